From an optimization exercise on the open Yosys and OpenROAD flow, aimed at small area; shortcuts taken in it are not production practice.
Function was checked by simulation only, so behaviour that the tests miss may differ from the original.
Runs are listed by start time; runs that overlapped did not see each other's results, and the first one shown may already differ from the original design.
Some runs may be left out. An edit can pass the tests and still lose a function that they never use.
Power figures rest on the tool's default switching activity, not on a simulated workload.

File: flow/config.mk
export PLATFORM = sky130hd
export DESIGN_NAME = processor_v3
export DESIGN_NICKNAME = processor_v3
export VERILOG_FILES = /design/flow/design.v
export SDC_FILE = /design/flow/constraint.sdc
export NUM_CORES = 8
export LEC_CHECK = 0
export CAP_MARGIN = 30
export CORE_MARGIN = 2
export CORE_UTILIZATION = 40
export SLEW_MARGIN = 35
File: flow/run.sh
#!/bin/bash
# synth_recipe.tcl (not shown) runs the flow's synth.tcl, then flattens the netlist and writes it again
# the make line also repeats each setting of config.mk as NAME=value (left out here)
make -C /OpenROAD-flow-scripts/flow DESIGN_CONFIG=/design/flow/config.mk WORK_HOME=/design/flow/orfs CLKGATE_MAP_FILE= SYNTH_SCRIPT=/design/flow/synth_recipe.tcl finish
File: flow/constraint.sdc
create_clock -name core_clock -period 8.5 [get_ports {clk}]
set_input_delay 1.7000 -clock core_clock [delete_from_list [all_inputs] [get_ports {clk}]]
set_output_delay 1.7000 -clock core_clock [all_outputs]
set_load 0.01 [all_outputs]
File: flow/design.v
`timescale 1ns / 1ps
module proc_pc(
    input clk,
    input nrst,
    input [31:0] new_pc,
    input pc_src,            
    output [31:0] pc
    );
    reg [31:0] r_pc;
    assign pc = r_pc;
    always@(posedge clk  ) begin
        if (nrst == 1) begin
            if (pc_src == 1) begin  
                r_pc <= new_pc;
            end
            else begin
                r_pc <= r_pc + 3'b100;
            end
        end
        else begin
            r_pc <= 0;
        end
    end
endmodule
`timescale 1ns / 1ps
module proc_rf(
    input clk,
    input nrst,
    input reg_write,
    input [4:0] rs1,
    input [4:0] rs2,
    input [4:0] rd,
    input [63:0] wdata,
    output [63:0] rdata1,
    output [63:0] rdata2
    );
    integer regs_i;
    reg [63:0] reg_arr [31:0];
    assign rdata1 = reg_arr[rs1];
    assign rdata2 = reg_arr[rs2];
    always@(posedge clk) begin
        if (nrst == 1) begin
            if (reg_write == 1 && rd != 0) begin
                reg_arr[rd] <= wdata;
            end
        end
        else begin
            for (regs_i = 0; regs_i < 32; regs_i = regs_i + 1) begin
                reg_arr[regs_i] <= 0;
            end
        end
    end
endmodule
`timescale 1ns / 1ps
module processor_v3
    #(  parameter DATA_DEP = 512,  
        parameter PROG_ADDR_WID = 30,    
        parameter DATA_ADDR_WID = 29
    ) 
    (
        input clk,
        input nrst,
        input [31:0] inst,
        input [63:0] rdata,
        output [31:0] pc,
        output [31:0] addr,
        output wr_en,
        output [63:0] wdata,
        output [7:0] wmask,
        output [63:0] ALUop1,
        output [63:0] ALUop2,
        output [63:0] ALUres,
        output [63:0] RFwrdata,
        output RFwren
    );
    reg RFi_wren;
    reg [4:0] RFi_rs1;
    reg [4:0] RFi_rs2;
    reg [4:0] RFi_rd;
    reg [63:0] RFi_wrdata;
    reg [63:0] wb_data;          
    wire [63:0] RFo_rs1data;
    wire [63:0] RFo_rs2data;
    reg [31:0] PCi_newpc;
    reg PCi_pcsrc;
    reg [31:0] mem_addr;
    reg mem_wren;
    reg [63:0] mem_wrdata;
    reg [7:0] mem_wrmask;
    reg [31:0] ID_inst;
    reg [63:0] ALU_op1;
    reg [63:0] ALU_op2;
    reg [63:0] ALU_res;
    reg [2:0] ALU_mode;
    reg IDf_RF_wren;             
    reg ALUf_RF_wren;
    reg MEMf_RF_wren;
    reg [4:0] IDf_RF_rd;         
    reg [4:0] ALUf_RF_rd;
    reg [4:0] MEMf_RF_rd;
    reg [7:0] IDf_RF_wrmask;     
    reg [7:0] ALUf_RF_wrmask;
    reg IDf_RF_u;                
    reg ALUf_RF_u;
    reg [63:0] IDf_mem_wrdata;   
    reg IDf_mem_wren;            
    reg [7:0] IDf_mem_wrmask;    
    reg IDf_RF_data_sel;         
    reg ALUf_RF_data_sel;       
    reg [31:0] IFf_pc;           
    assign addr = mem_addr;
    assign wr_en = mem_wren;
    assign wdata = mem_wrdata;
    assign wmask = mem_wrmask;
    assign ALUop1 = ALU_op1;
    assign ALUop2 = ALU_op2;
    assign ALUres = ALU_res;
    assign RFwrdata = RFi_wrdata;
    assign RFwren = RFi_wren;
    proc_rf RF(
        .clk(clk),
        .nrst(nrst),
        .reg_write(RFi_wren),
        .rs1(RFi_rs1),
        .rs2(RFi_rs2),
        .rd(RFi_rd),
        .wdata(RFi_wrdata),
        .rdata1(RFo_rs1data),
        .rdata2(RFo_rs2data)
    );
    proc_pc PC(
        .clk(clk),
        .nrst(nrst),
        .new_pc(PCi_newpc),
        .pc_src(PCi_pcsrc),
        .pc(pc)
    );
    always@(posedge clk) begin
        if (nrst == 1) begin
            if (ALUf_RF_data_sel) begin
                if (ALUf_RF_wrmask[7])
                    wb_data[63:56] = ALU_res[63:56];
                else
                    wb_data[63:56] = 0;
                if (ALUf_RF_wrmask[6])
                    wb_data[55:48] = ALU_res[55:48];
                else
                    wb_data[55:48] = 0;
                if (ALUf_RF_wrmask[5])
                    wb_data[47:40] = ALU_res[47:40];
                else
                    wb_data[47:40] = 0;
                if (ALUf_RF_wrmask[4])
                    wb_data[39:32] = ALU_res[39:32];
                else
                    wb_data[39:32] = 0;
                if (ALUf_RF_wrmask[3])
                    wb_data[31:24] = ALU_res[31:24];
                else
                    wb_data[31:24] = 0;
                if (ALUf_RF_wrmask[2])
                    wb_data[23:16] = ALU_res[23:16];
                else
                    wb_data[23:16] = 0;
                if (ALUf_RF_wrmask[1])
                    wb_data[15:8]  = ALU_res[15:8];
                else
                    wb_data[15:8] = 0;
                if (ALUf_RF_wrmask[0])
                    wb_data[7:0]   = ALU_res[7:0];
                else
                    wb_data[7:0] = 0;
            end
            else begin
                if (ALUf_RF_wrmask[7])
                    wb_data[63:56] = rdata[63:56];
                else
                    wb_data[63:56] = 0;
                if (ALUf_RF_wrmask[6])
                    wb_data[55:48] = rdata[55:48];
                else
                    wb_data[55:48] = 0;
                if (ALUf_RF_wrmask[5])
                    wb_data[47:40] = rdata[47:40];
                else
                    wb_data[47:40] = 0;
                if (ALUf_RF_wrmask[4])
                    wb_data[39:32] = rdata[39:32];
                else
                    wb_data[39:32] = 0;
                if (ALUf_RF_wrmask[3])
                    wb_data[31:24] = rdata[31:24];
                else
                    wb_data[31:24] = 0;
                if (ALUf_RF_wrmask[2])
                    wb_data[23:16] = rdata[23:16];
                else
                    wb_data[23:16] = 0;
                if (ALUf_RF_wrmask[1])
                    wb_data[15:8]  = rdata[15:8];
                else
                    wb_data[15:8] = 0;
                if (ALUf_RF_wrmask[0])
                    wb_data[7:0]   = rdata[7:0];
                else
                    wb_data[7:0] = 0;
            end
            if (!ALUf_RF_u) begin    
                if (ALUf_RF_wrmask == 8'h0F)
                    wb_data[63:32] = { 32{wb_data[31]} };
                else if (ALUf_RF_wrmask == 8'h03)
                    wb_data[63:16] = { 48{wb_data[15]} };
            end
            RFi_wrdata <= wb_data;
            RFi_wren <= ALUf_RF_wren;
            RFi_rd <= ALUf_RF_rd;
            if (ALU_mode == 0) begin  
                ALU_res = ALU_op1 + ALU_op2;
            end
            else if (ALU_mode == 1) begin  
                ALU_res = ALU_op1 - ALU_op2;
            end
            else if (ALU_mode == 2) begin  
                ALU_res = ALU_op1 & ALU_op2;
            end
            else if (ALU_mode == 3) begin  
                ALU_res = ALU_op1 | ALU_op2;
            end
            else if (ALU_mode == 4) begin  
                ALU_res = ALU_op1 ^ ALU_op2;
            end
            else if (ALU_mode == 5) begin  
                ALU_res = $signed(ALU_op1) < $signed(ALU_op2);
            end
            mem_addr = { ALU_res[31:3], 3'd0 };
            mem_wrdata = IDf_mem_wrdata;
            mem_wren = IDf_mem_wren;
            mem_wrmask = IDf_mem_wrmask;
            ALUf_RF_wren = IDf_RF_wren;
            ALUf_RF_data_sel = IDf_RF_data_sel;
            ALUf_RF_rd = IDf_RF_rd;
            ALUf_RF_wrmask = IDf_RF_wrmask;
            ALUf_RF_u = IDf_RF_u;
            if (ID_inst[6:0] == 7'b0000011) begin  
                ALU_op1 = RFo_rs1data;  
                ALU_op2 = { {52{ID_inst[31]}},ID_inst[31:20] };  
                ALU_mode = 0;  
                IDf_RF_wren = 1;  
                IDf_RF_data_sel = 0;  
                IDf_RF_rd = ID_inst[11:7];  
                IDf_mem_wren = 0;  
                IDf_mem_wrmask = 0;  
                PCi_pcsrc <= 0;  
                if (ID_inst[14:12] == 3'b011) begin  
                    IDf_RF_wrmask = 8'hFF;  
                    IDf_RF_u = 1;  
                end
                else if (ID_inst[14:12] == 3'b010) begin  
                    IDf_RF_wrmask = 8'h0F;  
                    IDf_RF_u = 0;  
                end
                else if (ID_inst[14:12] == 3'b110) begin  
                    IDf_RF_wrmask = 8'h0F;  
                    IDf_RF_u = 1;  
                end
                else if (ID_inst[14:12] == 3'b001) begin  
                    IDf_RF_wrmask = 8'h03;  
                    IDf_RF_u = 0;  
                end
                else if (ID_inst[14:12] == 3'b101) begin  
                    IDf_RF_wrmask = 8'h03;  
                    IDf_RF_u = 1;  
                end
            end
            else if (ID_inst[6:0] == 7'b0100011) begin  
                ALU_op1 = RFo_rs1data;  
                ALU_op2 = { {52{ID_inst[31]}}, {ID_inst[31:25],ID_inst[11:7]} };  
                IDf_mem_wrdata = RFo_rs2data;  
                ALU_mode = 0;  
                IDf_RF_wren = 0;  
                IDf_mem_wren = 1;  
                PCi_pcsrc <= 0;  
                if (ID_inst[14:12] == 3'b011) begin  
                    IDf_mem_wrmask = 8'hFF;  
                end
                else if (ID_inst[14:12] == 3'b010) begin  
                    IDf_mem_wrmask = 8'h0F;
                end
                else if (ID_inst[14:12] == 3'b001) begin  
                    IDf_mem_wrmask = 8'h03;
                end
            end
            else if (ID_inst[6:0] == 7'b0110011) begin  
                ALU_op1 = RFo_rs1data;
                ALU_op2 = RFo_rs2data;
                IDf_RF_wren = 1;  
                IDf_RF_data_sel = 1;  
                IDf_RF_rd = ID_inst[11:7];  
                IDf_RF_wrmask = 8'hFF;  
                IDf_RF_u = 1;  
                IDf_mem_wren = 0;  
                PCi_pcsrc <= 0;  
                if (ID_inst[14:12] == 3'b000 && ID_inst[31:25] == 7'b0) begin  
                    ALU_mode = 0;
                end
                else if (ID_inst[14:12] == 3'b000 && ID_inst[31:25] == 7'b0100000) begin  
                    ALU_mode = 1;
                end
                else if (ID_inst[14:12] == 3'b111) begin  
                    ALU_mode = 2;
                end
                else if (ID_inst[14:12] == 3'b110) begin  
                    ALU_mode = 3;
                end
                else if (ID_inst[14:12] == 3'b100) begin  
                    ALU_mode = 4;
                end
                else if (ID_inst[14:12] == 3'b010) begin  
                    ALU_mode = 5;
                end
            end
            else if (ID_inst[6:0] == 7'b0010011) begin  
                ALU_op1 = RFo_rs1data;
                ALU_op2 = { {52{ID_inst[31]}}, ID_inst[31:20]};
                ALU_mode = 0;
                IDf_RF_wren = 1;  
                IDf_RF_data_sel = 1;  
                IDf_RF_rd = ID_inst[11:7];  
                IDf_RF_wrmask = 8'hFF;  
                IDf_RF_u = 1;  
                IDf_mem_wren = 0;  
                PCi_pcsrc <= 0;  
            end
            else if (ID_inst[6:0] == 7'b1100011) begin  
                ALU_op1 = RFo_rs1data;
                ALU_op2 = RFo_rs2data;
                IDf_RF_wren = 0;  
                IDf_mem_wren = 0;  
                if ((ID_inst[14:12] == 3'b000 && RFo_rs1data == RFo_rs2data) 
                        || (ID_inst[14:12] == 3'b001 && RFo_rs1data != RFo_rs2data)) begin  
                    PCi_newpc <= IFf_pc + ({ {52{ID_inst[31]}}, ID_inst[31], ID_inst[7], ID_inst[30:25], ID_inst[11:8] } << 1);
                    PCi_pcsrc <= 1;
                end
            end
            else if (ID_inst[6:0] == 7'b1101111) begin  
                ALU_op1 = IFf_pc;
                ALU_op2 = 4;
                IDf_RF_wren = 1;  
                IDf_RF_data_sel = 1;  
                IDf_RF_rd = ID_inst[11:7];  
                IDf_RF_wrmask = 8'hFF;  
                IDf_RF_u = 1;  
                IDf_mem_wren = 0;  
                ALU_mode = 0;  
                PCi_newpc <= IFf_pc + { {13{ID_inst[31]}}, ID_inst[31], ID_inst[19:12], ID_inst[20], ID_inst[30:21], 1'b0 };
                PCi_pcsrc <= 1;
            end
            else if (ID_inst[6:0] == 7'b1100111) begin  
                ALU_op1 = IFf_pc;
                ALU_op2 = 4;
                IDf_RF_wren = 1;  
                IDf_RF_data_sel = 1;  
                IDf_RF_rd = ID_inst[11:7];  
                IDf_RF_wrmask = 8'hFF;  
                IDf_RF_u = 1;  
                IDf_mem_wren = 0;  
                ALU_mode = 0;  
                PCi_newpc <= RFo_rs1data + { {52{ID_inst[31]}},ID_inst[31:20] };
                PCi_pcsrc <= 1;
            end
            ID_inst = inst;
            IFf_pc = pc;
            RFi_rs1 <= ID_inst[19:15];  
            RFi_rs2 <= ID_inst[24:20];  
        end
        else begin
            RFi_wren <= 0;
            RFi_rs1 <= 0;
            RFi_rs2 <= 0;
            RFi_rd <= 0;
            RFi_wrdata <= 0;
            wb_data = 0;
            PCi_newpc <= 0;
            PCi_pcsrc <= 0;
            mem_addr = 0;
            mem_wren = 0;
            mem_wrdata = 0;
            mem_wrmask = 0;
            ID_inst = 0;
            ALU_op1 = 0;
            ALU_op2 = 0;
            ALU_res = 0;
            ALU_mode = 0;
            IDf_RF_wren = 0;
            ALUf_RF_wren = 0;
            MEMf_RF_wren = 0;
            IDf_RF_rd = 0;           
            ALUf_RF_rd = 0;
            MEMf_RF_rd = 0;
            IDf_RF_wrmask = 0;       
            ALUf_RF_wrmask = 0;
            IDf_RF_u = 0;            
            ALUf_RF_u = 0;
            IDf_mem_wrdata = 0;      
            IDf_mem_wren = 0;        
            IDf_mem_wrmask = 0;      
            IDf_RF_data_sel = 0;     
            ALUf_RF_data_sel = 0;
            IFf_pc = 0;              
        end
    end
endmodule
==> flow_metrics.tcl, run 1 <==
set metrics [dict create \
    worst_ep_required_time_ps 9260 \
    worst_setup_hold_path_clk_slew_ps 60 \
    pre_cts_ws_ps 1748 \
    tightest_slew_ps 1124 \
    htree_levels 5 \
    floorplan.die.width_um 590.2 \
    detail_route.drc_violations 0 \
    clock_sinks 2600 \
    yosys_warnings 3 \
    number_of_synthesized_flops_with_an_enable_pin 0 \
    cts_repair_resize_count 0 \
    cts_buffers 293 \
    postRouteAntennaNets 0 \
    postSynthCellCount 15930 \
    drt_pre_antenna_iters 10 \
    vdd_drop_max_mv 0.1401 \
    setup.worst_path.start_class "flop" \
    final_core_util_pct 45.72 \
    slowest_cell_on_the_critical_path "sky130_fd_sc_hd__dfxtp_4" \
    grt.overflow.total 0 \
    tritoncts_clock_tree "done" \
    number_of_antenna_violations_at_the_first_check_in_global_routing 59 \
    timing_max_transition_violations_final 0 \
    drt-total-wl_um 707500 \
    syn-mean-instance-area_um2 8.629 \
    cts_hold_buffers 0 \
    setup_viol 0 \
    routed_wire_length_per_instance_um 34.54 \
    nets 16000 \
    final-hold-violation-count 0 \
    max_stage_delay_ps 890 \
    portBuffers 488 \
    worstSetupPathType "flop to flop" \
    final_period_minus_worst_setup_slack_ps 7057 \
    via_per_inst 6.531 \
    dieHeight_um 590.2 \
    drt-initial-drc-count 21450 \
    clock-skew-final_ps 55.49 \
    first_pass_grt_wire_length_um 972700 \
    synth.largest_area_cell "sky130_fd_sc_hd__dfxtp_1" \
    timing.slew.headroom_pct 25.06 \
    grt_setup_unrepaired "no" \
    ys_ff_latch 2600 \
    layout-drive-gt1-share_pct 13.87 \
    critical_path_peak_fanout 57 \
    fin_total_pwr_mw 27.69 \
    ys_types 87 \
    gpl.final_weighted_congestion 1.014 \
    cts_setup_buffers 0 \
    areaGrowthSynthToFinish_pct 13.89 \
    cts-root-to-sink-buffers 4 \
    grt_util_all_layers_pct 39.18 \
    status "no timing/DRC/antenna violations" \
    cellLeakagePower_nw 51.57 \
    critPathArrivalTime_ps 7810 \
    grt_max_degree 207 \
    first_global_vias 121700 \
    synth.yosys.seq_area_share_pct 37.86 \
    io_pins 492 \
    maxCapViolations 0 \
    power.density_nw_per_um2 176.8 \
    synthesis.area_um2 137500 \
    clock_root_buffer "sky130_fd_sc_hd__clkbuf_16" \
    postLayoutSetupSlackWorst_ps 1443 \
    synth_async_sr_flop_share_pct 0 \
    period_share_pct 83.02 \
    via_count 133800 \
    min_path_type "flop to flop" \
    critical_path.top_delay_family "simple AND/OR/NAND/NOR gates" \
    buf_inv_stages_crit_path 4 \
    max_clock_freq_mhz 141.7 \
    insertion_delay_ps 920 \
    design.die.area_um2 348400 \
    dpl.hpwl_um 443000 \
    tns_ps 0 \
    worstSetupEndpointType "flop" \
    crit_chain "buf_12 -> buf_4 -> mux4_2 -> mux2i_1 -> o22ai_1 -> nor2_1 -> xor2_1 -> nand4_1 -> nor4_1 -> nand4_1 -> nor4_2 -> buf_4 -> xnor2_1 -> o41ai_4 -> buf_12 -> mux2i_1 -> nor2_1" \
    yosys_most_used_dff "sky130_fd_sc_hd__dfxtp_1" \
    post_synth_main_area_contributors "sky130_fd_sc_hd__dfxtp_1 38%, sky130_fd_sc_hd__mux4_2 17%, sky130_fd_sc_hd__nand2_1 13%" \
    yosysTopAreaCellShare_pct 37.86 \
    initial_core_utilization_pct 40.14 \
    core_area_um2 342400 \
    num_rows 215 \
]
## worst min-delay path, delay by kind of cell, from the launching register on
family        cells  cell delay (ps)
flops             1              300
buf+inv           1               50
simple gates      1               60
## worst paths after layout
path / from / to / slack [ps] / cells past startpoint
worst min register to register: IDf_RF_u$_SDFFE_PN0P_ / ALUf_RF_u$_SDFF_PN0_ / 430 / 2
worst max-delay path: ID_inst[16]$_SDFF_PN0_ / PCi_newpc[1]$_SDFFE_PN0P_ / 1440 / 17
worst min-delay path: IDf_RF_u$_SDFFE_PN0P_ / ALUf_RF_u$_SDFF_PN0_ / 430 / 2
worst max register to register: ID_inst[16]$_SDFF_PN0_ / PCi_newpc[1]$_SDFFE_PN0P_ / 1440 / 17
## cell usage in the layout, fill, tap and decap left out, types with 76 or more instances in the layout
cell | Yosys | final
sky130_fd_sc_hd__nand3_1 | 105 | 96
sky130_fd_sc_hd__inv_1 | 226 | 221
sky130_fd_sc_hd__dfxtp_1 | 2600 | 2573
sky130_fd_sc_hd__clkdlybuf4s50_1 | 0 | 487
sky130_fd_sc_hd__clkbuf_16 | 0 | 302
sky130_fd_sc_hd__a211oi_1 | 101 | 85
sky130_fd_sc_hd__mux4_2 | 1030 | 1030
sky130_fd_sc_hd__xnor2_1 | 119 | 117
sky130_fd_sc_hd__o21ai_0 | 309 | 307
sky130_fd_sc_hd__a22oi_1 | 76 | 76
sky130_fd_sc_hd__nand2_1 | 4643 | 4617
sky130_fd_sc_hd__nor3_1 | 89 | 84
sky130_fd_sc_hd__nor2_1 | 570 | 521
sky130_fd_sc_hd__a21oi_1 | 2507 | 2493
sky130_fd_sc_hd__buf_4 | 110 | 326
sky130_fd_sc_hd__ha_1 | 267 | 267
sky130_fd_sc_hd__and2_1 | 232 | 232
sky130_fd_sc_hd__mux2i_1 | 355 | 346
## registers in the layout, indices dropped and copies added (netlist names), 3 cells and up
register	count
ALU_op2	64
IDf_mem_wrdata	64
ID_inst	32
RFi_wrdata	64
RFi_rd	5
PCi_newpc	32
ALUf_RF_rd	5
IFf_pc	32
IDf_RF_wrmask	3
IDf_mem_wrmask	3
PC.r_pc	32
ALU_op1	64
mem_wrdata	64
RF.reg_arr	2048
ALU_res	35
ALU_mode	3
ALUf_RF_wrmask	3
IDf_RF_rd	5
mem_addr	29
mem_wrmask	3
## through the flow
stage / hold WS, ps / instance area [µm²] / std cells
6_report: 431.6 / 156600 / 20490
5_1_grt: 459.5 / 156400 / 20420
4_1_cts: 438.9 / 156100 / 20410
3_5_place_dp: 421.1 / 146800 / 19890
3_3_place_gp: 424.5 / 146200 / 19880
2_1_floorplan: 404.5 / 137500 / 15930
## cell type report
class                           instances  area [µm²]
Tap cell                             4557        5702
Sequential cell                      2600       52120
Clock inverter                        111       962.2
Antenna cell                           75       187.7
Clock buffer                          406        8408
Inverter                              234       910.9
Multi-Input combinational cell      11610       79330
Fill cell                           32790      185900
Timing Repair Buffer                  897        8940
## Yosys cell counts (53+ instances only)
cell type	number
sky130_fd_sc_hd__nand2_1	4643
sky130_fd_sc_hd__dfxtp_1	2600
sky130_fd_sc_hd__a21oi_1	2507
sky130_fd_sc_hd__clkbuf_1	1169
sky130_fd_sc_hd__mux4_2	1030
sky130_fd_sc_hd__nor2_1	570
sky130_fd_sc_hd__mux2i_1	355
sky130_fd_sc_hd__o21ai_0	309
sky130_fd_sc_hd__ha_1	267
sky130_fd_sc_hd__and2_1	232
sky130_fd_sc_hd__inv_1	226
sky130_fd_sc_hd__xnor2_1	119
sky130_fd_sc_hd__buf_2	111
sky130_fd_sc_hd__buf_4	110
sky130_fd_sc_hd__nand3_1	105
sky130_fd_sc_hd__a211oi_1	101
sky130_fd_sc_hd__nor3_1	89
sky130_fd_sc_hd__buf_1	77
sky130_fd_sc_hd__a22oi_1	76
sky130_fd_sc_hd__o22ai_1	74
sky130_fd_sc_hd__xor2_1	74
sky130_fd_sc_hd__a21o_1	72
sky130_fd_sc_hd__o211ai_1	66
sky130_fd_sc_hd__mux2_2	65
sky130_fd_sc_hd__a221oi_1	58
sky130_fd_sc_hd__o221ai_1	56
sky130_fd_sc_hd__o21bai_1	54
sky130_fd_sc_hd__and3_1	53
## cell families (layout without fill, tap and decap cells)
| kind of cell | count (synthesis) | count (layout) | synth area share (%) |
|---|---|---|---|
| other | 1 | 78 | 0.002728 |
| adders and majority gates | 272 | 272 | 2.503 |
| DFF | 2600 | 2600 | 37.86 |
| xor gates and xnor gates | 193 | 193 | 1.230 |
| muxes | 1450 | 1450 | 19.99 |
| and+or+nand+nor | 5912 | 5912 | 17.29 |
| buffers and inverters | 1727 | 1648 | 5.259 |
| AOI/OAI and AO/OA | 3776 | 3776 | 15.86 |
## power by group
part	internal [mW]	switching, mW	leakage (nW)
Sequential	12.2	0.120	21.0
Combinational	0.732	1.66	25.9
Clock	7.30	5.66	4.65
## routing by layer
| layer | track usage (%) | vias to the layer above | share of wire [%] |
|---|---|---|---|
| met1 | 47.85 | 64660 | 35 |
| met4 | 31.18 | 48 | 9.5 |
| met2 | 55.65 | 10920 | 41 |
| met3 | 14.06 | 2940 | 15 |
| li1 | - | 55230 | - |
| met5 | 0.3147 | - | 0.048 |
==> run 2: changes to the inputs <==
==> flow/design.v (replaced) <==
module proc_pc(
    input nrst,
    input [31:0] pc,
    input [31:0] new_pc,
    input pc_src,            
    output [31:0] d
    );
    wire [31:0] inc;
    wire [32:2] c;
    assign c[2] = 1'b1;
    assign inc[1:0] = pc[1:0];
    genvar i;
    generate
        for (i = 2; i < 32; i = i + 1) begin : g_inc
            if (i == 2) begin : g_first
                g_inv n(.a(pc[i]), .y(inc[i]));
                assign c[i+1] = pc[i];
            end else begin : g_rest
                g_ha h(.a(pc[i]), .b(c[i]), .s(inc[i]), .co(c[i+1]));
            end
        end
    endgenerate
    wire e_new = nrst & pc_src;
    wire e_inc = nrst & !pc_src;
    generate
        for (i = 0; i < 32; i = i + 1) begin : g_d
            g_a22o m(.a(e_new), .b(new_pc[i]), .c(e_inc), .d(inc[i]), .y(d[i]));
        end
    endgenerate
endmodule
module g_inv(input a, output y);
    assign y = !a;
endmodule
module g_nand2(input a, input b, output y);
    assign y = !(a & b);
endmodule
module g_and2(input a, input b, output y);
    assign y = a & b;
endmodule
module g_xor2(input a, input b, output y);
    assign y = a ^ b;
endmodule
module g_xnor2(input a, input b, output y);
    assign y = !(a ^ b);
endmodule
module g_nand3(input a, input b, input c, output y);
    assign y = !(a & b & c);
endmodule
module g_nand4(input a, input b, input c, input d, output y);
    assign y = !(a & b & c & d);
endmodule
module g_nor2(input a, input b, output y);
    assign y = !(a | b);
endmodule
module g_or3(input a, input b, input c, output y);
    assign y = a | b | c;
endmodule
module g_a21o(input a, input b, input c, output y);
    assign y = (a & b) | c;
endmodule
module g_a22o(input a, input b, input c, input d, output y);
    assign y = (a & b) | (c & d);
endmodule
module g_a221o(input a, input b, input c, input d, input e, output y);
    assign y = (a & b) | (c & d) | e;
endmodule
module g_a222oi(input a, input b, input c, input d, input e, input f, output y);
    assign y = !((a & b) | (c & d) | (e & f));
endmodule
module g_ha(input a, input b, output s, output co);
    assign s = a ^ b;
    assign co = a & b;
endmodule
module rf_rdbit(input [30:0] d, input [30:0] s, output y);
    wire [10:0] t;
    wire [2:0] u;
    genvar k;
    generate
        for (k = 0; k < 10; k = k + 1) begin : g_t
            g_a222oi a(.a(s[3*k]), .b(d[3*k]), .c(s[3*k+1]), .d(d[3*k+1]),
                       .e(s[3*k+2]), .f(d[3*k+2]), .y(t[k]));
        end
    endgenerate
    g_nand2 n0(.a(s[30]), .b(d[30]), .y(t[10]));
    g_nand4 n1(.a(t[0]), .b(t[1]), .c(t[2]), .d(t[3]), .y(u[0]));
    g_nand4 n2(.a(t[4]), .b(t[5]), .c(t[6]), .d(t[7]), .y(u[1]));
    g_nand3 n3(.a(t[8]), .b(t[9]), .c(t[10]), .y(u[2]));
    g_or3 o(.a(u[0]), .b(u[1]), .c(u[2]), .y(y));
endmodule
module proc_rf(
    input [31*64-1:0] d,
    input [30:0] sel,
    output [63:0] rdata
    );
    genvar j, k;
    generate
        for (j = 0; j < 64; j = j + 1) begin : g_bit
            wire [30:0] col;
            for (k = 0; k < 31; k = k + 1) begin : g_col
                assign col[k] = d[64*k+j];
            end
            rf_rdbit b(.d(col), .s(sel), .y(rdata[j]));
        end
    endgenerate
endmodule
module add_chain8(input [7:0] p, input [7:0] g, input ci, output [7:0] c);
    assign c[0] = ci;
    genvar k;
    generate
        for (k = 0; k < 7; k = k + 1) begin : g_c
            g_a21o a(.a(p[k]), .b(c[k]), .c(g[k]), .y(c[k+1]));
        end
    endgenerate
endmodule
module add_gp8(input [7:0] p, input [7:0] g, output gg, output pp);
    wire [7:0] c;
    assign c[0] = g[0];
    genvar k;
    generate
        for (k = 1; k < 8; k = k + 1) begin : g_c
            g_a21o a(.a(p[k]), .b(c[k-1]), .c(g[k]), .y(c[k]));
        end
    endgenerate
    assign gg = c[7];
    wire n0, n1;
    g_nand4 a0(.a(p[0]), .b(p[1]), .c(p[2]), .d(p[3]), .y(n0));
    g_nand4 a1(.a(p[4]), .b(p[5]), .c(p[6]), .d(p[7]), .y(n1));
    g_nor2 a2(.a(n0), .b(n1), .y(pp));
endmodule
module add_carry #(parameter N = 8) (input [8*N-1:0] p, input [8*N-1:0] g, input ci, output [8*N-1:0] c);
    wire [N:0] gc;
    assign gc[0] = ci;
    genvar j;
    generate
        for (j = 0; j < N; j = j + 1) begin : g_grp
            add_chain8 ch(.p(p[8*j +: 8]), .g(g[8*j +: 8]), .ci(gc[j]), .c(c[8*j +: 8]));
            if (j < N - 1) begin : g_la
                wire gg, pp;
                add_gp8 gp(.p(p[8*j +: 8]), .g(g[8*j +: 8]), .gg(gg), .pp(pp));
                g_a21o la(.a(pp), .b(gc[j]), .c(gg), .y(gc[j+1]));
            end
        end
    endgenerate
endmodule
module processor_v3
    #(  parameter DATA_DEP = 512,
        parameter PROG_ADDR_WID = 30,
        parameter DATA_ADDR_WID = 29
    )
    (
        input clk,
        input nrst,
        input [31:0] inst,
        input [63:0] rdata,
        output [31:0] pc,
        output [31:0] addr,
        output wr_en,
        output [63:0] wdata,
        output [7:0] wmask,
        output [63:0] ALUop1,
        output [63:0] ALUop2,
        output [63:0] ALUres,
        output [63:0] RFwrdata,
        output RFwren
    );
    reg RFi_wren;
    reg [4:0] RFi_rd;
    reg [63:0] RFi_wrdata;
    wire [63:0] RFo_rs1data;
    wire [63:0] RFo_rs2data;
    reg [31:0] PCi_newpc;
    reg PCi_pcsrc;
    reg mem_wren;
    reg [63:0] mem_wrdata;
    reg [2:0] mem_wrmask;        
    reg [31:0] ID_inst;
    reg ID_valid;                
    reg [31:0] IFf_pc;
    reg [63:0] ALU_op1;
    reg [63:0] ALU_op2;
    reg [63:0] ALU_res;
    reg [2:0] ALU_mode;
    reg IDf_RF_wren, ALUf_RF_wren;
    reg [4:0] IDf_RF_rd, ALUf_RF_rd;
    reg [2:0] IDf_RF_wrmask, ALUf_RF_wrmask;    
    reg IDf_RF_u, ALUf_RF_u;
    reg IDf_RF_data_sel, ALUf_RF_data_sel;
    reg [63:0] IDf_mem_wrdata;
    reg IDf_mem_wren;
    reg [2:0] IDf_mem_wrmask;
    assign addr = {ALU_res[31:3], 3'd0};
    assign wr_en = mem_wren;
    assign wdata = mem_wrdata;
    assign wmask = {{4{mem_wrmask[2]}}, {2{mem_wrmask[1]}}, {2{mem_wrmask[0]}}};
    assign ALUop1 = ALU_op1;
    assign ALUop2 = ALU_op2;
    assign ALUres = ALU_res;
    assign RFwrdata = RFi_wrdata;
    assign RFwren = RFi_wren;
    genvar gi, gj;
    wire [31*64-1:0] rf_q;
    wire [63:0] rf_wd = RFi_wrdata & {64{nrst}};
    generate
        for (gi = 1; gi < 32; gi = gi + 1) begin : g_row
            wire we = !nrst | (RFi_wren & (RFi_rd == gi));
            wire nwe = !we;
            wire [63:0] d;
            reg [63:0] q;
            for (gj = 0; gj < 64; gj = gj + 1) begin : g_b
                g_a22o h(.a(we), .b(rf_wd[gj]), .c(nwe), .d(q[gj]), .y(d[gj]));
            end
            always @(posedge clk)
                q <= d;
            assign rf_q[64*(gi-1) +: 64] = q;
        end
    endgenerate
    wire [30:0] sel1, sel2;
    generate
        for (gi = 1; gi < 32; gi = gi + 1) begin : g_sel
            assign sel1[gi-1] = ID_inst[19:15] == gi;
            assign sel2[gi-1] = ID_inst[24:20] == gi;
        end
    endgenerate
    proc_rf RP1(.d(rf_q), .sel(sel1), .rdata(RFo_rs1data));
    proc_rf RP2(.d(rf_q), .sel(sel2), .rdata(RFo_rs2data));
    wire [6:0] opc = {ID_inst[6:1], ID_inst[0] & ID_valid};
    wire [2:0] f3 = ID_inst[14:12];
    wire [6:0] f7 = ID_inst[31:25];
    wire is_ld   = opc == 7'b0000011;
    wire is_st   = opc == 7'b0100011;
    wire is_ar   = opc == 7'b0110011;
    wire is_ai   = opc == 7'b0010011;
    wire is_br   = opc == 7'b1100011;
    wire is_jal  = opc == 7'b1101111;
    wire is_jalr = opc == 7'b1100111;
    wire is_j    = is_jal | is_jalr;
    wire wr_rf   = is_ld | is_ar | is_ai | is_j;
    wire use_rs1 = is_ld | is_st | is_ar | is_ai | is_br;
    wire rs_eq;
    pipe_eq EQ(.a(RFo_rs1data), .b(RFo_rs2data), .y(rs_eq));
    wire taken = is_br & ((f3 == 3'b000 & rs_eq) | (f3 == 3'b001 & !rs_eq));
    wire redirect = taken | is_j;
    wire t_rs = is_jalr;
    wire t_pc = !is_jalr;
    wire [31:0] tgt_base;
    generate
        for (gi = 0; gi < 32; gi = gi + 1) begin : g_tb
            g_a22o m(.a(t_rs), .b(RFo_rs1data[gi]), .c(t_pc), .d(IFf_pc[gi]), .y(tgt_base[gi]));
        end
    endgenerate
    wire [31:0] tgt_off = is_jalr ? {{20{ID_inst[31]}}, ID_inst[31:20]} :
                          is_jal  ? {{12{ID_inst[31]}}, ID_inst[19:12], ID_inst[20], ID_inst[30:21], 1'b0} :
                                    {{20{ID_inst[31]}}, ID_inst[7], ID_inst[30:25], ID_inst[11:8], 1'b0};
    wire [31:0] tgt;
    pipe_add32 TGT(.a(tgt_base), .b(tgt_off), .y(tgt));
    wire np_en = redirect;
    wire np_hold = !redirect;
    wire [31:0] newpc_d;
    generate
        for (gi = 0; gi < 32; gi = gi + 1) begin : g_np
            g_a22o m(.a(np_en), .b(tgt[gi]), .c(np_hold), .d(PCi_newpc[gi]), .y(newpc_d[gi]));
        end
    endgenerate
    wire [31:0] pc_d;
    proc_pc PC(.nrst(nrst), .pc(pc), .new_pc(PCi_newpc), .pc_src(PCi_pcsrc), .d(pc_d));
    reg [31:0] r_pc;
    assign pc = r_pc;
    wire o1_rs = nrst & use_rs1;
    wire o1_pc = nrst & is_j;
    wire o1_h  = nrst & !(use_rs1 | is_j);
    wire [63:0] op1_d;
    generate
        for (gi = 0; gi < 32; gi = gi + 1) begin : g_o1l
            wire n;
            g_a222oi m(.a(o1_rs), .b(RFo_rs1data[gi]), .c(o1_pc), .d(IFf_pc[gi]), .e(o1_h), .f(ALU_op1[gi]), .y(n));
            g_inv i(.a(n), .y(op1_d[gi]));
        end
        for (gi = 32; gi < 64; gi = gi + 1) begin : g_o1h
            g_a22o m(.a(o1_rs), .b(RFo_rs1data[gi]), .c(o1_h), .d(ALU_op1[gi]), .y(op1_d[gi]));
        end
    endgenerate
    wire use_rs2 = is_ar | is_br;
    wire use_imm = is_ld | is_ai | is_st;
    wire o2_rs = nrst & use_rs2;
    wire o2_h  = nrst & !(use_rs2 | use_imm | is_j);
    wire o2_sx = nrst & use_imm & ID_inst[31];
    wire [63:0] op2_d;
    wire [11:0] imm12 = is_st ? {ID_inst[31:25], ID_inst[11:7]} : ID_inst[31:20];
    wire [11:0] op2_lo = use_imm ? imm12 : is_j ? 12'd4 : use_rs2 ? RFo_rs2data[11:0] : ALU_op2[11:0];
    assign op2_d[11:0] = nrst ? op2_lo : 12'd0;
    generate
        for (gi = 12; gi < 64; gi = gi + 1) begin : g_o2h
            g_a221o m(.a(o2_rs), .b(RFo_rs2data[gi]), .c(o2_h), .d(ALU_op2[gi]), .e(o2_sx), .y(op2_d[gi]));
        end
    endgenerate
    wire sd_en = nrst & is_st;
    wire sd_h = nrst & !is_st;
    wire [63:0] sdata_d;
    generate
        for (gi = 0; gi < 64; gi = gi + 1) begin : g_sd
            g_a22o m(.a(sd_en), .b(RFo_rs2data[gi]), .c(sd_h), .d(IDf_mem_wrdata[gi]), .y(sdata_d[gi]));
        end
    endgenerate
    wire [63:0] alu_n;           
    pipe_alu ALU(.mode(ALU_mode), .a(ALU_op1), .b(ALU_op2), .yn(alu_n));
    wire [63:0] wb_data;
    pipe_wb WB(.nrst(nrst), .sel(ALUf_RF_data_sel), .res(ALU_res), .rdata(rdata),
               .mask(ALUf_RF_wrmask), .u(ALUf_RF_u), .y(wb_data));
    always @(posedge clk) begin
        r_pc <= pc_d;
        PCi_newpc <= newpc_d;
        ALU_op1 <= op1_d;
        ALU_op2 <= op2_d;
        IDf_mem_wrdata <= sdata_d;
        RFi_wrdata <= wb_data;
        ALU_res <= ~alu_n & {64{nrst}};
        mem_wrdata <= IDf_mem_wrdata & {64{nrst}};
    end
    always @(posedge clk) begin
        if (!nrst) begin
            RFi_wren <= 0;
            PCi_pcsrc <= 0;
            mem_wren <= 0;
            mem_wrmask <= 0;
            ALU_mode <= 0;
            IDf_RF_wren <= 0;
            ALUf_RF_wren <= 0;
            IDf_RF_wrmask <= 0;
            ALUf_RF_wrmask <= 0;
            IDf_mem_wren <= 0;
            IDf_mem_wrmask <= 0;
            ID_valid <= 0;
        end else begin
            RFi_wren <= ALUf_RF_wren;
            mem_wren <= IDf_mem_wren;
            mem_wrmask <= IDf_mem_wrmask;
            ALUf_RF_wren <= IDf_RF_wren;
            ALUf_RF_wrmask <= IDf_RF_wrmask;
            if (is_ld | is_st | is_ai | is_j)
                ALU_mode <= 3'd0;
            else if (is_ar) begin
                if (f3 == 3'b000 && f7 == 7'b0000000) ALU_mode <= 3'd0;
                else if (f3 == 3'b000 && f7 == 7'b0100000) ALU_mode <= 3'd1;
                else if (f3 == 3'b111) ALU_mode <= 3'd2;
                else if (f3 == 3'b110) ALU_mode <= 3'd3;
                else if (f3 == 3'b100) ALU_mode <= 3'd4;
                else if (f3 == 3'b010) ALU_mode <= 3'd5;
            end
            if (wr_rf)
                IDf_RF_wren <= 1'b1;
            else if (is_st | is_br)
                IDf_RF_wren <= 1'b0;
            if (is_ld) begin
                case (f3)
                    3'b011: IDf_RF_wrmask <= 3'b111;
                    3'b010, 3'b110: IDf_RF_wrmask <= 3'b011;
                    3'b001, 3'b101: IDf_RF_wrmask <= 3'b001;
                    default: ;
                endcase
            end else if (is_ar | is_ai | is_j)
                IDf_RF_wrmask <= 3'b111;
            if (is_st)
                IDf_mem_wren <= 1'b1;
            else if (is_ld | is_ar | is_ai | is_br | is_j)
                IDf_mem_wren <= 1'b0;
            if (is_ld)
                IDf_mem_wrmask <= 3'b000;
            else if (is_st) begin
                case (f3)
                    3'b011: IDf_mem_wrmask <= 3'b111;
                    3'b010: IDf_mem_wrmask <= 3'b011;
                    3'b001: IDf_mem_wrmask <= 3'b001;
                    default: ;
                endcase
            end
            if (redirect)
                PCi_pcsrc <= 1'b1;
            else if (is_ld | is_st | is_ar | is_ai)
                PCi_pcsrc <= 1'b0;
            ID_valid <= 1'b1;
        end
    end
    always @(posedge clk) begin
        ID_inst <= inst;
        IFf_pc <= pc;
        RFi_rd <= ALUf_RF_rd;
        ALUf_RF_rd <= IDf_RF_rd;
        ALUf_RF_u <= IDf_RF_u;
        ALUf_RF_data_sel <= IDf_RF_data_sel;
        if (wr_rf)
            IDf_RF_rd <= ID_inst[11:7];
        if (is_ld)
            IDf_RF_data_sel <= 1'b0;
        else if (is_ar | is_ai | is_j)
            IDf_RF_data_sel <= 1'b1;
        if (is_ld) begin
            case (f3)
                3'b011, 3'b110, 3'b101: IDf_RF_u <= 1'b1;
                3'b010, 3'b001: IDf_RF_u <= 1'b0;
                default: ;
            endcase
        end else if (is_ar | is_ai | is_j)
            IDf_RF_u <= 1'b1;
    end
endmodule
module pipe_alu(input [2:0] mode, input [63:0] a, input [63:0] b, output [63:0] yn);
    wire sub = mode == 3'd1 || mode == 3'd5;
    wire k_sum = mode == 3'd0 || mode == 3'd1;
    wire k_g = mode == 3'd2 || mode == 3'd3;      
    wire k_p = mode == 3'd3 || mode == 3'd4;      
    wire k_slt = mode == 3'd5;
    wire [63:0] bx, p, g, c, s;
    genvar i;
    generate
        for (i = 0; i < 64; i = i + 1) begin : g_bit
            g_xor2 x0(.a(b[i]), .b(sub), .y(bx[i]));
            g_xor2 x1(.a(a[i]), .b(bx[i]), .y(p[i]));
            g_and2 a0(.a(a[i]), .b(bx[i]), .y(g[i]));
            g_xor2 x2(.a(p[i]), .b(c[i]), .y(s[i]));
        end
    endgenerate
    add_carry #(.N(8)) CY(.p(p), .g(g), .ci(sub), .c(c));
    wire slt = (a[63] ^ b[63]) ? a[63] : s[63];
    assign yn[0] = !((k_sum & s[0]) | (k_g & g[0]) | (k_p & p[0]) | (k_slt & slt));
    generate
        for (i = 1; i < 64; i = i + 1) begin : g_out
            g_a222oi m(.a(k_sum), .b(s[i]), .c(k_g), .d(g[i]), .e(k_p), .f(p[i]), .y(yn[i]));
        end
    endgenerate
endmodule
module pipe_wb(input nrst, input sel, input [63:0] res, input [63:0] rdata, input [2:0] mask, input u,
               output [63:0] y);
    wire [2:0] ms = {3{nrst & sel}} & mask;
    wire [2:0] mr = {3{nrst & !sel}} & mask;
    wire src15 = sel ? res[15] : rdata[15];
    wire src31 = sel ? res[31] : rdata[31];
    wire sx = nrst & !u;
    wire e1 = sx & !mask[1] & mask[0] & src15;
    wire e2 = sx & !mask[2] & (mask[1] ? src31 : mask[0] & src15);
    genvar i;
    generate
        for (i = 0; i < 16; i = i + 1) begin : g_r0
            g_a22o m(.a(ms[0]), .b(res[i]), .c(mr[0]), .d(rdata[i]), .y(y[i]));
        end
        for (i = 16; i < 32; i = i + 1) begin : g_r1
            g_a221o m(.a(ms[1]), .b(res[i]), .c(mr[1]), .d(rdata[i]), .e(e1), .y(y[i]));
        end
        for (i = 32; i < 64; i = i + 1) begin : g_r2
            g_a221o m(.a(ms[2]), .b(res[i]), .c(mr[2]), .d(rdata[i]), .e(e2), .y(y[i]));
        end
    endgenerate
endmodule
module pipe_eq(input [63:0] a, input [63:0] b, output y);
    assign y = a == b;
endmodule
module pipe_add32(input [31:0] a, input [31:0] b, output [31:0] y);
    wire [31:0] p, g, c;
    genvar i;
    generate
        for (i = 0; i < 32; i = i + 1) begin : g_bit
            g_xor2 x1(.a(a[i]), .b(b[i]), .y(p[i]));
            g_and2 a0(.a(a[i]), .b(b[i]), .y(g[i]));
            g_xor2 x2(.a(p[i]), .b(c[i]), .y(y[i]));
        end
    endgenerate
    add_carry #(.N(4)) CY(.p(p), .g(g), .ci(1'b0), .c(c));
endmodule
--- a/flow/config.mk
+++ b/flow/config.mk
@@ -7,5 +7,8 @@
 export LEC_CHECK = 0
-export CAP_MARGIN = 30
+export CAP_MARGIN = 20
 export CORE_MARGIN = 2
 export CORE_UTILIZATION = 40
-export SLEW_MARGIN = 35
+export CTS_CLUSTER_DIAMETER = 80
+export CTS_CLUSTER_SIZE = 20
+export SLEW_MARGIN = 20
+export SYNTH_HIERARCHICAL = 1
==> run 2 against run 1 <==
Still clean. First-iteration DRC count rose by 18%. Fmax fell by 9.5%. Clock power fell by 38%. Flip-flop and latch count fell by 63. Critical path type unchanged. Critical endpoint is now PCi_newpc[6]$_DFF_P_. Highest routed layer unchanged. Critical path depth fell by 1. Global-route usage rose by 2.3 points. Wire length fell by 23%. Total power fell by 22%. Via count fell by 25%. Largest power group is now registers. Sequential share of layout area rose by 11 points.
==> flow_metrics.tcl, run 2 <==
set metrics [dict create \
    cts_buffers 154 \
    critical_path.top_delay_family "simple AND/OR/NAND/NOR gates" \
    clock_sinks 2537 \
    first_global_vias 94280 \
    min_path_type "flop to flop" \
    mostFrequentLayoutCells "2531 x sky130_fd_sc_hd__dfxtp_1, 2193 x sky130_fd_sc_hd__a22o_1, 1375 x sky130_fd_sc_hd__a222oi_1" \
    timing.slew.headroom_pct 6.890 \
    fin_total_pwr_mw 21.48 \
    slowest_cell_on_the_critical_path "sky130_fd_sc_hd__nor3_4" \
    worstSetupPathType "flop to flop" \
    buf_inv_stages_crit_path 3 \
    initial_core_utilization_pct 40.14 \
    crit_chain "nand2b_1 -> nor3_4 -> buf_4 -> a222oi_1 -> nand4_1 -> or3_1 -> xor2_1 -> nor4_2 -> nand4_1 -> nor4_2 -> xnor2_1 -> nor4_1 -> o21ai_4 -> inv_1 -> buf_4 -> a22o_1" \
    core_area_um2 242800 \
    nets 9264 \
    pre_cts_ws_ps 1334 \
    via_count 100300 \
    grt_setup_unrepaired "no" \
    final_core_util_pct 47.29 \
    grt_max_degree 83 \
    grt.overflow.total 0 \
    cts_repair_resize_count 0 \
    critPathArrivalTime_ps 8540 \
    yosys_warnings 7 \
    worst_ep_required_time_ps 9250 \
    final_common_cell "sky130_fd_sc_hd__dfxtp_1" \
    cts-root-to-sink-buffers 3 \
    tns_ps 0 \
    clock_root_buffer "sky130_fd_sc_hd__clkbuf_16" \
    via_per_inst 8.071 \
    worst_setup_hold_path_clk_slew_ps 90 \
    final-hold-violation-count 0 \
    clock-skew-final_ps 59.17 \
    num_rows 181 \
    top_register_by_number_of_flip_flops "g_row.q" \
    cts_hold_buffers 0 \
    dieHeight_um 497.6 \
    drt-initial-drc-count 25280 \
    postLayoutSetupSlackWorst_ps 706.5 \
    number_of_flip_flops_in_the_largest_register 1984 \
    insertion_delay_ps 910 \
    critical_path_peak_fanout 16 \
    final_period_minus_worst_setup_slack_ps 7794 \
    floorplan.die.width_um 497.6 \
    first_pass_grt_wire_length_um 741300 \
    cts_setup_buffers 0 \
    max_stage_delay_ps 1230 \
    dpl.hpwl_um 339400 \
    detail_route.drc_violations 0 \
    postSynthCellCount 8218 \
    grt_util_all_layers_pct 41.47 \
    layout.filler_cells 21970 \
    areaGrowthSynthToFinish_pct 17.79 \
    vdd_drop_max_mv 0.2086 \
    tritoncts_clock_tree "done" \
    layout-drive-gt1-share_pct 8.416 \
    syn-mean-instance-area_um2 11.86 \
    routed_wire_length_per_instance_um 43.93 \
    placedCellCount 12180 \
    gpl.final_weighted_congestion 0.9922 \
    post_layout_nonfiller_instances 12430 \
    io_pins 492 \
    max_clock_freq_mhz 128.3 \
    setup_viol 0 \
    htree_levels 4 \
    setup.worst_path.start_class "flop" \
    design.die.area_um2 247600 \
    cellLeakagePower_nw 44.86 \
    number_of_antenna_violations_at_the_first_check_in_global_routing 46 \
    drt_pre_antenna_iters 17 \
    portBuffers 488 \
    power.density_nw_per_um2 187.1 \
    timing_max_transition_violations_final 0 \
    tightest_slew_ps 1392 \
    sequential_cell_area_um2 50850 \
    worstSetupEndpointType "flop" \
    period_share_pct 91.69 \
    drt-total-wl_um 545900 \
    postRouteAntennaNets 0 \
    multi_input_area_um2 46800 \
    status "no timing/DRC/antenna violations" \
    maxCapViolations 0 \
    synthesis.area_um2 97460 \
]
==> run 2: path summary, 6_finish.rpt <==
| path | from | to | slack, ps | cells past startpoint |
|---|---|---|---|---|
| setup / recovery | ID_inst[22]$_DFF_P_ | PCi_newpc[6]$_DFF_P_ | 710 | 16 |
| hold reg to reg | ALUf_RF_rd[1]$_DFF_P_ | RFi_rd[1]$_DFF_P_ | 330 | 0 |
| setup reg to reg | ID_inst[22]$_DFF_P_ | PCi_newpc[6]$_DFF_P_ | 710 | 16 |
| hold / removal | ALUf_RF_rd[1]$_DFF_P_ | RFi_rd[1]$_DFF_P_ | 330 | 0 |
==> run 2: area by class of cell <==
cell class | instances | share of cell area, %
Tap cell | 3202 | 3.490
Antenna cell | 40 | 0.08719
Clock inverter | 33 | 0.4044
Clock buffer | 171 | 3.565
Sequential cell | 2537 | 44.29
Multi-Input combinational cell | 5509 | 40.76
Timing Repair Buffer | 860 | 7.113
Inverter | 75 | 0.2823
==> run 2: where the power goes <==
group	internal, mW	switching (mW)	total [mW]
clock	3.63	4.42	8.05
sequential	12.0	0.0812	12.0
combinational	0.219	1.17	1.39
==> run 2: routing by layer <==
metal  vias up  wire length, µm  part of all wire, %  track usage (%)
met3      2814            90360                   17            18.67
li1      38190                -                    -                -
met1     48700           189700                   35            50.06
met2     10540           210100                   38            56.05
met4        48            54210                  9.9            33.21
met5         -             1504                 0.28            3.994
==> run 2: per-stage QoR <==
step / cell area (µm²) / hold WS [ps]
5_1_grt: 114700 / 337.4
2_1_floorplan: 97530 / 309.6
6_report: 114800 / 331.8
3_5_place_dp: 110000 / 312.1
4_1_cts: 114600 / 315.8
3_3_place_gp: 109900 / 311.6
==> run 3: changes to the inputs <==
==> flow/flow/run.sh (new file) <==
#!/bin/bash
# Layout: the standard flow (standard synthesis, floorplan, power grid,
# placement, CTS, routing), with three changes to how the layout is made:
#  - the port buffers are the platform's smallest buffer, buf_1, instead of
#    the one buffer_ports picks by default (clkdlybuf4s50_1);
#  - clock tree synthesis clusters the flip-flops into larger groups per
#    leaf buffer and inserts no dummy loads.
# Every tool's output goes to the ORFS logs under orfs/logs/; make's own
# output goes to make_standard.log in this folder.
set -euo pipefail
export BUFFER_PORTS_ARGS="-buffer_cell sky130_fd_sc_hd__buf_1"
export CTS_ARGS="-sink_clustering_enable -repair_clock_nets -dont_use_dummy_load -sink_clustering_size 24 -sink_clustering_max_diameter 90"
bash standard.sh > make_standard.log 2>&1
==> flow/standard.sh (new file) <==
#!/bin/bash
# synth_recipe.tcl (not shown) runs the flow's synth.tcl, then flattens the netlist and writes it again
# the make line also repeats each setting of config.mk as NAME=value (left out here)
make -C /OpenROAD-flow-scripts/flow DESIGN_CONFIG=/design/flow/config.mk WORK_HOME=/design/flow/orfs CLKGATE_MAP_FILE= SYNTH_SCRIPT=/design/flow/synth_recipe.tcl "${@:-finish}"
removed: flow/run.sh
==> run 3 against run 2 <==
Largest cell class unchanged. Clock skew increased by 46 ps. Final area decreased by 3.9%. Synthesized cell count unchanged. Global-route usage decreased by 0.12 points. Clock power decreased by 15%. Largest power group unchanged. Die area unchanged. Core utilization decreased by 1.8 points. Sequential power about the same.
==> flow_metrics.tcl, run 3 <==
set metrics [dict create \
    first_pass_grt_wire_length_um 737300 \
    drt_pre_antenna_iters 15 \
    final.hold.worst_slack_ps 332.1 \
    dieHeight_um 497.6 \
    yosys_warnings 7 \
    areaGrowthSynthToFinish_pct 13.21 \
    synthesis.area_um2 97460 \
    first_global_vias 91830 \
    power.density_nw_per_um2 183.1 \
    cts_hold_buffers 0 \
    setup.worst_path.start_class "flop" \
    final_core_util_pct 45.45 \
    max_stage_delay_ps 850 \
    vdd_drop_max_mv 0.2145 \
    core_area_um2 242800 \
    placedCellCount 12140 \
    htree_levels 4 \
    final-hold-violation-count 0 \
    insertion_delay_ps 890 \
    worstSetupEndpointType "flop" \
    reg2reg_to "PCi_newpc[30]$_DFF_P_" \
    crit_chain "nand2_1 -> nor2_4 -> buf_4 -> buf_4 -> a222oi_1 -> nand4_1 -> or3_1 -> xor2_1 -> nor4_1 -> nand4_1 -> nor4_2 -> xnor2_1 -> nor4_1 -> o21ai_4 -> buf_4 -> inv_1 -> buf_4 -> a22o_1" \
    worstSetupPathType "flop to flop" \
    worst_setup_hold_path_clk_slew_ps 100 \
    post_layout_nonfiller_instances 12300 \
    worst_ep_required_time_ps 9170 \
    min_path_type "flop to flop" \
    nets 9196 \
    critical_path.top_delay_family "simple AND/OR/NAND/NOR gates" \
    gpl.final_weighted_congestion 0.9752 \
    final_period_minus_worst_setup_slack_ps 7768 \
    drt-initial-drc-count 25080 \
    syn-mean-instance-area_um2 11.86 \
    num_rows 181 \
    timing_max_transition_violations_final 0 \
    portBuffers 488 \
    cts_repair_resize_count 0 \
    cts_setup_buffers 0 \
    ff2ff_setup_slack_ps 730 \
    mostFrequentLayoutCells "2531 x sky130_fd_sc_hd__dfxtp_1, 2193 x sky130_fd_sc_hd__a22o_1, 1375 x sky130_fd_sc_hd__a222oi_1" \
    max_clock_freq_mhz 128.7 \
    postRouteAntennaNets 0 \
    io_pins 492 \
    cellLeakagePower_nw 42.95 \
    timing.hold.worst.start "ALUf_RF_rd[2]$_DFF_P_" \
    grt_setup_unrepaired "no" \
    design.die.area_um2 247600 \
    tightest_slew_ps 1260 \
    routed_wire_length_per_instance_um 44.17 \
    pre_cts_ws_ps 1141 \
    detail_route.drc_violations 0 \
    critical_path_peak_fanout 22 \
    top_register_by_number_of_flip_flops "g_row.q" \
    crit_path_frequent_cell "sky130_fd_sc_hd__buf_4" \
    slowest_cell_on_the_critical_path "sky130_fd_sc_hd__nor2_4" \
    postLayoutSetupSlackWorst_ps 731.8 \
    dpl.hpwl_um 327100 \
    tns_ps 0 \
    clock_sinks 2537 \
    clock-skew-final_ps 104.9 \
    layout-drive-gt1-share_pct 7.312 \
    maxCapViolations 0 \
    whs_path_cells 0 \
    cts_buffers 132 \
    via_count 98830 \
    grt.overflow.total 0 \
    grt_max_degree 100 \
    buf_inv_stages_crit_path 5 \
    grt_util_all_layers_pct 41.35 \
    number_of_flip_flops_in_the_largest_register 1984 \
    critPathArrivalTime_ps 8440 \
    tritoncts_clock_tree "done" \
    postSynthCellCount 8218 \
    worstReg2RegStart "ID_inst[17]$_DFF_P_" \
    period_share_pct 91.39 \
    setup_viol 0 \
    r2r_cells 18 \
    final_common_cell "sky130_fd_sc_hd__dfxtp_1" \
    via_per_inst 8.036 \
    clock_root_buffer "sky130_fd_sc_hd__clkbuf_16" \
    floorplan.die.width_um 497.6 \
    initial_core_utilization_pct 40.14 \
    drt-total-wl_um 543200 \
    number_of_antenna_violations_at_the_first_check_in_global_routing 48 \
    timing.slew.headroom_pct 16.02 \
    status "no timing/DRC/antenna violations" \
    cts-root-to-sink-buffers 3 \
    timing.hold.worst_endpoint "RFi_rd[2]$_DFF_P_" \
]
==> run 3: metal layers <==
layer  GRT usage, %  up-vias  part of all wire, %
met5         0.9840        -                 0.11
met4          30.83       38                  9.2
met3          16.78     2432                   16
met2          56.85     9995                   39
met1          51.40    48390                   35
li1               -    37970                    -
==> run 3: worst max path at each step <==
stage | startpoint | endpoint | slack, ps | cells past startpoint
floorplan | nrst | ALU_op1[0]$_DFF_P_ | 280 | 5
global placement | ID_inst[18]$_DFF_P_ | PCi_newpc[10]$_DFF_P_ | 1240 | 17
detailed placement | ID_inst[17]$_DFF_P_ | PCi_newpc[17]$_DFF_P_ | 1140 | 17
CTS | ID_inst[17]$_DFF_P_ | PCi_newpc[30]$_DFF_P_ | 1010 | 17
global route | ALU_mode[0]$_SDFFE_PP0P_ | ALU_res[0]$_DFF_P_ | 770 | 29
finish | ID_inst[17]$_DFF_P_ | PCi_newpc[30]$_DFF_P_ | 730 | 18
==> run 3: per-stage QoR <==
step | instance area [µm²] | power (mW)
6_report | 110300 | 20.21
5_1_grt | 110300 | 20.49
4_1_cts | 110200 | 20.03
3_5_place_dp | 106900 | 13.53
3_3_place_gp | 106900 | 13.52
2_1_floorplan | 97530 | 12.73
==> run 3: final cells by class <==
| type | count | area (µm²) |
|---|---|---|
| inverters | 75 | 335.3 |
| flip-flops and latches | 2537 | 50850 |
| diodes | 29 | 72.57 |
| repair buffers | 814 | 4965 |
| well taps | 3202 | 4006 |
| fillers | 22250 | 132400 |
| multi-input cells | 5509 | 46800 |
| clock buffers | 132 | 3303 |
==> run 3: power by group <==
part	total (mW)	switching [mW]	internal (mW)
clock network	6.82	4.04	2.78
logic	1.34	1.16	0.177
registers	12.0	0.0820	12.0
==> run 4: changes to the inputs <==
--- a/flow/design.v
+++ b/flow/design.v
@@ -201,7 +201,8 @@
     wire [31*64-1:0] rf_q;
-    wire [63:0] rf_wd = RFi_wrdata & {64{nrst}};
+    wire [63:0] rf_wd = RFi_wrdata;
     generate
         for (gi = 1; gi < 32; gi = gi + 1) begin : g_row
-            wire we = !nrst | (RFi_wren & (RFi_rd == gi));
-            wire nwe = !we;
+            wire hit = RFi_wren & (RFi_rd == gi);
+            wire we = nrst & hit;
+            wire nwe = nrst & !hit;
             wire [63:0] d;
--- a/flow/flow/run.sh
+++ b/flow/flow/run.sh
@@ -6,3 +6,3 @@
 #  - clock tree synthesis clusters the flip-flops into larger groups per
-#    leaf buffer and inserts no dummy loads.
+#    leaf buffer (clkbuf_8 only) and inserts no dummy loads.
 # Every tool's output goes to the ORFS logs under orfs/logs/; make's own
@@ -11,3 +11,3 @@
 export BUFFER_PORTS_ARGS="-buffer_cell sky130_fd_sc_hd__buf_1"
-export CTS_ARGS="-sink_clustering_enable -repair_clock_nets -dont_use_dummy_load -sink_clustering_size 24 -sink_clustering_max_diameter 90"
+export CTS_ARGS="-sink_clustering_enable -repair_clock_nets -dont_use_dummy_load -sink_clustering_size 14 -sink_clustering_max_diameter 60 -buf_list sky130_fd_sc_hd__clkbuf_8"
 bash standard.sh > make_standard.log 2>&1
--- a/flow/config.mk
+++ b/flow/config.mk
@@ -10,4 +10,3 @@
 export CORE_UTILIZATION = 40
-export CTS_CLUSTER_DIAMETER = 80
-export CTS_CLUSTER_SIZE = 20
+export PLACE_DENSITY = 0.7
 export SLEW_MARGIN = 20
==> run 4 against run 3 <==
Still clean on timing, DRC and antenna. Combinational power is 35% lower. Synthesized cell count is 0.40% lower. Register-to-register slack better by 210 ps. Wire length is 5.7% lower. Non-clock buffer count is 5 lower. Clock-buffer cell count is 71 higher. Die area is 0.21% lower. Sequential share of layout area is 0.40 points higher. Worst setup slack better by 210 ps. Hold slack worse by 1.6 ps. Final cell count is 0.40% higher.
==> flow_metrics.tcl, run 4 <==
set metrics [dict create \
    final.hold.worst_slack_ps 330.4 \
    num_rows 181 \
    slowest_cell_on_the_critical_path "sky130_fd_sc_hd__nor2_4" \
    status "no timing/DRC/antenna violations" \
    crit_chain "or3b_1 -> nor2_4 -> buf_4 -> a222oi_1 -> nand4_1 -> or3_1 -> xor2_1 -> nor4_1 -> nand4_1 -> nor4_2 -> buf_4 -> xnor2_1 -> nor4_1 -> o21ai_2 -> inv_2 -> a22o_1" \
    post_dp_cell_area_um2 106400 \
    clock_sinks 2537 \
    worstSetupEndpointType "flop" \
    layout-drive-gt1-share_pct 7.746 \
    clock-skew-final_ps 123.8 \
    synthesis.area_um2 97250 \
    placedCellCount 12100 \
    cts_setup_buffers 0 \
    final-hold-violation-count 0 \
    postRouteAntennaNets 0 \
    maxCapViolations 0 \
    period_share_pct 88.87 \
    worst_setup_hold_path_clk_slew_ps 100 \
    syn-mean-instance-area_um2 11.88 \
    drt_pre_antenna_iters 21 \
    via_count 101500 \
    via_per_inst 8.220 \
    tritoncts_clock_tree "done" \
    postSynthCellCount 8185 \
    clock_root_buffer "sky130_fd_sc_hd__clkbuf_8" \
    critical_path.top_delay_family "simple AND/OR/NAND/NOR gates" \
    critPathArrivalTime_ps 8490 \
    grt_setup_unrepaired "no" \
    top_register_by_number_of_flip_flops "g_row.q" \
    cellLeakagePower_nw 42.27 \
    setup_viol 0 \
    htree_levels 4 \
    insertion_delay_ps 1070 \
    worst_ep_required_time_ps 9440 \
    timing_max_transition_violations_final 0 \
    min_path_type "flop to flop" \
    final_period_minus_worst_setup_slack_ps 7554 \
    layout.cell_area.non_filler_um2 109400 \
    max_clock_freq_mhz 132.4 \
    core_area_um2 242500 \
    detail_route.drc_violations 0 \
    worstReg2RegStart "ID_inst[15]$_DFF_P_" \
    cts_buffers 203 \
    timing.slew.headroom_pct 5.043 \
    setup.worst_path.start_class "flop" \
    dieHeight_um 497.1 \
    final_common_cell "sky130_fd_sc_hd__dfxtp_1" \
    layout.filler_cells 22130 \
    yosys_warnings 7 \
    drt-initial-drc-count 28460 \
    cts_hold_buffers 0 \
    first_global_vias 94830 \
    initial_core_utilization_pct 40.10 \
    tightest_slew_ps 1420 \
    grt_max_degree 65 \
    design.die.area_um2 247100 \
    routed_wire_length_per_instance_um 41.49 \
    buf_inv_stages_crit_path 3 \
    cts_repair_resize_count 0 \
    ff2ff_setup_slack_ps 950 \
    first_pass_grt_wire_length_um 705100 \
    drt-total-wl_um 512300 \
    gpl.final_weighted_congestion 0.9836 \
    areaGrowthSynthToFinish_pct 12.49 \
    fin_total_pwr_mw 19.02 \
    number_of_antenna_violations_at_the_first_check_in_global_routing 37 \
    critical_path_peak_fanout 32 \
    timing.hold.worst.start "r_pc[17]$_DFF_P_" \
    io_pins 492 \
    max_stage_delay_ps 990 \
    worstSetupPathType "flop to flop" \
    cts-root-to-sink-buffers 3 \
    crit_start "ID_inst[15]$_DFF_P_" \
    floorplan.die.width_um 497.1 \
    mostFrequentLayoutCells "2526 x sky130_fd_sc_hd__dfxtp_1, 2194 x sky130_fd_sc_hd__a22o_1, 1375 x sky130_fd_sc_hd__a222oi_1" \
    nets 9230 \
    power.density_nw_per_um2 173.8 \
    grt_util_all_layers_pct 38.80 \
    number_of_flip_flops_in_the_largest_register 1984 \
    tns_ps 0 \
    post_layout_nonfiller_instances 12350 \
    portBuffers 488 \
    grt.overflow.total 0 \
    vdd_drop_max_mv 0.1432 \
    dpl.hpwl_um 307000 \
]
run 4: cell count changes in the layout (fill, tap and decap cells not counted), sizes merged, moves of 17 or more:
cell	before	now
nand2	156	173
nor2	147	217
o21ai	57	23
clkinv	24	0
and2	236	177
clkbuf	133	204
run 4: worst reg2reg max path, stage by stage, from the launching register on:
cell and delay [ps]:
sky130_fd_sc_hd__dfxtp_1 480, sky130_fd_sc_hd__or3b_1 550, sky130_fd_sc_hd__nor2_4 990, sky130_fd_sc_hd__buf_4 680, sky130_fd_sc_hd__a222oi_1 370, sky130_fd_sc_hd__nand4_1 160, sky130_fd_sc_hd__or3_1 440, sky130_fd_sc_hd__xor2_1 370
sky130_fd_sc_hd__nor4_1 970, sky130_fd_sc_hd__nand4_1 650, sky130_fd_sc_hd__nor4_2 370, sky130_fd_sc_hd__buf_4 200, sky130_fd_sc_hd__xnor2_1 80, sky130_fd_sc_hd__nor4_1 250, sky130_fd_sc_hd__o21ai_2 110, sky130_fd_sc_hd__inv_2 540
sky130_fd_sc_hd__a22o_1 270
run 4: layer usage:
layer / GRT usage, % / part of all wire [%] / vias to the layer above / wire, µm
li1: - / - / 37980 / -
met1: 46.55 / 34 / 48730 / 172000
met2: 51.10 / 37 / 11490 / 190900
met3: 20.99 / 19 / 3244 / 96920
met4: 29.26 / 10 / 49 / 51150
met5: 2.470 / 0.26 / - / 1321
run 4: through the flow:
step           utilization (%)  setup WS [ps]
3_5_place_dp             43.89           1342
2_1_floorplan                -          307.6
3_3_place_gp             43.86           1317
4_1_cts                  45.04           1273
6_report                 45.11          946.3
5_1_grt                  45.07          901.5
run 4: cell type report:
type                       count  area (µm²)  share of cell area (%)
antenna                       44       110.1                  0.1006
clock buffer                 203        2794                   2.554
inverter                      42       162.7                  0.1487
multi-input combinational   5510       46800                   42.77
sequential                  2537       50860                   46.48
tap                         3202        4006                   3.662
timing repair buffer         809        4681                   4.278
run 4: path summary, 6_finish.rpt:
kind / cells after the start / endpoint
setup / recovery: 16 / PCi_newpc[19]$_DFF_P_
setup reg to reg: 16 / PCi_newpc[19]$_DFF_P_
hold reg to reg: 0 / IFf_pc[17]$_DFF_P_
hold / removal: 0 / IFf_pc[17]$_DFF_P_
run 4: report_power, final:
group	total (mW)	switching, mW	internal [mW]
clock	6.16	4.04	2.12
combinational	0.873	0.751	0.122
sequential	12.0	0.0550	11.9
total	19.0	4.85	14.2
==> run 5: changes to the inputs <==
--- a/flow/design.v
+++ b/flow/design.v
@@ -54,2 +54,5 @@
 endmodule
+module g_nor4(input a, input b, input c, input d, output y);
+    assign y = !(a | b | c | d);
+endmodule
 module g_or3(input a, input b, input c, output y);
@@ -454,3 +457,22 @@
 module pipe_eq(input [63:0] a, input [63:0] b, output y);
-    assign y = a == b;
+    wire [63:0] d;
+    wire [31:0] e2;
+    wire [7:0] n8;
+    wire [1:0] e32;
+    genvar i;
+    generate
+        for (i = 0; i < 64; i = i + 1) begin : g_d
+            g_xor2 x(.a(a[i]), .b(b[i]), .y(d[i]));
+        end
+        for (i = 0; i < 32; i = i + 1) begin : g_e2
+            g_nor2 n(.a(d[2*i]), .b(d[2*i+1]), .y(e2[i]));
+        end
+        for (i = 0; i < 8; i = i + 1) begin : g_n8
+            g_nand4 n(.a(e2[4*i]), .b(e2[4*i+1]), .c(e2[4*i+2]), .d(e2[4*i+3]), .y(n8[i]));
+        end
+        for (i = 0; i < 2; i = i + 1) begin : g_e32
+            g_nor4 n(.a(n8[4*i]), .b(n8[4*i+1]), .c(n8[4*i+2]), .d(n8[4*i+3]), .y(e32[i]));
+        end
+    endgenerate
+    g_and2 o(.a(e32[0]), .b(e32[1]), .y(y));
 endmodule
--- a/flow/config.mk
+++ b/flow/config.mk
@@ -10,3 +10,2 @@
 export CORE_UTILIZATION = 40
-export PLACE_DENSITY = 0.7
 export SLEW_MARGIN = 20
==> run 5 against run 4 <==
Still clean on timing, DRC and antenna. Die area is essentially flat. Clock power grew 3.4%. Global-route usage grew 1.7 points. Area after synthesis is essentially flat. Final area grew 0.14%. Synthesized cell count grew 0.27%. Total power grew 1.3%. Clock-buffer cell count grew 10. Largest cell class unchanged. Largest power group unchanged.
==> flow_metrics.tcl, run 5 <==
set metrics [dict create \
    via_per_inst 8.080 \
    final_period_minus_worst_setup_slack_ps 7374 \
    max_stage_delay_ps 860 \
    first_pass_grt_wire_length_um 725000 \
    worst_ep_required_time_ps 9420 \
    crit_path_frequent_cell "sky130_fd_sc_hd__buf_4" \
    yosys_warnings 7 \
    grt_max_degree 70 \
    routed_wire_length_per_instance_um 43.08 \
    cts_repair_resize_count 0 \
    timing.slew.headroom_pct 13.86 \
    critical_path.top_delay_family "simple AND/OR/NAND/NOR gates" \
    grt.overflow.total 0 \
    core_area_um2 242500 \
    mostFrequentLayoutCells "2513 x sky130_fd_sc_hd__dfxtp_1, 2194 x sky130_fd_sc_hd__a22o_1, 1375 x sky130_fd_sc_hd__a222oi_1" \
    layout.filler_cells 22260 \
    cts_hold_buffers 0 \
    pre_cts_ws_ps 1535 \
    initial_core_utilization_pct 40.12 \
    vdd_drop_max_mv 0.1375 \
    period_share_pct 86.75 \
    layout-drive-gt1-share_pct 7.869 \
    insertion_delay_ps 1130 \
    cts_setup_buffers 0 \
    critical_path_peak_fanout 34 \
    dpl.hpwl_um 308600 \
    setup_viol 0 \
    postRouteAntennaNets 0 \
    setup.worst_path.start_class "flop" \
    gpl.final_weighted_congestion 0.9484 \
    worstSetupPathType "flop to flop" \
    postLayoutSetupSlackWorst_ps 1126 \
    areaGrowthSynthToFinish_pct 12.57 \
    nets 9253 \
    number_of_flip_flops_in_the_largest_register 1984 \
    worstSetupEndpointType "flop" \
    power.density_nw_per_um2 175.9 \
    status "no timing/DRC/antenna violations" \
    critPathArrivalTime_ps 8300 \
    maxCapViolations 0 \
    tritoncts_clock_tree "done" \
    synthesis.area_um2 97320 \
    final-hold-violation-count 0 \
    num_rows 181 \
    syn-mean-instance-area_um2 11.86 \
    crit_chain "nand2_1 -> nor2_4 -> buf_4 -> buf_4 -> a222oi_1 -> nand3_1 -> or3_1 -> xor2_1 -> nor2_1 -> nand4_1 -> nor4_4 -> buf_4 -> and2_1 -> xnor2_1 -> nor4_1 -> o21ai_2 -> buf_4 -> inv_1 -> buf_4 -> a22o_1" \
    via_count 99840 \
    cts-root-to-sink-buffers 3 \
    grt_util_all_layers_pct 40.50 \
    clock-skew-final_ps 189.8 \
    top_register_by_number_of_flip_flops "g_row.q" \
    portBuffers 488 \
    htree_levels 4 \
    design.die.area_um2 247300 \
    io_pins 492 \
    cellLeakagePower_nw 42.33 \
    final_common_cell "sky130_fd_sc_hd__dfxtp_1" \
    cts_buffers 213 \
    drt_pre_antenna_iters 14 \
    max_clock_freq_mhz 135.6 \
    grt_setup_unrepaired "no" \
    floorplan.die.width_um 497.3 \
    tightest_slew_ps 1292 \
    clock_sinks 2537 \
    postSynthCellCount 8207 \
    number_of_antenna_violations_at_the_first_check_in_global_routing 36 \
    drt-total-wl_um 532400 \
    first_global_vias 93660 \
    detail_route.drc_violations 0 \
    timing_max_transition_violations_final 0 \
    buf_inv_stages_crit_path 6 \
    slowest_cell_on_the_critical_path "sky130_fd_sc_hd__nor2_4" \
    dieHeight_um 497.3 \
    worst_setup_hold_path_clk_slew_ps 100 \
    tns_ps 0 \
    min_path_type "flop to flop" \
    drt-initial-drc-count 24800 \
    clock_root_buffer "sky130_fd_sc_hd__clkbuf_8" \
]
run 5: final timing paths:
check,start,end,slack [ps],depth (start not counted)
setup / recovery,ID_inst[23]$_DFF_P_,PCi_newpc[10]$_DFF_P_,1130,20
hold / removal,ALUf_RF_rd[1]$_DFF_P_,RFi_rd[1]$_DFF_P_,310,0
setup reg to reg,ID_inst[23]$_DFF_P_,PCi_newpc[10]$_DFF_P_,1130,20
hold reg to reg,ALUf_RF_rd[1]$_DFF_P_,RFi_rd[1]$_DFF_P_,310,0
run 5: layer usage:
layer  up-vias  track usage [%]  part of all wire (%)
li1      38060                -                     -
met1     48460            49.24                    35
met2     10390            54.86                    38
met3      2899            19.93                    18
met4        35            29.13                   9.1
met5         -           0.8682                 0.090
run 5: stage by stage:
stage	util, %	hold slack, ps	power (mW)	std cells	area (µm²)
2_1_floorplan	-	309.6	12.54	8211	97390
3_3_place_gp	43.84	314.4	13.07	12110	106300
3_5_place_dp	43.92	312.1	13.09	12110	106500
4_1_cts	45.13	314.3	19.12	12330	109500
5_1_grt	45.14	314.9	19.58	12330	109500
6_report	45.17	307.5	19.27	12360	109600
run 5: area by class of cell:
cell class                 instances  area (µm²)  area share [%]
clock buffer                     213        2932           2.676
multi-input combinational       5532       46860           42.77
inverter                          42       165.2          0.1508
antenna                           31       77.57         0.07081
sequential                      2537       50870           46.43
timing repair buffer             800        4647           4.242
tap                             3202        4006           3.657
run 5: report_power, final:
group / leakage (nW) / switching, mW / internal (mW)
logic: 20.3 / 0.796 / 0.124
registers: 20.5 / 0.0574 / 11.9
clock network: 1.53 / 4.15 / 2.22
total: 42.3 / 5.00 / 14.3
==> run 6: changes to the inputs <==
==> flow/run.sh (new file) <==
#!/bin/bash
# synth_recipe.tcl (not shown) runs the flow's synth.tcl, then flattens the netlist and writes it again
# the make line also repeats each setting of config.mk as NAME=value (left out here)
make -C /OpenROAD-flow-scripts/flow DESIGN_CONFIG=/design/flow/config.mk WORK_HOME=/design/flow/orfs CLKGATE_MAP_FILE= SYNTH_SCRIPT=/design/flow/synth_recipe.tcl finish
--- a/flow/config.mk
+++ b/flow/config.mk
@@ -10,2 +10,4 @@
 export CORE_UTILIZATION = 40
+export CTS_CLUSTER_DIAMETER = 80
+export CTS_CLUSTER_SIZE = 20
 export SLEW_MARGIN = 20
removed: flow/flow/run.sh
removed: flow/standard.sh
==> run 6 against run 5 <==
Sequential power hardly changed. Die area stayed put. Flip-flop and latch count did not move. Core utilization up 2.0 points. Clock power increased by 26%. Hold slack better by 28 ps. Combinational power increased by 2.9%. Register-to-register slack gained 200 ps. Synthesized cell count stayed put. Clock-buffer cell count shrank 43. Wire length shrank 0.58%. Total power up 8.6%.
==> flow_metrics.tcl, run 6 <==
set metrics [dict create \
    cts_buffers 154 \
    max_clock_freq_mhz 139.4 \
    design.die.area_um2 247300 \
    status "no timing/DRC/antenna violations" \
    final-hold-violation-count 0 \
    final_common_cell "sky130_fd_sc_hd__dfxtp_1" \
    tightest_slew_ps 1286 \
    yosys_warnings 7 \
    first_global_vias 94130 \
    synthesis.area_um2 97320 \
    htree_levels 4 \
    post_dp_cell_area_um2 109700 \
    post_layout_nonfiller_instances 12410 \
    first_pass_grt_wire_length_um 727500 \
    clock-skew-final_ps 48.71 \
    layout-drive-gt1-share_pct 8.202 \
    placedCellCount 12160 \
    core_area_um2 242500 \
    dieHeight_um 497.3 \
    critical_path_peak_fanout 32 \
    clock_root_buffer "sky130_fd_sc_hd__clkbuf_16" \
    postSynthCellCount 8207 \
    cts_hold_buffers 0 \
    timing_max_transition_violations_final 0 \
    detail_route.drc_violations 0 \
    grt_setup_unrepaired "no" \
    floorplan.die.width_um 497.3 \
    gpl.final_weighted_congestion 0.9664 \
    grt_util_all_layers_pct 40.31 \
    areaGrowthSynthToFinish_pct 17.53 \
    cts_repair_resize_count 0 \
    tns_ps 0 \
    via_per_inst 8.058 \
    dpl.hpwl_um 322800 \
    syn-mean-instance-area_um2 11.86 \
    setup_viol 0 \
    num_rows 181 \
    timing.slew.headroom_pct 14.29 \
    vdd_drop_max_mv 0.1895 \
    final_period_minus_worst_setup_slack_ps 7175 \
    initial_core_utilization_pct 40.12 \
    fin_total_pwr_mw 20.93 \
    via_count 100000 \
    critPathArrivalTime_ps 7970 \
    min_path_type "flop to flop" \
    portBuffers 488 \
    final_core_util_pct 47.16 \
    drt-total-wl_um 529300 \
    cts_setup_buffers 0 \
    layout.cell_area.non_filler_um2 114400 \
    worstSetupEndpointType "flop" \
    number_of_flip_flops_in_the_largest_register 1984 \
    cellLeakagePower_nw 44.35 \
    insertion_delay_ps 880 \
    mostFrequentLayoutCells "2515 x sky130_fd_sc_hd__dfxtp_1, 2194 x sky130_fd_sc_hd__a22o_1, 1375 x sky130_fd_sc_hd__a222oi_1" \
    worst_setup_hold_path_clk_slew_ps 80 \
    top_register_by_number_of_flip_flops "g_row.q" \
    routed_wire_length_per_instance_um 42.64 \
    grt.overflow.total 0 \
    setup.worst_path.start_class "flop" \
    worstSetupPathType "flop to flop" \
    drt-initial-drc-count 24280 \
    clock_sinks 2537 \
    drt_pre_antenna_iters 17 \
    period_share_pct 84.41 \
    postRouteAntennaNets 0 \
    power.density_nw_per_um2 183.0 \
    nets 9245 \
    maxCapViolations 0 \
    number_of_antenna_violations_at_the_first_check_in_global_routing 36 \
    io_pins 492 \
    tritoncts_clock_tree "done" \
    cts-root-to-sink-buffers 3 \
    grt_max_degree 64 \
    worst_ep_required_time_ps 9290 \
]
-- run 6: final cells by class --
cell class              count  area [µm²]
clock inverters            36       499.2
flip-flops and latches   2537       50870
diodes                     44       110.1
well taps                3202        4006
multi-input cells        5532       46850
clock buffers             170        4028
inverters                  42       162.7
repair buffers            851        7845
fillers                 21750      128200
-- run 6: power breakdown --
| part | leakage [nW] | switching [mW] | total, mW | internal, mW |
|---|---|---|---|---|
| clock | 2.21 | 4.45 | 8.00 | 3.55 |
| sequential | 20.5 | 0.0631 | 12.0 | 11.9 |
| combinational | 21.7 | 0.783 | 0.948 | 0.165 |
-- run 6: final timing paths --
path	start	to	slack [ps]	cells after the start
setup / recovery	ID_inst[24]$_DFF_P_	PCi_newpc[0]$_DFF_P_	1330	18
hold / removal	ALUf_RF_rd[2]$_DFF_P_	RFi_rd[2]$_DFF_P_	340	0
setup reg to reg	ID_inst[24]$_DFF_P_	PCi_newpc[0]$_DFF_P_	1330	18
hold reg to reg	ALUf_RF_rd[2]$_DFF_P_	RFi_rd[2]$_DFF_P_	340	0
-- run 6: worst max-delay path, cell delays in order (launching register included) --
cell and delay, ps:
sky130_fd_sc_hd__dfxtp_1 1100, sky130_fd_sc_hd__nand3_1 520, sky130_fd_sc_hd__nor2_4 890, sky130_fd_sc_hd__buf_4 700, sky130_fd_sc_hd__a222oi_1 150, sky130_fd_sc_hd__nand4_1 260, sky130_fd_sc_hd__or3_1 240, sky130_fd_sc_hd__xor2_1 90
sky130_fd_sc_hd__nor2_1 400, sky130_fd_sc_hd__nand4_1 620, sky130_fd_sc_hd__nor4_4 400, sky130_fd_sc_hd__buf_4 240, sky130_fd_sc_hd__and2_1 280, sky130_fd_sc_hd__xnor2_1 90, sky130_fd_sc_hd__nor4_1 260, sky130_fd_sc_hd__o21ai_2 90
sky130_fd_sc_hd__inv_1 70, sky130_fd_sc_hd__buf_4 360, sky130_fd_sc_hd__a22o_1 220
-- run 6: per-stage QoR --
step / hold slack [ps] / setup slack (ps)
after floorplan: 309.6 / 307.6
after global placement: 313.9 / 1530
after detailed placement: 312.1 / 1549
after CTS: 331.8 / 1536
after global routing: 339.0 / 1230
final: 335.1 / 1325
-- run 6: per-layer routing --
layer | part of all wire (%) | GRT usage (%) | vias up
met3 | 17 | 18.03 | 2908
li1 | - | - | 38170
met5 | 0.12 | 1.968 | -
met1 | 35 | 48.93 | 48560
met2 | 39 | 55.54 | 10380
met4 | 9.3 | 29.88 | 27
==> run 7: changes to the inputs <==
==> flow/flow/run.sh (new file) <==
#!/bin/bash
# Layout: the standard flow (standard synthesis, floorplan, power grid,
# placement, CTS, routing), with three changes to how the layout is made:
#  - the port buffers are the platform's smallest buffer, buf_1, instead of
#    the one buffer_ports picks by default (clkdlybuf4s50_1);
#  - clock tree synthesis clusters the flip-flops into larger groups per
#    leaf buffer (clkbuf_8 only) and inserts no dummy loads.
# Every tool's output goes to the ORFS logs under orfs/logs/; make's own
# output goes to make_standard.log in this folder.
set -euo pipefail
export BUFFER_PORTS_ARGS="-buffer_cell sky130_fd_sc_hd__buf_1"
export CTS_ARGS="-sink_clustering_enable -repair_clock_nets -dont_use_dummy_load -sink_clustering_size 14 -sink_clustering_max_diameter 60 -buf_list sky130_fd_sc_hd__clkbuf_8"
bash standard.sh > make_standard.log 2>&1
==> flow/standard.sh (new file) <==
#!/bin/bash
# synth_recipe.tcl (not shown) runs the flow's synth.tcl, then flattens the netlist and writes it again
# the make line also repeats each setting of config.mk as NAME=value (left out here)
make -C /OpenROAD-flow-scripts/flow DESIGN_CONFIG=/design/flow/config.mk WORK_HOME=/design/flow/orfs CLKGATE_MAP_FILE= SYNTH_SCRIPT=/design/flow/synth_recipe.tcl "${@:-finish}"
--- a/flow/config.mk
+++ b/flow/config.mk
@@ -10,4 +10,3 @@
 export CORE_UTILIZATION = 40
-export CTS_CLUSTER_DIAMETER = 80
-export CTS_CLUSTER_SIZE = 20
+export PLACE_DENSITY = 0.7
 export SLEW_MARGIN = 20
removed: flow/run.sh
==> run 7 against run 6 <==
Die area unchanged. Worst setup slack worse by 920 ps. Clock power fell by 22%. Area after synthesis is the same. Still clean. Critical path type unchanged. Sequential share of layout area rose by 1.9 points. Synthesized cell count is the same. Clock-buffer cell count is 42 higher. First-iteration DRC count increased by 14%. Largest power group unchanged.
==> flow_metrics.tcl, run 7 <==
set metrics [dict create \
    status "no timing/DRC/antenna violations" \
    worstSetupPathType "flop to flop" \
    timing_max_transition_violations_final 0 \
    grt_max_degree 66 \
    tritoncts_clock_tree "done" \
    period_share_pct 95.23 \
    mostFrequentLayoutCells "2512 x sky130_fd_sc_hd__dfxtp_1, 2194 x sky130_fd_sc_hd__a22o_1, 1375 x sky130_fd_sc_hd__a222oi_1" \
    min_path_type "flop to flop" \
    drt-initial-drc-count 27650 \
    floorplan.die.width_um 497.3 \
    cts_hold_buffers 0 \
    yosys_warnings 7 \
    num_rows 181 \
    number_of_antenna_violations_at_the_first_check_in_global_routing 44 \
    dpl.hpwl_um 303100 \
    via_count 101300 \
    cts_repair_resize_count 0 \
    portBuffers 488 \
    core_area_um2 242500 \
    final-hold-violation-count 0 \
    timing.slew.headroom_pct 13.03 \
    worstSetupEndpointType "flop" \
    clock_root_buffer "sky130_fd_sc_hd__clkbuf_8" \
    busiest_layer "met2" \
    insertion_delay_ps 1150 \
    maxCapViolations 0 \
    design.die.area_um2 247300 \
    final_common_cell "sky130_fd_sc_hd__dfxtp_1" \
    worst_ep_required_time_ps 9490 \
    layout-drive-gt1-share_pct 7.971 \
    gr-usage-met3_pct 21.48 \
    max_clock_freq_mhz 123.5 \
    slowest_cell_on_the_critical_path "sky130_fd_sc_hd__nor4_4" \
    nets 9262 \
    gpl.final_weighted_congestion 0.9651 \
    clock_sinks 2537 \
    vdd_drop_max_mv 0.1411 \
    crit_path_frequent_cell "sky130_fd_sc_hd__buf_4" \
    use_met2_pct 52.21 \
    grt_setup_unrepaired "no" \
    drt_pre_antenna_iters 23 \
    number_of_flip_flops_in_the_largest_register 1984 \
    synthesis.area_um2 97320 \
    grt_util_all_layers_pct 38.82 \
    critical_path_peak_fanout 34 \
    critPathArrivalTime_ps 9090 \
    postSynthCellCount 8207 \
    final_core_util_pct 45.27 \
    power.density_nw_per_um2 174.5 \
    layout.filler_cells 22010 \
    drt-total-wl_um 511900 \
    dieHeight_um 497.3 \
    postRouteAntennaNets 0 \
    routed_wire_length_per_instance_um 41.34 \
    io_pins 492 \
    via_per_inst 8.183 \
    pre_cts_ws_ps 1120 \
    max_stage_delay_ps 1220 \
    cts-root-to-sink-buffers 3 \
    first_global_vias 95920 \
    critical_path.top_delay_family "simple AND/OR/NAND/NOR gates" \
    crit_chain "nand2_1 -> nor2_4 -> buf_4 -> buf_4 -> a222oi_1 -> nand3_1 -> or3_1 -> xor2_1 -> nor2_1 -> nand4_1 -> nor4_4 -> and2_1 -> xnor2_1 -> nor4_1 -> o21ai_2 -> buf_4 -> inv_1 -> buf_4 -> a22o_1" \
    cts_setup_buffers 0 \
    setup_viol 0 \
    top_register_by_number_of_flip_flops "g_row.q" \
    worst_setup_hold_path_clk_slew_ps 100 \
    global_route.usage.met1_pct 45.54 \
    first_pass_grt_wire_length_um 705600 \
    initial_core_utilization_pct 40.12 \
    cts_buffers 212 \
    detail_route.drc_violations 0 \
    setup.worst_path.start_class "flop" \
    cellLeakagePower_nw 42.41 \
    htree_levels 4 \
    final_period_minus_worst_setup_slack_ps 8095 \
    syn-mean-instance-area_um2 11.86 \
    tns_ps 0 \
    postLayoutSetupSlackWorst_ps 405.2 \
    grt.overflow.total 0 \
    buf_inv_stages_crit_path 5 \
    areaGrowthSynthToFinish_pct 12.83 \
    tightest_slew_ps 1301 \
    clock-skew-final_ps 213.2 \
]
run 7: power by group:
part	switching (mW)	leakage (nW)	internal, mW	total [mW]
sequential	0.0571	20.5	11.9	12.0
combinational	0.771	20.4	0.126	0.896
clock	4.07	1.52	2.21	6.28
total	4.90	42.4	14.3	19.2
run 7: layer usage:
layer  share of wire [%]  vias to the layer above
li1                    -                    38060
met1                  33                    48430
met2                  38                    11370
met3                  19                     3429
met4                 9.6                       45
met5                0.25                        -
run 7: metrics by stage:
step	power, mW	cell area [µm²]	hold WS (ps)	std cells
2_1_floorplan	12.54	97390	309.6	8211
3_3_place_gp	13.03	106500	312.3	12110
3_5_place_dp	13.04	106600	312.1	12120
4_1_cts	18.96	109500	319.6	12330
5_1_grt	19.45	109700	326.9	12340
6_report	19.16	109800	322.6	12380
run 7: area by class of cell:
class	instances	area (µm²)	share of cell area (%)
flip-flops and latches	2537	50870	46.33
diodes	48	120.1	0.1094
multi-input cells	5532	46860	42.67
clock buffers	212	2918	2.657
repair buffers	810	4866	4.431
well taps	3202	4006	3.648
inverters	42	165.2	0.1504
run 7: final timing paths:
check | depth (start not counted) | slack, ps | start | to
setup / recovery | 19 | 410 | ID_inst[23]$_DFF_P_ | PCi_newpc[19]$_DFF_P_
hold / removal | 0 | 320 | ALUf_RF_rd[0]$_DFF_P_ | RFi_rd[0]$_DFF_P_
setup reg to reg | 19 | 410 | ID_inst[23]$_DFF_P_ | PCi_newpc[19]$_DFF_P_
hold reg to reg | 0 | 320 | ALUf_RF_rd[0]$_DFF_P_ | RFi_rd[0]$_DFF_P_
==> run 8: changes to the inputs <==
--- a/flow/design.v
+++ b/flow/design.v
@@ -92,2 +92,18 @@
 endmodule
+module rf_dec(input [4:0] a, output [30:0] sel);
+    wire [3:0] hn;
+    wire [7:0] ln;
+    genvar h, l, k;
+    generate
+        for (h = 0; h < 4; h = h + 1) begin : g_h
+            assign hn[h] = a[4:3] != h;
+        end
+        for (l = 0; l < 8; l = l + 1) begin : g_l
+            assign ln[l] = a[2:0] != l;
+        end
+        for (k = 1; k < 32; k = k + 1) begin : g_k
+            g_nor2 n(.a(hn[k/8]), .b(ln[k%8]), .y(sel[k-1]));
+        end
+    endgenerate
+endmodule
 module proc_rf(
@@ -205,7 +221,17 @@
     wire [63:0] rf_wd = RFi_wrdata;
+    wire [3:0] wr_hn;
+    wire [7:0] wr_ln;
+    generate
+        for (gi = 0; gi < 4; gi = gi + 1) begin : g_wh
+            assign wr_hn[gi] = !(nrst & RFi_wren & (RFi_rd[4:3] == gi));
+        end
+        for (gi = 0; gi < 8; gi = gi + 1) begin : g_wl
+            assign wr_ln[gi] = RFi_rd[2:0] != gi;
+        end
+    endgenerate
     generate
         for (gi = 1; gi < 32; gi = gi + 1) begin : g_row
-            wire hit = RFi_wren & (RFi_rd == gi);
-            wire we = nrst & hit;
-            wire nwe = nrst & !hit;
+            wire we, nwe;
+            g_nor2 w(.a(wr_hn[gi/8]), .b(wr_ln[gi%8]), .y(we));
+            g_nor2 nw(.a(we), .b(!nrst), .y(nwe));
             wire [63:0] d;
@@ -221,8 +247,4 @@
     wire [30:0] sel1, sel2;
-    generate
-        for (gi = 1; gi < 32; gi = gi + 1) begin : g_sel
-            assign sel1[gi-1] = ID_inst[19:15] == gi;
-            assign sel2[gi-1] = ID_inst[24:20] == gi;
-        end
-    endgenerate
+    rf_dec D1(.a(ID_inst[19:15]), .sel(sel1));
+    rf_dec D2(.a(ID_inst[24:20]), .sel(sel2));
     proc_rf RP1(.d(rf_q), .sel(sel1), .rdata(RFo_rs1data));
--- a/flow/config.mk
+++ b/flow/config.mk
@@ -10,3 +10,2 @@
 export CORE_UTILIZATION = 40
-export PLACE_DENSITY = 0.7
 export SLEW_MARGIN = 20
==> run 8 against run 7 <==
Combinational power shrank 4.6%. Clock-buffer cell count rose by 2. Global-route usage shrank 0.14 points. Final area decreased by 0.33%. Largest cell class unchanged. Still clean on timing, DRC and antenna. Clock skew down 49 ps. Clock power rose by 1%. Final cell count shrank 0.48%. Critical path depth is 7 higher. First-iteration DRC count down 16%. Hold slack better by 8.6 ps. Critical endpoint is now PCi_newpc[31]$_DFF_P_. Synthesized cell count down 0.50%.
==> flow_metrics.tcl, run 8 <==
set metrics [dict create \
    post_dp_cell_area_um2 106200 \
    worst_ep_required_time_ps 9460 \
    portBuffers 488 \
    nets 9243 \
    detail_route.drc_violations 0 \
    areaGrowthSynthToFinish_pct 12.75 \
    max_clock_freq_mhz 135.0 \
    top_register_by_number_of_flip_flops "g_row.q" \
    via_count 97030 \
    tightest_slew_ps 1323 \
    mostFrequentLayoutCells "2516 x sky130_fd_sc_hd__dfxtp_1, 2193 x sky130_fd_sc_hd__a22o_1, 1375 x sky130_fd_sc_hd__a222oi_1" \
    tns_ps 0 \
    drt_pre_antenna_iters 15 \
    clock_sinks 2537 \
    syn-mean-instance-area_um2 11.89 \
    drt-total-wl_um 504900 \
    floorplan.die.width_um 496.6 \
    yosys_warnings 7 \
    num_rows 180 \
    initial_core_utilization_pct 40.28 \
    dpl.hpwl_um 312000 \
    postRouteAntennaNets 0 \
    number_of_flip_flops_in_the_largest_register 1984 \
    timing.slew.headroom_pct 11.59 \
    drt-initial-drc-count 23110 \
    io_pins 492 \
    synthesis.area_um2 97070 \
    clock-skew-final_ps 164.5 \
    maxCapViolations 0 \
    timing_max_transition_violations_final 0 \
    via_per_inst 7.874 \
    cts-root-to-sink-buffers 3 \
    worstSetupEndpointType "flop" \
    critical_path_peak_fanout 26 \
    number_of_antenna_violations_at_the_first_check_in_global_routing 38 \
    critPathArrivalTime_ps 8370 \
    layout-drive-gt1-share_pct 7.834 \
    routed_wire_length_per_instance_um 40.98 \
    layout.cell_area.non_filler_um2 109400 \
    postSynthCellCount 8166 \
    final_common_cell "sky130_fd_sc_hd__dfxtp_1" \
    dieHeight_um 496.6 \
    tritoncts_clock_tree "done" \
    status "no timing/DRC/antenna violations" \
    grt_setup_unrepaired "no" \
    insertion_delay_ps 1110 \
    design.die.area_um2 246600 \
    grt_util_all_layers_pct 38.68 \
    cts_buffers 214 \
    cts_hold_buffers 0 \
    power.density_nw_per_um2 175.3 \
    vdd_drop_max_mv 0.1516 \
    clock_root_buffer "sky130_fd_sc_hd__clkbuf_8" \
    first_global_vias 92150 \
    htree_levels 4 \
    cellLeakagePower_nw 42.35 \
    final-hold-violation-count 0 \
    worstSetupPathType "flop to flop" \
    gpl.final_weighted_congestion 0.9822 \
    grt_max_degree 65 \
    cts_setup_buffers 0 \
    core_area_um2 241000 \
    setup_viol 0 \
    cts_repair_resize_count 0 \
    final.hold.worst_slack_ps 331.2 \
    grt.overflow.total 0 \
    period_share_pct 87.12 \
    final_period_minus_worst_setup_slack_ps 7405 \
    first_pass_grt_wire_length_um 692900 \
    setup.worst_path.start_class "flop" \
    worst_setup_hold_path_clk_slew_ps 100 \
    min_path_type "flop to flop" \
]
## run 8: worst paths after layout
check                                      startpoint               endpoint  slack (ps)  cells past startpoint
worst max-delay path              ID_inst[19]$_DFF_P_  PCi_newpc[31]$_DFF_P_        1100                     26
worst max register to register    ID_inst[19]$_DFF_P_  PCi_newpc[31]$_DFF_P_        1100                     26
worst min register to register  ALUf_RF_rd[4]$_DFF_P_      RFi_rd[4]$_DFF_P_         330                      0
worst min-delay path            ALUf_RF_rd[4]$_DFF_P_      RFi_rd[4]$_DFF_P_         330                      0
## run 8: layout make-up
cell class	count	area, µm²
flip-flops and latches	2537	50870
diodes	24	60.06
multi-input cells	5507	46600
repair buffers	814	4823
well taps	3185	3985
clock buffers	214	2945
inverters	42	165.2
fillers	22100	131500
## run 8: stage by stage
stage / worst slack [ps] / std cells / utilization, % / power (mW)
after detailed placement: 1325 / 12080 / 44.08 / 13.03
after floorplan: 800.2 / 8170 / - / 12.53
final: 1095 / 12320 / 45.42 / 19.18
after CTS: 1260 / 12290 / 45.30 / 19.08
after global routing: 779.3 / 12300 / 45.40 / 19.54
after global placement: 1269 / 12070 / 44.03 / 13.02
## run 8: report_power, final
part           switching [mW]  leakage [nW]  internal, mW  total (mW)
Combinational           0.728          20.3         0.126       0.855
Sequential             0.0546          20.5          11.9        12.0
Clock                    4.12          1.54          2.23        6.35
Total                    4.90          42.4          14.3        19.2
## run 8: critical path, cell delays in order (launching register included)
cell and delay (ps):
sky130_fd_sc_hd__dfxtp_1 480, sky130_fd_sc_hd__nand2b_1 730, sky130_fd_sc_hd__nor2_4 410, sky130_fd_sc_hd__buf_4 400
sky130_fd_sc_hd__a222oi_1 430, sky130_fd_sc_hd__nand4_1 430, sky130_fd_sc_hd__or3_1 660, sky130_fd_sc_hd__a22o_1 280
sky130_fd_sc_hd__xor2_1 190, sky130_fd_sc_hd__a21o_1 220, sky130_fd_sc_hd__a21o_1 160, sky130_fd_sc_hd__a21o_1 160
sky130_fd_sc_hd__a21o_1 150, sky130_fd_sc_hd__a21o_1 160, sky130_fd_sc_hd__a21o_1 150, sky130_fd_sc_hd__a21o_1 140
sky130_fd_sc_hd__a21o_1 210, sky130_fd_sc_hd__a21o_1 240, sky130_fd_sc_hd__a21o_1 200, sky130_fd_sc_hd__a21o_1 180
sky130_fd_sc_hd__a21o_1 180, sky130_fd_sc_hd__a21o_1 180, sky130_fd_sc_hd__a21o_1 180, sky130_fd_sc_hd__a21o_1 180
sky130_fd_sc_hd__a21o_1 160, sky130_fd_sc_hd__xor2_1 150, sky130_fd_sc_hd__a22o_1 210
## run 8: per-layer routing
layer,GRT usage (%),vias to the layer above,share of wire (%)
met4,26.20,38,8.1
met2,54.28,9436,40
met3,16.55,2449,16
met5,0.3089,-,0.080
met1,47.70,47140,36
li1,-,37970,-
==> run 9: changes to the inputs <==
--- a/flow/config.mk
+++ b/flow/config.mk
@@ -10,2 +10,3 @@
 export CORE_UTILIZATION = 40
+export PLACE_DENSITY = 0.7
 export SLEW_MARGIN = 20
==> run 9 against run 8 <==
Final area decreased by 0.22%. Highest routed layer unchanged. Worst setup slack worse by 300 ps. Wire length down 2.7%. Largest power group unchanged.
==> flow_metrics.tcl, run 9 <==
set metrics [dict create \
    floorplan.die.width_um 496.6 \
    number_of_flip_flops_in_the_largest_register 1984 \
    grt_max_degree 66 \
    power.density_nw_per_um2 174.7 \
    number_of_antenna_violations_at_the_first_check_in_global_routing 36 \
    postSynthCellCount 8166 \
    grt_util_all_layers_pct 37.26 \
    status "no timing/DRC/antenna violations" \
    cts-root-to-sink-buffers 3 \
    tritoncts_clock_tree "done" \
    io_pins 492 \
    setup.worst_path.start_class "flop" \
    yosys_warnings 7 \
    drt_pre_antenna_iters 22 \
    first_pass_grt_wire_length_um 676200 \
    dpl.hpwl_um 294100 \
    timing.slew.headroom_pct 11.31 \
    grt.overflow.total 0 \
    clock_sinks 2537 \
    syn-mean-instance-area_um2 11.89 \
    vdd_drop_max_mv 0.1383 \
    grt_setup_unrepaired "no" \
    timing_max_transition_violations_final 0 \
    worst_setup_hold_path_clk_slew_ps 90 \
    postRouteAntennaNets 0 \
    htree_levels 4 \
    tightest_slew_ps 1330 \
    insertion_delay_ps 1120 \
    tns_ps 0 \
    design.die.area_um2 246600 \
    gpl.final_weighted_congestion 0.9785 \
    final_period_minus_worst_setup_slack_ps 7709 \
    core_area_um2 241000 \
    max_clock_freq_mhz 129.7 \
    worstSetupPathType "flop to flop" \
    worstSetupEndpointType "flop" \
    areaGrowthSynthToFinish_pct 12.51 \
    crit_path_frequent_cell "sky130_fd_sc_hd__a21o_1" \
    critPathArrivalTime_ps 8590 \
    via_per_inst 8.071 \
    mostFrequentLayoutCells "2519 x sky130_fd_sc_hd__dfxtp_1, 2193 x sky130_fd_sc_hd__a22o_1, 1375 x sky130_fd_sc_hd__a222oi_1" \
    via_count 99290 \
    min_path_type "flop to flop" \
    period_share_pct 90.69 \
    cts_buffers 211 \
    initial_core_utilization_pct 40.28 \
    cts_setup_buffers 0 \
    slowest_cell_on_the_critical_path "sky130_fd_sc_hd__nor2b_4" \
    cts_repair_resize_count 0 \
    cts_hold_buffers 0 \
    num_rows 180 \
    layout-drive-gt1-share_pct 7.598 \
    critical_path_peak_fanout 18 \
    final_common_cell "sky130_fd_sc_hd__dfxtp_1" \
    detail_route.drc_violations 0 \
    clock-skew-final_ps 230.8 \
    first_global_vias 93500 \
    routed_wire_length_per_instance_um 39.95 \
    cellLeakagePower_nw 42.22 \
    portBuffers 488 \
    synthesis.area_um2 97070 \
    clock_root_buffer "sky130_fd_sc_hd__clkbuf_8" \
    drt-initial-drc-count 25920 \
    drt-total-wl_um 491400 \
    maxCapViolations 0 \
    top_register_by_number_of_flip_flops "g_row.q" \
    final.hold.worst_slack_ps 259.4 \
    setup_viol 0 \
    final-hold-violation-count 0 \
    worst_ep_required_time_ps 9380 \
    max_stage_delay_ps 650 \
    nets 9223 \
    dieHeight_um 496.6 \
]
run 9: final cells by class:
type / instances / area, µm²
Timing Repair Buffer: 797 / 4651
Multi-Input combinational cell: 5507 / 46590
Tap cell: 3185 / 3985
Sequential cell: 2537 / 50860
Fill cell: 22100 / 131800
Inverter: 42 / 162.7
Clock buffer: 211 / 2904
Antenna cell: 23 / 57.56
run 9: final timing paths:
check	endpoint	cells after the start	from	slack, ps
max	ALU_res[0]$_DFF_P_	28	ALU_mode[0]$_SDFFE_PP0P_	790
min	RFi_rd[0]$_DFF_P_	0	ALUf_RF_rd[0]$_DFF_P_	260
max reg2reg	ALU_res[0]$_DFF_P_	28	ALU_mode[0]$_SDFFE_PP0P_	790
min reg2reg	RFi_rd[0]$_DFF_P_	0	ALUf_RF_rd[0]$_DFF_P_	260
run 9: metrics by stage:
stage / area (µm²) / util, % / power (mW) / instances / worst slack, ps
final: 109200 / 45.32 / 19.08 / 12300 / 791.2
after global routing: 109200 / 45.30 / 19.38 / 12280 / 538.0
after CTS: 109000 / 45.24 / 18.91 / 12270 / 1152
after detailed placement: 106100 / 44.03 / 13.02 / 12060 / 1219
after global placement: 106000 / 44.00 / 13.00 / 12060 / 1166
after floorplan: 97090 / - / 12.53 / 8170 / 800.2
run 9: per-layer routing:
layer	GRT usage [%]	vias up	wire, µm	share of wire (%)
li1	-	37950	-	-
met1	44.88	47640	166300	34
met2	51.21	10640	188900	38
met3	18.71	3004	90660	18
met4	25.42	57	44380	9.0
met5	2.490	-	1219	0.25
run 9: where the power goes:
group,internal (mW),switching (mW)
registers,11.9,0.0567
clock network,2.20,4.04
logic,0.121,0.736
total,14.2,4.83
run 9: worst max-delay path: cells and delay by family, from the launching register on:
family / cells / cell delay (ps)
AND/OR/NAND/NOR: 3 / 850
XOR/XNOR: 3 / 840
buffers and inverters: 1 / 460
flip-flops: 1 / 510
AO/OA/AOI/OAI: 21 / 4840

## what the ideal ports hide
The flow's constraints put no driver on any port. The routed layouts listed below were extracted and timed again, unchanged, in two steps. Step 1, drivers: a clkbuf_16 drives clk and a buf_2 each remaining input, both assumed. Step 2, shift: input delay + t, output delay - t, t = (earliest + latest rising clock arrival at the registers) / 2. This alone moves slack from input paths to output paths. a / b / c = no drivers / after step 1 / after step 2; a / b = the first two.
run	shift t [ns]	setup WS [ns]	slew at the worst register clock pin (ns)	worst slew at a driven data input, ns
run 1	1.011	1.443 / 1.443 / 1.443	0.07 / 0.07	0.12
run 2	0.982	0.706 / 0.706 / 0.706	0.09 / 0.09	0.09
run 3	0.948	0.732 / 0.732 / 0.732	0.11 / 0.11	0.06
run 4	1.109	0.946 / 0.946 / 0.946	0.11 / 0.11	0.08
run 5	1.136	1.126 / 1.126 / 1.126	0.11 / 0.11	0.19
run 6	0.964	1.325 / 1.325 / 1.325	0.10 / 0.10	0.05
run 7	1.156	0.405 / 0.405 / 0.405	0.10 / 0.10	0.06
run 8	1.129	1.095 / 1.095 / 1.095	0.11 / 0.11	0.17
run 9	1.119	0.791 / 0.791 / 0.791	0.10 / 0.10	0.06
After both steps every run listed still meets setup and hold.
